Background: an optimization exercise with open tools, aiming at small area. Do not read the settings as production practice. Where RTL was checked, it was by simulation tests only, not by an equivalence proof against the original. The runs stand in the order in which they began. Some may have run side by side, so a run need not build on the results above it, and the first need not be the original design. Not every run is shown, and edits may drop behaviour that the tests do not exercise. Only the layout flow was run in run 11; the RTL was not checked for function there. The clock cells of runs 10 to 14 come from the design's own scripts or RTL, not from TritonCTS. No driver is modelled on the clock port, so clock power and skew are understated where the tree is cut down; a real chip needs a root buffer or a tree. Power is estimated from default activity; no workload was simulated.

File: run.sh
#!/bin/bash
# synth_recipe.tcl (not shown) runs the flow's synth.tcl, then flattens the netlist and writes it again
# the make line also repeats each setting of config.mk as NAME=value (left out here)
make -C /OpenROAD-flow-scripts/flow DESIGN_CONFIG=/design/flow/config.mk WORK_HOME=/design/flow/orfs CLKGATE_MAP_FILE= SYNTH_SCRIPT=/design/flow/synth_recipe.tcl finish
File: config.mk
export PLATFORM = sky130hd
export DESIGN_NAME = arkanoid_audio
export DESIGN_NICKNAME = arkanoid_audio
export VERILOG_FILES = /design/flow/design.v
export SDC_FILE = /design/flow/constraint.sdc
export NUM_CORES = 4
export LEC_CHECK = 0
export CAP_MARGIN = 20
export CORE_MARGIN = 2
export CORE_UTILIZATION = 40
export SLEW_MARGIN = 20
File: constraint.sdc
create_clock -name core_clock -period 20.0 [get_ports {clk_48m}]
set_input_delay 4.0000 -clock core_clock [delete_from_list [all_inputs] [get_ports {clk_48m}]]
set_output_delay 4.0000 -clock core_clock [all_outputs]
set_load 0.01 [all_outputs]
File: design.v
module jt49_dcrm2 #(parameter sw=8) (
    input                clk,
    input                cen,
    input                rst,
    input         [sw-1:0]  din,
    output signed [sw-1:0]  dout
);
localparam dw=10;  
reg  signed [sw+dw:0] integ, exact, error;
reg  signed [sw:0] pre_dout;
reg signed [sw:0] q;
always @(*) begin
    exact = integ+error;
    q = exact[sw+dw:dw];
    pre_dout  = { 1'b0, din } - q;
end
assign dout = pre_dout[sw-1:0];
always @(posedge clk)
    if( rst ) begin
        integ <= {sw+dw+1{1'b0}};
        error <= {sw+dw+1{1'b0}};
    end else if( cen ) begin
        integ <= integ + pre_dout;  
        error <= exact-{q, {dw{1'b0}}};
    end
endmodule
module iir_1st_order
#(
	parameter COEFF_WIDTH = 18,
	parameter COEFF_SCALE = 15,
	parameter DATA_WIDTH  = 16,
	parameter COUNT_BITS  = 10
)
(
	input clk,
	input reset,
	input [COUNT_BITS - 1 : 0] div,
	input signed [COEFF_WIDTH - 1 : 0] A2, B1, B2,
   input signed [DATA_WIDTH - 1 :0] in,
   output [DATA_WIDTH - 1:0] out
);
	reg signed [DATA_WIDTH-1:0] x0,x1,y0;
	reg signed [DATA_WIDTH + COEFF_WIDTH - 1 : 0] out32;
	reg [COUNT_BITS - 1:0] count;
	assign out = y0;
	always @ (*) begin
		out32 <= (B1*x0 + B2*x1) - A2*y0;  
	end
	always @ (posedge clk) begin
		if(reset) begin
			count <= 0;
			x0 <= 0;
			x1 <= 0;
			y0 <= 0;
		end
		else begin
			count <= count + 1'd1;
			if (count == div - 1) begin
					count <= 0;
					y0 <= {out32[DATA_WIDTH + COEFF_WIDTH - 1] , out32[COEFF_SCALE + DATA_WIDTH - 2 : COEFF_SCALE]};
					x1 <= x0;
					x0 <= in;
			end
		end
	end
endmodule  
module iir_2nd_order
#(
	parameter COEFF_WIDTH = 18,
	parameter COEFF_SCALE = 14,
	parameter DATA_WIDTH  = 16,
	parameter COUNT_BITS  = 10
)
(
	input clk,
	input reset,
	input [COUNT_BITS - 1 : 0] div,
	input signed [COEFF_WIDTH - 1 : 0] A2, A3, B1, B2, B3,
   input signed [DATA_WIDTH - 1 : 0] in,
   output [DATA_WIDTH - 1 : 0] out
);
	reg signed [DATA_WIDTH-1 : 0] x0,x1,x2;
	reg signed [DATA_WIDTH-1 : 0] y0,y1;
	reg signed [(DATA_WIDTH + COEFF_WIDTH - 1) : 0] out32;
	reg [COUNT_BITS : 0] count;
	assign out = y0;
	always @ (*) begin
		out32 <= (B1*x0 + B2*x1 + B3*x2) - (A2*y0 + A3*y1);  
	end
	always @ (posedge clk) begin
		if(reset) begin
			count <=  0;
			x0 <= 0;
			x1 <= 0;
			x2 <= 0;
			y0 <= 0;
			y1 <= 0; 
		end
		else begin
			count <= count + 1'd1;
			if (count == div - 1) begin
					count <= 0;
					y1 <= y0;
					y0 <= {out32[DATA_WIDTH + COEFF_WIDTH - 1] , out32[(DATA_WIDTH + COEFF_SCALE - 2) : COEFF_SCALE]};
					x2 <= x1;
					x1 <= x0;
					x0 <= in;
			end
		end
	end
endmodule  
module arkanoid_lpf(
	input clk,
	input reset,
	input signed [15:0] in,
	output signed [15:0] out);
	wire [9:0] div = 10'd256;  
	wire signed [17:0] A2;
	wire signed [17:0] B2;
	wire signed [17:0] B1;
	wire signed [15:0] audio_post_lpf1;
	assign A2 = -18'd18211;
	assign B1 = 18'd7278;
	assign B2 = 18'd7278;
	iir_1st_order lpf6db(.clk(clk),
								.reset(reset),
								.div(div),
								.A2(A2),
								.B1(B1),
								.B2(B2),
								.in(in),
								.out(audio_post_lpf1)); 
	assign out = audio_post_lpf1;
endmodule
module arkanoid_audio
(
	input                clk_48m,
	input                reset,       
	input          [9:0] sound_raw,   
	input                pause,
	input                vol_boost,
	output signed [15:0] sound
);
reg [8:0] div;
always @(posedge clk_48m) begin
	if(!reset)
		div <= 9'd0;
	else
		div <= div + 9'd1;
end
wire dcrm_cen = !div;
wire signed [15:0] sound_dcrm;
jt49_dcrm2 #(16) dcrm
(
	.clk(clk_48m),
	.cen(dcrm_cen),
	.rst(~reset),
	.din({5'd0, sound_raw}),
	.dout(sound_dcrm)
);
wire signed [15:0] sound_filtered;
arkanoid_lpf lpf
(
	.clk(clk_48m),
	.reset(~reset),
	.in(sound_dcrm),
	.out(sound_filtered)
);
assign sound = pause ? 16'd0 : vol_boost ? (sound_filtered <<< 16'd5) : (sound_filtered <<< 16'd4);
endmodule
==> run summary, run 1 <==
outcome timing/DRC/antenna clean; CTS tree yes; maxcap violations 0; Die Span X 239 microns; die height 239 microns; Post-DP HPWL 46800 microns; FILL cells 5480; Final min period 10.13 ns; crit-path max cell delay 0.55 ns; fraction of the yosys area taken by sequential cells 0.0939; vias per inst 4.99; Die ar. 57400 sq um; share of cells above drive strength 1 0.0255; final hold violation count 0; crit path max-delay cell type fa_1; gr usage total 0.198; DR vias 16100; Post-Syn Area 22200 sq um; crit share post-route 0.507; IO buf count 25; clock root buffer clkbuf_16; async set-reset flop share out of synthesis 0; Clock transition at path regs 0.09 ns; Seq cells post-synth 104; number of synthesized flops with an enable pin 0; HP Class register to register; First DRT Iteration DRCs 760; worst-skew pair later-pin latency 0.40 ns; ranking of synthesized cells by area fa_1 32%, ha_1 19%, inv_1 9.7%; Initial Util 0.403; gpl congestion 0.916; Num Clock Sinks 104; worst reg2reg path depth 37; Worst setup EP type register; Setup CP Type register to register; worst-case clock buffer depth 2; average routed wire per standard cell 16.8 microns; post-CTS setup buffers 0; Area Overhead vs Synth 5.96%; Synth area leader fa_1; WP data arrival 10.44 ns; crit-path most repeated cell fa_1; Synth Warn # 4; post-synthesis instance total 2463; H-tree depth 3; Pwr Density 44.5 nW/um^2; drt pass-1 iters 5; initial antenna violation count 0; Worst slew margin 0.337; most common cell after layout, fill and taps aside inv_1; total congestion overflow 0; Layout Skew 0.0190 ns; Nets 3171; Setup TNS 0 ns; vias in the first global route 16900; hold_ws 0.467 ns; core area 55000 sq um; CTS buffer count 9; CP Launch Type register; Antenna Nets Post-Route 0; Syn Area/Cell 9.01 sq um; # IOs 30; DRC Markers 0; drt total wl 54100 microns; largest net degree at the start of global routing 79; Worst Path Max Fanout 7; most frequent cells in the layout 574 x inv_1, 355 x fa_1, 336 x ha_1; leakage power 12.0 nW; CTS-repair resized insts 0; required time worst endpoint 20.31 ns; worst hold stages 2; Slew @ Worst Pin 0.991 ns; ant diodes 0; post-synth cell types 86; final setup vio count 0; row count 86; RSZ-0062 raised after global routing false; Synth Flop Type dfxtp_1; maximum clock frequency 98.7 MHz; Final Max Tran Viols 0; Max VDD drop 0.0000897 V; share of the synthesized area in the top cell type 0.320; first-pass GRT wire length 88100 microns; Hold-fix buffers, CTS 0
## flip-flops by register name, summed over array words and instances, names as in the netlist
signal / cells
lpf.lpf6db.x0: 16
lpf.lpf6db.y0: 16
lpf.lpf6db.count: 10
div: 9
dcrm.integ: 27
dcrm.error: 10
lpf.lpf6db.x1: 16
## routing by layer
layer,track usage,part of all wire
met5,0,0
met2,0.343,0.49
met3,0.0300,0.035
met1,0.251,0.44
met4,0.0678,0.033
## power breakdown
| part | total, W | internal (W) | switching, W |
|---|---|---|---|
| combinational | 0.000589 | 0.000256 | 0.000334 |
| sequential | 0.000269 | 0.000233 | 0.0000358 |
| clock | 0.000188 | 0.0000875 | 0.000100 |
## synthesized netlist by cell type (all sizes together) (3+ instances only)
| cell type | number |
|---|---|
| a2111oi | 3 |
| a211o | 4 |
| a211oi | 19 |
| a21boi | 7 |
| a21o | 57 |
| a21oi | 160 |
| a311oi | 3 |
| a31o | 3 |
| a31oi | 11 |
| and2 | 12 |
| and3 | 17 |
| and4 | 5 |
| buf | 8 |
| clkbuf | 37 |
| dfxtp | 104 |
| fa | 355 |
| ha | 336 |
| inv | 576 |
| mux2i | 20 |
| nand2 | 171 |
| nand2b | 12 |
| nand3 | 33 |
| nand4 | 20 |
| nand4b | 4 |
| nor2 | 118 |
| nor2b | 16 |
| nor3 | 23 |
| nor4 | 6 |
| nor4b | 3 |
| o211ai | 9 |
| o21a | 9 |
| o21ai | 59 |
| o21bai | 15 |
| o311ai | 3 |
| o31ai | 9 |
| or2 | 4 |
| or3 | 20 |
| or4 | 3 |
| xnor2 | 109 |
| xor2 | 52 |
## cell families after synthesis
group                    count (synthesis)  share of synthesized area
other                                    1                   0.000169
adder cells (fa/ha/maj)                691                      0.510
XOR/XNOR                               161                     0.0636
AO/OA/AOI/OAI                          394                      0.113
multiplexers                            20                    0.00903
buffers and inverters                  623                      0.109
AND/OR/NAND/NOR                        469                      0.101
flip-flops                             104                     0.0939
## critical path: cells and delay by family, from the launching register on
| kind | cells | cell delay (ns) |
|---|---|---|
| fa+ha+maj | 13 | 5.92 |
| compound gates | 15 | 2.84 |
| flops | 1 | 0.36 |
| simple gates | 2 | 0.35 |
| xor+xnor | 2 | 0.34 |
| buf+inv | 5 | 0.25 |
## layout make-up
class	instances	area, sq um	share of cell area
clock buffers	9	225	0.00958
clock inverters	7	66.3	0.00282
inverters	576	2160	0.0920
multi-input cells	1739	17700	0.753
flip-flops and latches	104	2080	0.0886
well taps	748	936	0.0398
repair buffers	36	333	0.0142
## final timing paths
kind         slack, ns                 to              from
max               9.87  lpf.lpf6db.y0[15]  lpf.lpf6db.x0[8]
min               0.47      dcrm.error[7]     dcrm.error[7]
max reg2reg       9.87  lpf.lpf6db.y0[15]  lpf.lpf6db.x0[8]
min reg2reg       0.47      dcrm.error[7]     dcrm.error[7]
## per-stage QoR
step                      setup WS [ns]  total power, W   util  instance area [sq um]  cells
final                              9.87         0.00105  0.427                  23500   3219
after global routing               9.31         0.00114  0.427                  23500   3219
after CTS                          9.90         0.00105  0.427                  23500   3219
after detailed placement           9.91        0.000855  0.422                  23200   3203
after global placement            10.09        0.000844  0.422                  23200   3203
after floorplan                   10.54        0.000737      -                  22200   2466
==> run 2: changes to the inputs <==
==> design.v (replaced) <==
module arkanoid_audio
(
	input                clk_48m,
	input                reset,       
	input          [9:0] sound_raw,   
	input                pause,
	input                vol_boost,
	output signed [15:0] sound
);
reg [8:0] div;
always @(posedge clk_48m) begin
	if(!reset)
		div <= 9'd0;
	else
		div <= div + 9'd1;
end
wire [7:0] t8 = div[7:0];
wire [3:0] mi = t8[3:0];           
wire [3:0] mk = t8[7:4];           
wire dw    = ~div[8] & (t8 >= 8'd1) & (t8 <= 8'd21);    
wire cw    = (t8 >= 8'd1) & (t8 <= 8'd12);              
wire mw    = t8[7] | t8[6];                             
wire j0    = (t8 == 8'd1);
wire jlt10 = (t8 >= 8'd1) & (t8 <= 8'd10);
wire jle10 = (t8 >= 8'd1) & (t8 <= 8'd11);
wire lpf_edge = (t8 == 8'd255);
reg vB;
always @(posedge clk_48m) begin
	if(!reset)
		vB <= 1'b0;
	else if(div == 9'd511)
		vB <= 1'b1;
end
wire vA = vB | div[8];
reg [31:0] er;      
reg [14:0] ar;      
reg [11:0] X;       
reg [11:0] S;       
reg [10:0] y;       
reg  [2:0] dc;      
reg        mc;      
reg        cc;      
reg        sc;      
wire eE = er[10] & vB;                
wire eR = eE & jlt10;
wire ee = er[0] & vB & jlt10;         
wire eq = er[20] & vB & jle10;        
wire es = S[0] & jlt10;               
wire [2:0] dcin = j0 ? 3'd2 : dc;
wire [3:0] dsum = eE + eR + !ee + es + !eq + dcin;
always @(posedge clk_48m) begin
	dc <= dsum[3:1];
	er[30:10] <= er[31:11];
	er[8:0] <= er[9:1];
	er[9] <= dw ? dsum[0] : er[10];
	er[31] <= (dw & jlt10) ? eE : er[0];
end
wire cs = ar[0] & jlt10;
wire cq = er[20] & jle10;
wire ccin = j0 | cc;
wire xbit = cs ^ !cq ^ ccin;
wire Xo = X[0] & vB;
wire scin = !j0 & sc;
wire sbit = xbit ^ Xo ^ scin;
always @(posedge clk_48m) begin
	cc <= (cs & !cq) | (cs & ccin) | (!cq & ccin);
	sc <= (xbit & Xo) | (xbit & scin) | (Xo & scin);
	if(cw)
		X <= {xbit, X[11:1]};
	if(div == 9'd0)
		S <= {2'b00, sound_raw};
	else if(cw | (mw & (mi == 4'd15)))
		S <= {sbit, S[11:1]};
end
reg yb;
always @(*) begin
	case(mk)
		4'd4:  yb = y[0];
		4'd5:  yb = y[1];
		4'd6:  yb = y[2];
		4'd7:  yb = y[3];
		4'd8:  yb = y[4];
		4'd9:  yb = y[5];
		4'd10: yb = y[6];
		4'd11: yb = y[7];
		4'd12: yb = y[8];
		4'd13: yb = y[9];
		default: yb = y[10];
	endcase
end
wire bs = S[0] & vA & mw;
wire by = yb & vA & mw;
wire [15:0] cpos = (bs ? 16'd7278 : 16'd0) + (by ? 16'd18211 : 16'd0);
wire [15:0] op16 = (mk == 4'd15) ? -cpos : cpos;
wire opb = op16[mi];
wire ma = ar[0];
wire mcin = (mi != 4'd0) & mc;
wire msum = ma ^ opb ^ mcin;
wire ain = mw & ((mi == 4'd0) ? mc : msum);
always @(posedge clk_48m) begin
	mc <= (ma & opb) | (ma & mcin) | (opb & mcin);
	ar[14] <= ain;
	ar[13:12] <= ar[14:13];
	ar[11] <= !lpf_edge & ar[12];
	ar[10:1] <= lpf_edge ? sound_raw : ar[11:2];
	ar[0] <= ar[1];
	if(lpf_edge)
		y <= ar[14:4];
end
wire en = vA & !pause;
assign sound = !en ? 16'd0 : vol_boost ? {y, 5'd0} : {y[10], y, 4'd0};
endmodule
==> run 2 against run 1 <==
Still clean. Sequential cell count shrank 6. First-iteration DRC count shrank 87%. Hold slack lost 0.15 ns. Die area shrank 81%. Sequential power shrank 9.3%. Clock skew shrank 0.0071 ns. Critical path depth shrank 33. Wire length shrank 88%. Sequential share of layout area grew 42 points. Global-route usage shrank 6.7 points. Via count shrank 86%. Cell area shrank 81%.
==> run summary, run 2 <==
Worst slew margin 0.581 (was 0.337); Clock Power Share 0.335 (was 0.180); worst hold stages 0 (was 2); Area Overhead vs Synth 13.4% (was 5.96%); Syn Area/Cell 12.9 sq um (was 9.01 sq um); most frequent cell after synthesis dfxtp_1 (was inv_1); vias per inst 4.81 (was 4.99); drt total wl 6620 microns (was 54100 microns); Die Span X 104 microns (was 239 microns); most common cell after layout, fill and taps aside dfxtp_1 (was inv_1); die height 104 microns (was 239 microns); ant diodes 0 (unchanged); gr usage total 0.130 (was 0.198); CTS-repair resized insts 0 (unchanged); Pwr Density 91.6 nW/um^2 (was 44.5 nW/um^2); worst-skew pair later-pin latency 0.35 ns (was 0.40 ns); Die ar. 10800 sq um (was 57400 sq um); Gate power share 0.078 (was 0.563); min-delay src er[22] (was dcrm.error[7]); HP Class register to register (unchanged); Nets 365 (was 3171); Synth Flop Type dfxtp_1 (unchanged); Hold-fix buffers, CTS 0 (unchanged); DR vias 2270 (was 16100); max reg flops 32 (was 27); First DRT Iteration DRCs 97 (was 760); final setup vio count 0 (unchanged); core area 9730 sq um (was 55000 sq um); Seq pwr share 0.587 (was 0.257); Slew @ Worst Pin 0.628 ns (was 0.991 ns); Setup TNS 0 ns (unchanged); async set-reset flop share out of synthesis 0 (unchanged); Final min period 9.67 ns (was 10.13 ns); gpl congestion 0.804 (was 0.916); Max VDD drop 0.0000511 V (was 0.0000897 V); CTS tree yes (unchanged); Tot Pwr 0.000416 W (was 0.00105 W); row count 36 (was 86); IO buf count 25 (unchanged); worst reg2reg path depth 13 (was 37); required time worst endpoint 16.00 ns (was 20.31 ns); CTS buffer count 9 (unchanged); r2r startpoint div[0] (was lpf.lpf6db.x0[8]); Synth area leader dfxtp_1 (was fa_1); Num Clock Sinks 98 (was 104); worst-case clock buffer depth 2 (unchanged); Initial Util 0.411 (was 0.403); share of the synthesized area in the top cell type 0.325 (was 0.320); Post-DP HPWL 4690 microns (was 46800 microns); RSZ-0062 raised after global routing false (unchanged); maxcap violations 0 (unchanged); # IOs 30 (unchanged); Synth Warn # 1 (was 4); outcome timing/DRC/antenna clean (unchanged); P_int 0.000326 W (was 0.000577 W); Worst Path Max Fanout 11 (was 7); average routed wire per standard cell 14.0 microns (was 16.8 microns); vias in the first global route 2233 (was 16900); most frequent cells in the layout 65 x dfxtp_1, 33 x edfxtp_1, 25 x clkdlybuf4s50_1 (was 574 x inv_1, 355 x fa_1, 336 x ha_1); post-synth cell types 59 (was 86); number of synthesized flops with an enable pin 33 (was 0); top cells by instance count after synthesis 65 x dfxtp_1, 33 x edfxtp_1, 23 x nor2_1 (was 575 x inv_1, 355 x fa_1, 336 x ha_1); Antenna Nets Post-Route 0 (unchanged); crit share post-route 0.484 (was 0.507); WP data arrival 5.67 ns (was 10.44 ns); Reg2Reg Setup Slack 16.06 ns (was 9.87 ns); DRC Markers 0 (unchanged); Seq cells post-synth 98 (was 104); fraction of the yosys area taken by sequential cells 0.573 (was 0.0939); drt pass-1 iters 4 (was 5); Clock transition at path regs 0.09 ns (about the same); sw frac 0.216 (was 0.449); maximum clock frequency 103 MHz (was 98.7 MHz); H-tree depth 3 (unchanged); post-CTS setup buffers 0 (unchanged); clock root buffer clkbuf_8 (was clkbuf_16); Setup CP Type input port to primary output (was register to register); Post-Syn Area 4000 sq um (was 22200 sq um); RR Endpoint dc[1] (was lpf.lpf6db.y0[15]); largest register by flop count er (was dcrm.integ); share of cells above drive strength 1 0.159 (was 0.0255); first-pass GRT wire length 11200 microns (was 88100 microns); Final Max Tran Viols 0 (unchanged); leakage power 1.79 nW (was 12.0 nW); Worst setup EP type primary output (was register); post-synthesis instance total 311 (was 2463); Switch Pwr 0.0000899 W (was 0.000470 W); largest net degree at the start of global routing 24 (was 79); ranking of synthesized cells by area dfxtp_1 33%, edfxtp_1 25%, mux2_2 6.2% (was fa_1 32%, ha_1 19%, inv_1 9.7%); Hold Path End er[21] (was dcrm.error[7]); Largest regs er: 32 flops, ar: 15 flops; final hold violation count 0 (unchanged); total congestion overflow 0 (unchanged); initial antenna violation count 0 (unchanged); CP Launch Type input port (was register); Layout Skew 0.0119 ns (was 0.0190 ns)
run 2: kinds of logic (layout without fill, tap and decap cells):
family / after synthesis / after routing / synth area share
DFF: 98 / 98 / 0.573
buffers and inverters: 32 / 57 / 0.0447
AOI/OAI and AO/OA: 30 / 30 / 0.0560
adders and majority gates: 17 / 17 / 0.0644
xor gates and xnor gates: 7 / 7 / 0.0153
other: 1 / 4 / 0.000937
muxes: 43 / 43 / 0.122
and+or+nand+nor: 83 / 83 / 0.123
run 2: worst max-delay path, cell delays in order:
cell	delay, ns
clkdlybuf4s50_1	0.84
mux2i_1	0.17
nor2_1	0.11
clkdlybuf4s50_1	0.55
run 2: how the worst max path moves through the flow:
stage	startpoint	end	slack, ns	cells after the start
global route	vol_boost	sound[10]	10.19	4
floorplan	vol_boost	sound[10]	11.27	3
finish	vol_boost	sound[10]	10.33	4
CTS	vol_boost	sound[7]	10.33	4
detailed placement	vol_boost	sound[7]	10.33	4
global placement	vol_boost	sound[8]	10.36	4
run 2: power by group through the flow:
stage / logic [W] / clock network [W] / registers, W
6_report: 0.0000325 / 0.000139 / 0.000244
2_1_floorplan: 0.0000251 / 0 / 0.000245
3_5_place_dp: 0.0000328 / 0 / 0.000249
4_1_cts: 0.0000332 / 0.000144 / 0.000245
5_1_grt: 0.0000363 / 0.000151 / 0.000247
3_3_place_gp: 0.0000322 / 0 / 0.000248
run 2: layer usage:
layer  wire length [microns]  up-vias  share of wire  track usage
li1                        -     1125              -            -
met1                    3390     1100           0.51        0.183
met2                    2910       37           0.44        0.193
met3                     214        8          0.032       0.0338
met4                     102        0          0.015       0.0512
met5                       0        -              0            0
run 2: area by class of cell:
type / instances / area [sq um]
Fill cell: 910 / 5190
Sequential cell: 98 / 2290
Multi-Input combinational cell: 184 / 1550
Timing Repair Buffer: 25 / 250
Tap cell: 133 / 166
Clock buffer: 12 / 145
Clock inverter: 4 / 75.1
Inverter: 16 / 60.1
run 2: through the flow:
stage	hold WS (ns)	utilization	area, sq um	setup slack (ns)	cells
3_3_place_gp	0.310	0.443	4310	10.36	456
5_1_grt	0.330	0.466	4540	10.19	472
3_5_place_dp	0.312	0.443	4310	10.33	456
6_report	0.318	0.466	4540	10.33	472
2_1_floorplan	0.310	-	4010	11.27	314
4_1_cts	0.321	0.466	4530	10.33	472
==> run 3: changes to the inputs <==
--- a/config.mk
+++ b/config.mk
@@ -7,2 +7,3 @@
 export LEC_CHECK = 0
+export ABC_AREA = 1
 export CAP_MARGIN = 20
==> run 3 against run 2 <==
Critical path depth is 2 higher. Critical endpoint is now sound[6]. Total power is 3.9% lower. Maximum frequency is 1.2% lower. Still clean. Largest cell class unchanged. Non-clock buffer count stayed put. Largest power group unchanged. Via count is 15% higher. Combinational power is 8.3% lower.
==> run summary, run 3 <==
post-synthesis instance total 419 (was 311); sw frac 0.246 (was 0.216); Nets 475 (was 365); CTS tree yes (unchanged); Synth Flop Type dfxtp_1 (unchanged); Synth area leader dfxtp_1 (unchanged); total congestion overflow 0 (unchanged); Die Span X 103 microns (was 104 microns); Syn Area/Cell 9.41 sq um (was 12.9 sq um); DP Cell Count 566 (was 456); Worst setup EP type primary output (unchanged); RSZ-0062 raised after global routing false (unchanged); register area 2290 sq um (unchanged); HP Class register to register (unchanged); gpl congestion 0.830 (was 0.804); core area 9680 sq um (was 9730 sq um); top cells by instance count after synthesis 85 x nand2_1, 65 x dfxtp_1, 65 x inv_1 (was 65 x dfxtp_1, 33 x edfxtp_1, 23 x nor2_1); CP Launch Type input port (unchanged); final worst slack 10.21 ns (was 10.33 ns); WP data arrival 5.79 ns (was 5.67 ns); number of synthesized flops with an enable pin 33 (unchanged); vias in the first global route 2610 (was 2233); Initial Util 0.407 (was 0.411); post-CTS setup buffers 0 (unchanged); Max VDD drop 0.0000457 V (was 0.0000511 V); max reg flops 32 (unchanged); Clock transition at path regs 0.09 ns (about the same); CTS buffer count 9 (unchanged); average routed wire per standard cell 11.6 microns (was 14.0 microns); largest register by flop count er (unchanged); H-tree depth 3 (unchanged); crit share post-route 0.490 (was 0.484); most common cell after layout, fill and taps aside nand2_1 (was dfxtp_1); Post-DP HPWL 4860 microns (was 4690 microns); DR vias 2618 (was 2270); Clock Power Share 0.316 (was 0.335); FILL cells 930 (was 910); Layout Cells excl Fill 582 (was 472); CP cell instances clkdlybuf4s50_1 > nand2_1 > o21ai_0 > nand2_1 > inv_1 > clkdlybuf4s50_1 (was clkdlybuf4s50_1 > mux2i_1 > nor2_1 > clkdlybuf4s50_1); gr usage total 0.144 (was 0.130); total buffers and inverters traversed by the critical path 3 (was 2); Slew @ Worst Pin 0.668 ns (was 0.628 ns); most frequent cell after synthesis nand2_1 (was dfxtp_1); DP Worst Slack 10.21 ns (was 10.33 ns); ranking of synthesized cells by area dfxtp_1 33%, edfxtp_1 25%, nand2_1 8.1% (was dfxtp_1 33%, edfxtp_1 25%, mux2_2 6.2%); DRC Markers 0 (unchanged); worst-skew pair later-pin latency 0.36 ns (was 0.35 ns); vias per inst 4.50 (was 4.81); drt total wl 6730 microns (was 6620 microns); Final min period 9.79 ns (was 9.67 ns); clock root buffer clkbuf_8 (unchanged); Switch Pwr 0.0000983 W (was 0.0000899 W); ant diodes 0 (unchanged); Num Clock Sinks 98 (unchanged); Synth Warn # 1 (unchanged); maximum clock frequency 102 MHz (was 103 MHz); Post-Syn Area 3940 sq um (was 4000 sq um); initial antenna violation count 0 (unchanged); Final Max Tran Viols 0 (unchanged); Layout Skew 0.0171 ns (was 0.0119 ns); row count 36 (unchanged); P_int 0.000301 W (was 0.000326 W); post-synth cell types 35 (was 59); CP Launch Point vol_boost (unchanged); Area Overhead vs Synth 13.8% (was 13.4%); Largest regs er: 32 flops, ar: 15 flops (unchanged); Hold-fix buffers, CTS 0 (unchanged); outcome timing/DRC/antenna clean (unchanged); delay-heaviest family, CP buffers and inverters (unchanged); Worst slew margin 0.554 (was 0.581); Util after Layout 0.464 (was 0.466); area of the multi-input gates 1310 sq um (was 1550 sq um); r2r startpoint div[0] (unchanged); worst-case clock buffer depth 2 (unchanged); crit path max-delay cell type clkdlybuf4s50_1 (unchanged); final setup vio count 0 (unchanged); leakage power 1.93 nW (was 1.79 nW); Pwr Density 89.0 nW/um^2 (was 91.6 nW/um^2); First DRT Iteration DRCs 84 (was 97); required time worst endpoint 16.00 ns (about the same); Seq pwr share 0.609 (was 0.587); most frequent cells in the layout 85 x nand2_1, 65 x dfxtp_1, 65 x inv_1 (was 65 x dfxtp_1, 33 x edfxtp_1, 25 x clkdlybuf4s50_1); share of the synthesized area in the top cell type 0.330 (was 0.325); largest net degree at the start of global routing 24 (unchanged); Seq cells post-synth 98 (unchanged); final hold violation count 0 (unchanged); Gate power share 0.075 (was 0.078); # IOs 30 (unchanged); crit-path max cell delay 0.86 ns (was 0.84 ns); Die ar. 10700 sq um (was 10800 sq um); Tot Pwr 0.000399 W (was 0.000416 W); first-pass GRT wire length 11700 microns (was 11200 microns); Antenna Nets Post-Route 0 (unchanged); share of cells above drive strength 1 0.0757 (was 0.159); async set-reset flop share out of synthesis 0 (unchanged); CTS-repair resized insts 0 (unchanged); drt pass-1 iters 4 (unchanged); Setup CP Type input port to primary output (unchanged); maxcap violations 0 (unchanged); IO buf count 25 (unchanged); Setup TNS 0 ns (unchanged); fraction of the yosys area taken by sequential cells 0.581 (was 0.573); die height 103 microns (was 104 microns); Worst Path Max Fanout 18 (was 11); min-delay src er[13] (was er[22])
[run 3: cell types whose count changed after synthesis, sizes merged, moves of 4 or more]
cell and change:
nor2 +23, xnor2 -4, mux2i -14, nor3b -4, nand2 +73, nand3 +16
and2 -12, inv +52, mux2 -24, a21oi +5, o21ai +28
[run 3: per-stage QoR]
stage / hold slack, ns / instance area (sq um)
floorplan: 0.310 / 3960
global placement: 0.310 / 4280
detailed placement: 0.312 / 4280
CTS: 0.326 / 4490
global route: 0.339 / 4490
finish: 0.326 / 4490
[run 3: final cells by class]
| cell class | count | share of cell area |
|---|---|---|
| flip-flops and latches | 98 | 0.511 |
| multi-input cells | 240 | 0.292 |
| inverters | 70 | 0.0585 |
| repair buffers | 25 | 0.0557 |
| well taps | 133 | 0.0371 |
| clock buffers | 10 | 0.0332 |
| clock inverters | 6 | 0.0128 |
[run 3: logic make-up after synthesis]
| kind of cell | share of synthesized area |
|---|---|
| and+or+nand+nor | 0.178 |
| DFF | 0.581 |
| buffers and inverters | 0.0891 |
| AOI/OAI and AO/OA | 0.0714 |
| adders and majority gates | 0.0654 |
| xor gates and xnor gates | 0.00666 |
| muxes | 0.00761 |
| other | 0.000951 |
[run 3: final timing paths]
path,end,slack (ns),cells after the start
worst max register to register,dc[0],16.45,15
worst max-delay path,sound[6],10.21,6
worst min register to register,er[12],0.33,0
worst min-delay path,er[12],0.33,0
[run 3: power by group through the flow]
| stage | sequential [W] | clock, W | combinational (W) |
|---|---|---|---|
| finish | 0.000243 | 0.000126 | 0.0000298 |
| detailed placement | 0.000248 | 0 | 0.0000295 |
| global placement | 0.000248 | 0 | 0.0000290 |
| global route | 0.000247 | 0.000137 | 0.0000346 |
| floorplan | 0.000245 | 0 | 0.0000219 |
| CTS | 0.000244 | 0.000131 | 0.0000302 |
[run 3: layer usage]
metal,vias up,global-route usage,share of wire
li1,1365,-,-
met1,1209,0.192,0.51
met2,33,0.226,0.45
met3,11,0.0323,0.029
met4,0,0.0628,0.018
met5,-,0,0
==> run 4: changes to the inputs <==
--- a/config.mk
+++ b/config.mk
@@ -10,3 +10,4 @@
 export CORE_MARGIN = 2
-export CORE_UTILIZATION = 40
+export CORE_UTILIZATION = 75
+export PLACE_DENSITY = 0.8
 export SLEW_MARGIN = 20
==> run 4 against run 3 <==
Sequential cell count did not move. Maximum frequency shrank 0.10%. Total power decreased by 1.6%. Non-clock buffer count unchanged. Highest routed layer unchanged. Cell count fell by 11%. Clock skew is 0.0056 ns lower. Die area shrank 45%. Synthesized cell count stayed put. Largest power group unchanged. Sequential share of layout area increased by 1.2 points. Via count up 7.3%. Worst setup slack got worse by 0.010 ns.
==> run summary, run 4 <==
Clock transition at path regs 0.10 ns (was 0.09 ns); HP Class register to register (unchanged); H-tree depth 3 (unchanged); hold_ws 0.327 ns (was 0.326 ns); IO buf count 25 (unchanged); fraction of the yosys area taken by sequential cells 0.581 (unchanged); Synth Warn # 1 (unchanged); max reg flops 32 (unchanged); final non-filler cell area 4390 sq um (was 4490 sq um); Nets 475 (unchanged); Post-Syn Area 3940 sq um (unchanged); worst-case clock buffer depth 2 (unchanged); share of cells above drive strength 1 0.0757 (unchanged); Post-DP HPWL 5320 microns (was 4860 microns); Synth Flop Type dfxtp_1 (unchanged); CTS tree yes (unchanged); area share of xor/xnor cells in the synthesized design 0.00666 (unchanged); Final min period 9.80 ns (was 9.79 ns); core area 5070 sq um (was 9680 sq um); async set-reset flop share out of synthesis 0 (unchanged); vias per inst 5.41 (was 4.50); Worst slew margin 0.553 (was 0.554); Pwr Density 89.6 nW/um^2 (was 89.0 nW/um^2); Initial Util 0.777 (was 0.407); die height 76.5 microns (was 103 microns); post-synthesis instance total 419 (unchanged); Max VDD drop 0.0000794 V (was 0.0000457 V); largest net degree at the start of global routing 24 (unchanged); Syn Area/Cell 9.41 sq um (unchanged); post-CTS setup buffers 0 (unchanged); crit-path most repeated cell clkdlybuf4s50_1; CP cell instances clkdlybuf4s50_1 > nor2_1 > a211oi_1 > clkdlybuf4s50_1 (was clkdlybuf4s50_1 > nand2_1 > o21ai_0 > nand2_1 > inv_1 > clkdlybuf4s50_1); Die ar. 5850 sq um (was 10700 sq um); Antenna Nets Post-Route 0 (unchanged); drt total wl 7400 microns (was 6730 microns); Synth area leader dfxtp_1 (unchanged); Setup TNS 0 ns (unchanged); Area Overhead vs Synth 11.3% (was 13.8%); Slew @ Worst Pin 0.665 ns (was 0.668 ns); first-pass GRT wire length 12600 microns (was 11700 microns); DR vias 2809 (was 2618); RSZ-0062 raised after global routing false (unchanged); DRC Markers 0 (unchanged); Compound-Gate Fraction of Synth Area 0.0714 (unchanged); CTS-repair resized insts 0 (unchanged); clock root buffer clkbuf_8 (unchanged); maximum clock frequency 102 MHz (about the same); DP Cell Count 503 (was 566); gpl congestion 0.905 (was 0.830); largest family of logic cells by synthesized area simple AND/OR/NAND/NOR gates (unchanged); mux contribution to synthesized area 0.00761 (unchanged); number of synthesized flops with an enable pin 33 (unchanged); gr usage total 0.280 (was 0.144); Post-Synth Adder-Cell Area 0.0654 (unchanged); Die Span X 76.5 microns (was 103 microns); drt pass-1 iters 5 (was 4); Final Max Tran Viols 0 (unchanged); outcome timing/DRC/antenna clean (unchanged); FILL cells 260 (was 930); Util after Layout 0.865 (was 0.464); average routed wire per standard cell 14.3 microns (was 11.6 microns); most frequent cells in the layout 85 x nand2_1, 65 x dfxtp_1, 65 x inv_1 (unchanged); most frequent cell after synthesis nand2_1 (unchanged); First DRT Iteration DRCs 208 (was 84); placed cell area 4200 sq um (was 4280 sq um); final hold violation count 0 (unchanged); Num Clock Sinks 98 (unchanged); crit-path max cell delay 0.87 ns (was 0.86 ns); maxcap violations 0 (unchanged); vias in the first global route 2832 (was 2610); ranking of synthesized cells by area dfxtp_1 33%, edfxtp_1 25%, nand2_1 8.1% (unchanged); Largest regs er: 32 flops, ar: 15 flops (unchanged); CTS buffer count 9 (unchanged); WP data arrival 5.80 ns (was 5.79 ns); Worst setup EP type primary output (unchanged); row count 26 (was 36); top cells by instance count after synthesis 85 x nand2_1, 65 x dfxtp_1, 65 x inv_1 (unchanged); crit share post-route 0.490 (about the same); final setup vio count 0 (unchanged); worst-skew pair later-pin latency 0.36 ns (about the same); post-synth cell types 35 (unchanged); Post-Synth Simple-Gate Area 0.178 (unchanged); largest register by flop count er (unchanged); crit path max-delay cell type clkdlybuf4s50_1 (unchanged); CP Launch Type input port (unchanged); Setup CP Type input port to primary output (unchanged); total congestion overflow 0 (unchanged); share of the synthesized area in the top cell type 0.330 (unchanged); Layout Skew 0.0114 ns (was 0.0171 ns); initial antenna violation count 0 (unchanged); Layout Cells excl Fill 519 (was 582); required time worst endpoint 16.00 ns (about the same); ant diodes 0 (unchanged); leakage power 1.93 nW (about the same); # IOs 30 (unchanged); Worst Path Max Fanout 18 (unchanged); Hold-fix buffers, CTS 0 (unchanged); most common cell after layout, fill and taps aside nand2_1 (unchanged); Seq cells post-synth 98 (unchanged)
## run 4: cell types whose count changed in the layout (fill, tap and decap cells not counted), sizes merged
cell / delta
clkinvlp: -1
clkinv: -1
inv: +2
## run 4: final timing paths
kind,slack [ns],depth (start not counted),to,start
worst max register to register,16.45,15,dc[0],div[0]
worst min register to register,0.33,0,er[18],er[19]
worst max-delay path,10.20,4,sound[7],vol_boost
worst min-delay path,0.33,0,er[18],er[19]
## run 4: area by class of cell
type                            instances  area, sq um  area share
Clock buffer                           10          138      0.0314
Sequential cell                        98         2290       0.522
Tap cell                               70         87.6      0.0200
Inverter                               70          263      0.0599
Timing Repair Buffer                   25          250      0.0570
Multi-Input combinational cell        240         1310       0.299
Clock inverter                          6         46.3      0.0106
## run 4: logic make-up after synthesis
group	Yosys count
xor+xnor	3
mux	3
compound gates	51
buf+inv	84
fa+ha+maj	17
simple gates	162
flops	98
other cells	1
## run 4: power breakdown
part           internal (W)  total (W)  switching [W]
sequential         0.000236   0.000245     0.00000954
clock             0.0000501   0.000118      0.0000677
combinational     0.0000103  0.0000302      0.0000198
total              0.000296   0.000393      0.0000971
## run 4: worst max-delay path: cells and delay by family
family,cells,cell delay (ns)
buffers and inverters,2,1.44
AOI/OAI and AO/OA,1,0.24
and+or+nand+nor,1,0.11
## run 4: per-layer routing
metal  share of wire  global-route usage  wire length (microns)  up-vias
met3           0.057              0.0889                    419       22
met2            0.51               0.479                   3800      107
met5               0                   0                      0        -
li1                -                   -                      -     1362
met4           0.022               0.105                    160        0
met1            0.41               0.333                   3020     1318
## run 4: stage by stage
stage                     setup slack (ns)  power [W]
after global routing                 10.04   0.000409
final                                10.20   0.000393
after detailed placement             10.20   0.000278
after floorplan                      11.25   0.000266
after global placement               10.27   0.000275
after CTS                            10.21   0.000395
==> run 5: changes to the inputs <==
==> flow/run.sh (new file) <==
#!/bin/bash
# Standard ORFS layout with smaller port buffers and no CTS dummy loads.
set -euo pipefail
cd "$(dirname "${BASH_SOURCE[0]}")/.."
export BUFFER_PORTS_ARGS="-buffer_cell sky130_fd_sc_hd__buf_1"
export CTS_ARGS="-sink_clustering_enable -repair_clock_nets -dont_use_dummy_load"
bash standard.sh finish > flow_standard.log 2>&1
==> standard.sh (new file) <==
#!/bin/bash
# synth_recipe.tcl (not shown) runs the flow's synth.tcl, then flattens the netlist and writes it again
# the make line also repeats each setting of config.mk as NAME=value (left out here)
make -C /OpenROAD-flow-scripts/flow DESIGN_CONFIG=/design/flow/config.mk WORK_HOME=/design/flow/orfs CLKGATE_MAP_FILE= SYNTH_SCRIPT=/design/flow/synth_recipe.tcl "${@:-finish}"
--- a/config.mk
+++ b/config.mk
@@ -10,4 +10,4 @@
 export CORE_MARGIN = 2
-export CORE_UTILIZATION = 75
-export PLACE_DENSITY = 0.8
+export CORE_UTILIZATION = 70
+export PLACE_DENSITY = 0.75
 export SLEW_MARGIN = 20
removed: run.sh
==> run 5 against run 4 <==
Sequential share of layout area grew 2.7 points. Area after synthesis unchanged. Maximum frequency increased by 7.9%. First-iteration DRC count down 8.2%. Global-route usage fell by 5.4 points. Critical path depth did not move. Clock-buffer cell count decreased by 1. Critical endpoint is now sound[14]. Largest cell class unchanged. Largest power group unchanged.
==> run summary, run 5 <==
CP Launch Type input port (unchanged); fraction of the yosys area taken by sequential cells 0.581 (unchanged); RSZ-0062 raised after global routing false (unchanged); Worst slew margin 0.513 (was 0.553); worst reg2reg path depth 15 (unchanged); WP data arrival 5.08 ns (was 5.80 ns); HP Class register to register (unchanged); average routed wire per standard cell 12.5 microns (was 14.3 microns); leakage power 1.83 nW (was 1.93 nW); most frequent cell after synthesis nand2_1 (unchanged); H-tree depth 3 (unchanged); DRC Markers 0 (unchanged); maximum clock frequency 110 MHz (was 102 MHz); DR vias 2598 (was 2809); largest family of logic cells by synthesized area simple AND/OR/NAND/NOR gates (unchanged); Die Span X 79.1 microns (was 76.5 microns); first-pass GRT wire length 10800 microns (was 12600 microns); clock root buffer clkbuf_8 (unchanged); die height 79.1 microns (was 76.5 microns); share of the synthesized area in the top cell type 0.330 (unchanged); CP cell instances buf_1 > nor2_1 > a211oi_1 > buf_1 (was clkdlybuf4s50_1 > nor2_1 > a211oi_1 > clkdlybuf4s50_1); Area Overhead vs Synth 5.84% (was 11.3%); critical path depth 4 (unchanged); number of synthesized flops with an enable pin 33 (unchanged); gr usage total 0.226 (was 0.280); final non-filler cell area 4170 sq um (was 4390 sq um); vias per inst 5.05 (was 5.41); ranking of synthesized cells by area dfxtp_1 33%, edfxtp_1 25%, nand2_1 8.1% (unchanged); Compound-Gate Fraction of Synth Area 0.0714 (unchanged); worst-case clock buffer depth 2 (unchanged); ant diodes 0 (unchanged); area share of xor/xnor cells in the synthesized design 0.00666 (unchanged); Antenna Nets Post-Route 0 (unchanged); most common cell after layout, fill and taps aside nand2_1 (unchanged); Worst setup EP type primary output (unchanged); share of cells above drive strength 1 0.0611 (was 0.0757); worst hold stages 0 (unchanged); Largest regs er: 32 flops, ar: 15 flops (unchanged); required time worst endpoint 16.00 ns (about the same); Util after Layout 0.763 (was 0.865); post-synthesis instance total 419 (unchanged); Synth Flop Type dfxtp_1 (unchanged); core area 5470 sq um (was 5070 sq um); Post-Synth Adder-Cell Area 0.0654 (unchanged); crit-path max cell delay 0.54 ns (was 0.87 ns); crit-path most repeated cell buf_1 (was clkdlybuf4s50_1); # IOs 30 (unchanged); initial antenna violation count 0 (unchanged); Hold-fix buffers, CTS 0 (unchanged); First DRT Iteration DRCs 191 (was 208); largest register by flop count er (unchanged); Setup TNS 0 ns (unchanged); Die ar. 6250 sq um (was 5850 sq um); final setup vio count 0 (unchanged); max reg flops 32 (unchanged); Post-Syn Area 3940 sq um (unchanged); Clock transition at path regs 0.11 ns (was 0.10 ns); Initial Util 0.721 (was 0.777); DP Worst Slack 10.94 ns (was 10.20 ns); maxcap violations 0 (unchanged); delay-heaviest family, CP buffers and inverters (unchanged); Synth area leader dfxtp_1 (unchanged); Slew @ Worst Pin 0.730 ns (was 0.665 ns); crit share post-route 0.454 (was 0.490); mux contribution to synthesized area 0.00761 (unchanged); Final min period 9.08 ns (was 9.80 ns); post-synth cell types 35 (unchanged); Seq cells post-synth 98 (unchanged); Layout Skew 0.0401 ns (was 0.0114 ns); Worst Path Max Fanout 18 (unchanged); total buffers and inverters traversed by the critical path 2 (unchanged); Setup CP Type input port to primary output (unchanged); outcome timing/DRC/antenna clean (unchanged); Post-Synth Simple-Gate Area 0.178 (unchanged); hold_ws 0.316 ns (was 0.327 ns); Post-DP HPWL 4750 microns (was 5320 microns); IO buf count 25 (unchanged); worst-skew pair later-pin latency 0.36 ns (about the same); post-CTS setup buffers 0 (unchanged); Num Clock Sinks 98 (unchanged); async set-reset flop share out of synthesis 0 (unchanged); CTS-repair resized insts 0 (unchanged); Final Max Tran Viols 0 (unchanged); CTS tree yes (unchanged); drt total wl 6450 microns (was 7400 microns); Pwr Density 88.3 nW/um^2 (was 89.6 nW/um^2); Max VDD drop 0.0000769 V (was 0.0000794 V); top cells by instance count after synthesis 85 x nand2_1, 65 x dfxtp_1, 65 x inv_1 (unchanged); gpl congestion 0.857 (was 0.905); largest net degree at the start of global routing 24 (unchanged); placed cell area 4050 sq um (was 4200 sq um); crit path max-delay cell type buf_1 (was clkdlybuf4s50_1); row count 27 (was 26); Syn Area/Cell 9.41 sq um (unchanged); CTS buffer count 9 (unchanged); drt pass-1 iters 4 (was 5); final worst slack 10.92 ns (was 10.20 ns); total congestion overflow 0 (unchanged); vias in the first global route 2446 (was 2832); Nets 475 (unchanged); final hold violation count 0 (unchanged); Synth Warn # 1 (unchanged); most frequent cells in the layout 85 x nand2_1, 65 x dfxtp_1, 65 x inv_1 (unchanged)
run 5: cell counts after synthesis:
No cell type changed its count.
run 5: worst reg2reg max path, delay by kind of cell, from the launching register on:
kind          cells  cell delay [ns]
flops             1             0.53
buf+inv           5             0.50
fa+ha+maj         5             1.87
simple gates      5             0.49
run 5: per-stage QoR:
stage	cells	power, W
floorplan	422	0.000266
detailed placement	505	0.000277
global route	514	0.000383
global placement	505	0.000274
CTS	514	0.000371
finish	514	0.000369
run 5: path summary, 6_finish.rpt:
path              from         to  slack [ns]
min reg2reg      er[3]      er[2]        0.32
max          vol_boost  sound[14]       10.92
max reg2reg     div[0]      dc[0]       16.52
min              er[3]      er[2]        0.32
run 5: logic make-up (layout without fill, tap and decap cells):
logic type / count (synthesis) / in the layout
adder cells (fa/ha/maj): 17 / 17
flip-flops: 98 / 98
buffers and inverters: 84 / 104
AO/OA/AOI/OAI: 51 / 51
XOR/XNOR: 3 / 3
multiplexers: 3 / 3
AND/OR/NAND/NOR: 162 / 162
other: 1 / 4
run 5: layer usage:
metal / wire [microns] / part of all wire / global-route usage
met1: 3080 / 0.48 / 0.301
met2: 3050 / 0.47 / 0.373
met3: 179 / 0.028 / 0.0341
met4: 135 / 0.021 / 0.0983
met5: 0 / 0 / 0
run 5: cell type report:
class,instances,area (sq um)
Tap cell,72,90.1
Sequential cell,98,2290
Clock buffer,9,124
Timing Repair Buffer,25,93.8
Multi-Input combinational cell,240,1310
Inverter,70,263
Fill cell,395,1300
run 5: report_power, final:
part / switching (W) / leakage, nW / total (W) / internal (W)
clock network: 0.0000558 / 0.0647 / 0.0000962 / 0.0000404
registers: 0.00000861 / 0.858 / 0.000244 / 0.000236
logic: 0.0000193 / 0.907 / 0.0000281 / 0.00000886
total: 0.0000837 / 1.83 / 0.000369 / 0.000285
==> run 6: changes to the inputs <==
--- a/design.v
+++ b/design.v
@@ -36,4 +36,5 @@
 reg [14:0] ar;      
-reg [11:0] X;       
-reg [11:0] S;       
+reg [15:0] X;       
+reg [14:0] S;       
+reg        bsl;     
 reg [10:0] y;       
@@ -67,8 +68,8 @@
 	sc <= (xbit & Xo) | (xbit & scin) | (Xo & scin);
-	if(cw)
-		X <= {xbit, X[11:1]};
-	if(div == 9'd0)
-		S <= {2'b00, sound_raw};
-	else if(cw | (mw & (mi == 4'd15)))
-		S <= {sbit, S[11:1]};
+	X <= {cw ? xbit : X[0], X[15:1]};
+	S[14] <= cw ? sbit : S[0];
+	S[13:10] <= S[14:11];
+	S[9:0] <= (div == 9'd0) ? sound_raw : S[10:1];
+	if(mi == 4'd15)
+		bsl <= S[13];
 end
@@ -90,9 +91,10 @@
 end
-wire bs = S[0] & vA & mw;
-wire by = yb & vA & mw;
+wire mg = vA & mw;
+wire bs = bsl & mg;
+wire by = yb & mg;
+wire last = (mk == 4'd15);        
 wire [15:0] cpos = (bs ? 16'd7278 : 16'd0) + (by ? 16'd18211 : 16'd0);
-wire [15:0] op16 = (mk == 4'd15) ? -cpos : cpos;
-wire opb = op16[mi];
+wire opb = cpos[mi] ^ last;
 wire ma = ar[0];
-wire mcin = (mi != 4'd0) & mc;
+wire mcin = (mi == 4'd0) ? last : mc;
 wire msum = ma ^ opb ^ mcin;
==> run 6 against run 5 <==
Wire length shrank 3.6%. Sequential power grew 7%. Worst setup slack lost 0.054 ns. Highest routed layer unchanged.
==> run summary, run 6 <==
outcome timing/DRC/antenna clean (unchanged); vias per inst 5.14 (was 5.05); initial antenna violation count 0 (unchanged); Max VDD drop 0.0000880 V (was 0.0000769 V); worst reg2reg path depth 20 (was 15); worst-case clock buffer depth 2 (unchanged); most frequent cells in the layout 94 x dfxtp_1, 79 x nand2_1, 45 x inv_1 (was 85 x nand2_1, 65 x dfxtp_1, 65 x inv_1); Post-DP HPWL 4520 microns (was 4750 microns); CP Launch Type input port (unchanged); crit-path max cell delay 0.53 ns (was 0.54 ns); Hold-fix buffers, CTS 0 (unchanged); crit path max-delay cell type buf_1 (unchanged); First DRT Iteration DRCs 157 (was 191); largest net degree at the start of global routing 20 (was 24); Nets 439 (was 475); Final Max Tran Viols 0 (unchanged); Seq cells post-synth 106 (was 98); crit-path most repeated cell buf_1 (unchanged); Final min period 9.14 ns (was 9.08 ns); most common cell after layout, fill and taps aside dfxtp_1 (was nand2_1); Die Span X 77.1 microns (was 79.1 microns); Synth Flop Type dfxtp_1 (unchanged); drt total wl 6210 microns (was 6450 microns); post-synth cell types 31 (was 35); Worst Path Max Fanout 15 (was 18); maximum clock frequency 109 MHz (was 110 MHz); largest register by flop count er (unchanged); DRC Markers 0 (unchanged); r2r startpoint div[5] (was div[0]); IO buf count 25 (unchanged); row count 26 (was 27); Pwr Density 96.3 nW/um^2 (was 88.3 nW/um^2); Util after Layout 0.783 (was 0.763); Syn Area/Cell 9.96 sq um (was 9.41 sq um); required time worst endpoint 16.00 ns (about the same); drt pass-1 iters 4 (unchanged); Largest regs er: 32 flops, X: 16 flops (was er: 32 flops, ar: 15 flops); CTS buffer count 9 (unchanged); number of synthesized flops with an enable pin 12 (was 33); average routed wire per standard cell 13.1 microns (was 12.5 microns); Reg2Reg Setup Slack 16.41 ns (was 16.52 ns); die height 77.1 microns (was 79.1 microns); worst-skew pair later-pin latency 0.37 ns (was 0.36 ns); WP data arrival 5.14 ns (was 5.08 ns); Antenna Nets Post-Route 0 (unchanged); Hold Path End er[15] (was er[2]); # IOs 30 (unchanged); ranking of synthesized cells by area dfxtp_1 50%, edfxtp_1 9.6%, nand2_1 7.9% (was dfxtp_1 33%, edfxtp_1 25%, nand2_1 8.1%); CTS-repair resized insts 0 (unchanged); Area Overhead vs Synth 7.45% (was 5.84%); Initial Util 0.729 (was 0.721); fraction of the yosys area taken by sequential cells 0.599 (was 0.581); total congestion overflow 0 (unchanged); leakage power 1.80 nW (was 1.83 nW); HP Class register to register (unchanged); Layout Skew 0.0347 ns (was 0.0401 ns); Worst slew margin 0.499 (was 0.513); Slew @ Worst Pin 0.746 ns (was 0.730 ns); clock root buffer clkbuf_8 (unchanged); ant diodes 0 (unchanged); Setup CP Type input port to primary output (unchanged); CP cell instances buf_1 > mux2_2 > nand2_1 > inv_1 > buf_1 (was buf_1 > nor2_1 > a211oi_1 > buf_1); gpl congestion 0.885 (was 0.857); first-pass GRT wire length 11000 microns (was 10800 microns); Die ar. 5950 sq um (was 6250 sq um); final non-filler cell area 4020 sq um (was 4170 sq um); Clock transition at path regs 0.08 ns (was 0.11 ns); share of cells above drive strength 1 0.0714 (was 0.0611); Synth area leader dfxtp_1 (unchanged); most frequent cell after synthesis dfxtp_1 (was nand2_1); placed cell area 3900 sq um (was 4050 sq um); Tot Pwr 0.000388 W (was 0.000369 W); final hold violation count 0 (unchanged); Worst setup EP type primary output (unchanged); gr usage total 0.239 (was 0.226); crit share post-route 0.457 (was 0.454); Post-Syn Area 3740 sq um (was 3940 sq um); Synth Warn # 1 (unchanged); min-delay src er[16] (was er[3]); final setup vio count 0 (unchanged); post-synthesis instance total 376 (was 419); async set-reset flop share out of synthesis 0 (unchanged); RR Endpoint ar[14] (was dc[0]); post-CTS setup buffers 0 (unchanged); worst hold stages 0 (unchanged); maxcap violations 0 (unchanged); Num Clock Sinks 106 (was 98); CTS tree yes (unchanged); Setup TNS 0 ns (unchanged); top cells by instance count after synthesis 94 x dfxtp_1, 79 x nand2_1, 45 x inv_1 (was 85 x nand2_1, 65 x dfxtp_1, 65 x inv_1); H-tree depth 3 (unchanged); max reg flops 32 (unchanged); share of the synthesized area in the top cell type 0.503 (was 0.330); DR vias 2449 (was 2598); vias in the first global route 2540 (was 2446); core area 5140 sq um (was 5470 sq um); RSZ-0062 raised after global routing false (unchanged)
run 6: stage by stage:
stage,hold slack (ns),setup slack [ns],cells
after detailed placement,0.312,10.87,467
final,0.317,10.86,476
after global placement,0.310,10.90,467
after CTS,0.315,10.88,476
after floorplan,0.310,11.02,379
after global routing,0.318,10.76,476
run 6: kinds of logic after synthesis:
group                    count (synthesis)  share of synthesized area
AND/OR/NAND/NOR                        147                      0.171
AO/OA/AOI/OAI                           27                     0.0404
XOR/XNOR                                 2                    0.00468
flip-flops                             106                      0.599
other                                    1                    0.00100
multiplexers                            18                     0.0525
adder cells (fa/ha/maj)                 17                     0.0688
buffers and inverters                   58                     0.0631
run 6: critical path, delay by kind of cell:
kind	cells	cell delay, ns
AND/OR/NAND/NOR	1	0.05
buffers and inverters	3	0.68
multiplexers	1	0.40
run 6: cell type report:
class / count / area, sq um
fillers: 350 / 1120
clock buffers: 9 / 124
flip-flops and latches: 106 / 2240
well taps: 70 / 87.6
repair buffers: 27 / 109
multi-input cells: 215 / 1280
inverters: 49 / 184
run 6: how the worst max path moves through the flow:
stage                          from   endpoint  cells after the start
after global routing      vol_boost   sound[5]                      5
after CTS                 vol_boost   sound[5]                      5
after global placement    vol_boost   sound[5]                      5
final                     vol_boost   sound[5]                      5
after detailed placement  vol_boost   sound[5]                      5
after floorplan           vol_boost  sound[13]                      4
run 6: per-layer routing:
metal  vias to the layer above  GRT usage  share of wire
li1                       1249          -              -
met1                      1128      0.297           0.46
met2                        58      0.388           0.47
met3                        14     0.0671          0.051
met4                         0      0.105          0.023
met5                         -          0              0
run 6: power by group:
group	internal, W	leakage (nW)	total [W]	switching [W]
Clock	0.0000405	0.0647	0.0000994	0.0000590
Combinational	0.0000123	0.853	0.0000264	0.0000141
Sequential	0.000251	0.882	0.000262	0.0000105
Total	0.000304	1.80	0.000388	0.0000836
==> run 7: changes to the inputs <==
==> flow/run.sh (replaced) <==
#!/bin/bash
set -euo pipefail
cd "$(dirname "${BASH_SOURCE[0]}")/.."
export BUFFER_PORTS_ARGS="-buffer_cell sky130_fd_sc_hd__buf_1"
export CTS_ARGS="-sink_clustering_enable -repair_clock_nets -dont_use_dummy_load -sink_clustering_size 30 -sink_clustering_max_diameter 100 -buf_list sky130_fd_sc_hd__clkbuf_8"
bash standard.sh finish > flow_standard.log 2>&1
==> run 7 against run 6 <==
Via count unchanged. Cell area unchanged. Hold slack unchanged.
==> run summary, run 7 <==
crit path max-delay cell type buf_1 (unchanged); DR vias 2449 (unchanged); average routed wire per standard cell 13.1 microns (unchanged); met2 wire length 2900 microns (unchanged); Compound-Gate Fraction of Synth Area 0.0404 (unchanged); vias per inst 5.14 (unchanged); HP Class register to register (unchanged); Layout Skew 0.0347 ns (unchanged); Slew @ Worst Pin 0.746 ns (unchanged); Syn Area/Cell 9.96 sq um (unchanged); max reg flops 32 (unchanged); Seq cells post-synth 106 (unchanged); required time worst endpoint 16.00 ns (about the same); DP Worst Slack 10.87 ns (unchanged); final worst slack 10.86 ns (unchanged); Worst setup EP type primary output (unchanged); maxcap violations 0 (unchanged); worst reg2reg path depth 20 (unchanged); gpl congestion 0.885 (unchanged); async set-reset flop share out of synthesis 0 (unchanged); Die Span X 77.1 microns (unchanged); CTS tree yes (unchanged); share of cells above drive strength 1 0.0714 (unchanged); Nets 439 (unchanged); post-synthesis instance total 376 (unchanged); final non-filler cell area 4020 sq um (unchanged); most frequent cell after synthesis dfxtp_1 (unchanged); CTS buffer count 9 (unchanged); min-delay src er[16] (unchanged); Antenna Nets Post-Route 0 (unchanged); r2r startpoint div[5] (unchanged); Tot Pwr 0.000388 W (unchanged); Initial Util 0.729 (unchanged); share of the synthesized area in the top cell type 0.503 (unchanged); Setup TNS 0 ns (unchanged); crit-path max cell delay 0.53 ns (about the same); Num Clock Sinks 106 (unchanged); RSZ-0062 raised after global routing false (unchanged); Worst Path Max Fanout 15 (unchanged); Hold-fix buffers, CTS 0 (unchanged); Clock transition at path regs 0.08 ns (about the same); worst-skew pair later-pin latency 0.37 ns (about the same); most frequent cells in the layout 94 x dfxtp_1, 79 x nand2_1, 45 x inv_1 (unchanged); CP Launch Type input port (unchanged); # IOs 30 (unchanged); mux contribution to synthesized area 0.0525 (unchanged); Post-Synth Simple-Gate Area 0.171 (unchanged); number of synthesized flops with an enable pin 12 (unchanged); vias in the first global route 2540 (unchanged); placed cell area 3900 sq um (unchanged); crit-path most repeated cell buf_1 (unchanged); area share of xor/xnor cells in the synthesized design 0.00468 (unchanged); RR Endpoint ar[14] (unchanged); Max VDD drop 0.0000880 V (unchanged); final setup vio count 0 (unchanged); Synth Flop Type dfxtp_1 (unchanged); ranking of synthesized cells by area dfxtp_1 50%, edfxtp_1 9.6%, nand2_1 7.9% (unchanged); Final min period 9.14 ns (unchanged); post-CTS setup buffers 0 (unchanged); Worst slew margin 0.499 (unchanged); fraction of the yosys area taken by sequential cells 0.599 (unchanged); post-synth cell types 31 (unchanged); ant diodes 0 (unchanged); Reg2Reg Setup Slack 16.41 ns (about the same); gr usage total 0.239 (unchanged); H-tree depth 3 (unchanged); DP Cell Count 467 (unchanged); CTS-repair resized insts 0 (unchanged); outcome timing/DRC/antenna clean (unchanged); wl on met1 2860 microns (unchanged); Post-DP HPWL 4520 microns (unchanged); DR top layer met4 (unchanged); Hold Path End er[15] (unchanged); delay-heaviest family, CP buffers and inverters (unchanged); largest register by flop count er (unchanged); Area Overhead vs Synth 7.45% (unchanged); Synth area leader dfxtp_1 (unchanged); die height 77.1 microns (unchanged); worst-case clock buffer depth 2 (unchanged); Largest regs er: 32 flops, X: 16 flops (unchanged); Layout Cells excl Fill 476 (unchanged); Pwr Density 96.3 nW/um^2 (unchanged); Post-Synth Adder-Cell Area 0.0688 (unchanged); total congestion overflow 0 (unchanged); top cells by instance count after synthesis 94 x dfxtp_1, 79 x nand2_1, 45 x inv_1 (unchanged); leakage power 1.80 nW (unchanged); WP data arrival 5.14 ns (about the same); largest net degree at the start of global routing 20 (unchanged); Final Max Tran Viols 0 (unchanged); core area 5140 sq um (unchanged); largest family of logic cells by synthesized area simple AND/OR/NAND/NOR gates (unchanged); clock root buffer clkbuf_8 (unchanged); crit share post-route 0.457 (unchanged); Post-Syn Area 3740 sq um (unchanged); Die ar. 5950 sq um (unchanged); drt pass-1 iters 4 (unchanged); final hold violation count 0 (unchanged); first-pass GRT wire length 11000 microns (unchanged); Met3 Wirelength 314 microns (unchanged); maximum clock frequency 109 MHz (unchanged); drt total wl 6210 microns (unchanged); IO buf count 25 (unchanged); DRC Markers 0 (unchanged); CP cell instances buf_1 > mux2_2 > nand2_1 > inv_1 > buf_1 (unchanged); row count 26 (unchanged); initial antenna violation count 0 (unchanged); First DRT Iteration DRCs 157 (unchanged); total buffers and inverters traversed by the critical path 3 (unchanged); Synth Warn # 1 (unchanged); worst hold stages 0 (unchanged); most common cell after layout, fill and taps aside dfxtp_1 (unchanged); Setup CP Type input port to primary output (unchanged)
run 7: cell counts after synthesis:
No cell type changed its count.
run 7: layer usage:
| layer | global-route usage | up-vias |
|---|---|---|
| met5 | 0 | - |
| met4 | 0.105 | 0 |
| met2 | 0.388 | 58 |
| met1 | 0.297 | 1128 |
| met3 | 0.0671 | 14 |
| li1 | - | 1249 |
run 7: cells by family (layout without fill, tap and decap cells):
family | after synthesis | after routing
adder cells (fa/ha/maj) | 17 | 17
XOR/XNOR | 2 | 2
AND/OR/NAND/NOR | 147 | 147
buffers and inverters | 58 | 85
multiplexers | 18 | 18
other | 1 | 4
flip-flops | 106 | 106
AO/OA/AOI/OAI | 27 | 27
run 7: how the worst max path moves through the flow:
stage               startpoint   endpoint  slack, ns  depth (start not counted)
floorplan            vol_boost  sound[13]      11.02                          4
global placement     vol_boost   sound[5]      10.90                          5
detailed placement   vol_boost   sound[5]      10.87                          5
CTS                  vol_boost   sound[5]      10.88                          5
global route         vol_boost   sound[5]      10.76                          5
finish               vol_boost   sound[5]      10.86                          5
run 7: cell type report:
cell class	instances	area [sq um]
multi-input combinational	215	1280
clock buffer	9	124
sequential	106	2240
tap	70	87.6
fill	350	1120
inverter	49	184
timing repair buffer	27	109
run 7: where the power goes:
group	switching (W)	internal [W]
clock	0.0000590	0.0000405
combinational	0.0000141	0.0000123
sequential	0.0000105	0.000251
run 7: stage by stage:
stage                     hold WS (ns)  utilization
after floorplan                  0.310            -
after global placement           0.310        0.759
after detailed placement         0.312        0.759
after CTS                        0.315        0.783
after global routing             0.318        0.783
final                            0.317        0.783
==> run 8: changes to the inputs <==
==> flow/run.sh (replaced) <==
#!/bin/bash
set -euo pipefail
cd "$(dirname "${BASH_SOURCE[0]}")/.."
export BUFFER_PORTS_ARGS="-buffer_cell sky130_fd_sc_hd__buf_1"
export CTS_ARGS="-sink_clustering_enable -repair_clock_nets -dont_use_dummy_load -sink_clustering_size 10 -sink_clustering_max_diameter 40 -root_buf sky130_fd_sc_hd__clkbuf_8 -buf_list sky130_fd_sc_hd__clkbuf_4"
bash standard.sh finish > flow_standard.log 2>&1
==> run 8 against run 7 <==
Still clean on timing, DRC and antenna. Clock power about the same. Cell count did not move. Critical path depth unchanged. Via count is the same. Clock skew is the same.
==> run summary, run 8 <==
post-synth cell types 31 (unchanged); hold_ws 0.317 ns (unchanged); final setup vio count 0 (unchanged); DRC Markers 0 (unchanged); HP Class register to register (unchanged); FILL cells 350 (unchanged); Post-Syn Area 3740 sq um (unchanged); number of synthesized flops with an enable pin 12 (unchanged); area of the multi-input gates 1280 sq um (unchanged); drt total wl 6210 microns (unchanged); r2r startpoint div[5] (unchanged); Num Clock Sinks 106 (unchanged); First DRT Iteration DRCs 157 (unchanged); ranking of synthesized cells by area dfxtp_1 50%, edfxtp_1 9.6%, nand2_1 7.9% (unchanged); crit-path max cell delay 0.53 ns (about the same); Slew @ Worst Pin 0.746 ns (unchanged); DR vias 2449 (unchanged); gpl congestion 0.885 (unchanged); Setup CP Type input port to primary output (unchanged); Die Span X 77.1 microns (unchanged); Util after Layout 0.783 (unchanged); Synth area leader dfxtp_1 (unchanged); RSZ-0062 raised after global routing false (unchanged); row count 26 (unchanged); crit share post-route 0.457 (unchanged); delay-heaviest family, CP buffers and inverters (unchanged); min-delay src er[16] (unchanged); Seq cells post-synth 106 (unchanged); fraction of the yosys area taken by sequential cells 0.599 (unchanged); core area 5140 sq um (unchanged); outcome timing/DRC/antenna clean (unchanged); most frequent cells in the layout 94 x dfxtp_1, 79 x nand2_1, 45 x inv_1 (unchanged); largest register by flop count er (unchanged); worst-skew pair later-pin latency 0.37 ns (about the same); Worst slew margin 0.499 (unchanged); maxcap violations 0 (unchanged); maximum clock frequency 109 MHz (unchanged); Post-DP HPWL 4520 microns (unchanged); Pwr Density 96.3 nW/um^2 (unchanged); WP data arrival 5.14 ns (about the same); worst reg2reg path depth 20 (unchanged); post-synthesis instance total 376 (unchanged); IO buf count 25 (unchanged); CTS buffer count 9 (unchanged); Hold Path End er[15] (unchanged); average routed wire per standard cell 13.1 microns (unchanged); Hold-fix buffers, CTS 0 (unchanged); async set-reset flop share out of synthesis 0 (unchanged); post-CTS setup buffers 0 (unchanged); H-tree depth 3 (unchanged); CP cell instances buf_1 > mux2_2 > nand2_1 > inv_1 > buf_1 (unchanged); total congestion overflow 0 (unchanged); Antenna Nets Post-Route 0 (unchanged); Area Overhead vs Synth 7.45% (unchanged); Worst Path Max Fanout 15 (unchanged); worst-case clock buffer depth 2 (unchanged); Clock transition at path regs 0.08 ns (about the same); worst hold stages 0 (unchanged); initial antenna violation count 0 (unchanged); top cells by instance count after synthesis 94 x dfxtp_1, 79 x nand2_1, 45 x inv_1 (unchanged); Layout Skew 0.0347 ns (unchanged); vias in the first global route 2540 (unchanged); Worst setup EP type primary output (unchanged); share of the synthesized area in the top cell type 0.503 (unchanged); most frequent cell after synthesis dfxtp_1 (unchanged); largest net degree at the start of global routing 20 (unchanged); most common cell after layout, fill and taps aside dfxtp_1 (unchanged); CP Launch Type input port (unchanged); Nets 439 (unchanged); Final min period 9.14 ns (unchanged); Max VDD drop 0.0000880 V (unchanged); Tot Pwr 0.000388 W (unchanged); vias per inst 5.14 (unchanged); final hold violation count 0 (unchanged); Initial Util 0.729 (unchanged); leakage power 1.80 nW (unchanged); CTS-repair resized insts 0 (unchanged); # IOs 30 (unchanged); crit path max-delay cell type buf_1 (unchanged); crit-path most repeated cell buf_1 (unchanged); Final Max Tran Viols 0 (unchanged); max reg flops 32 (unchanged); RR Endpoint ar[14] (unchanged); Synth Warn # 1 (unchanged); Synth Flop Type dfxtp_1 (unchanged); CTS tree yes (unchanged); register area 2240 sq um (unchanged); gr usage total 0.239 (unchanged); die height 77.1 microns (unchanged); ant diodes 0 (unchanged); first-pass GRT wire length 11000 microns (unchanged); total buffers and inverters traversed by the critical path 3 (unchanged); share of cells above drive strength 1 0.0714 (unchanged); required time worst endpoint 16.00 ns (about the same); drt pass-1 iters 4 (unchanged); clock root buffer clkbuf_8 (unchanged); Setup TNS 0 ns (unchanged); Syn Area/Cell 9.96 sq um (unchanged); Reg2Reg Setup Slack 16.41 ns (about the same); Die ar. 5950 sq um (unchanged); Largest regs er: 32 flops, X: 16 flops (unchanged)
## run 8: where the power goes
group | switching [W] | internal, W | total [W]
Combinational | 0.0000141 | 0.0000123 | 0.0000264
Sequential | 0.0000105 | 0.000251 | 0.000262
Clock | 0.0000590 | 0.0000405 | 0.0000994
Total | 0.0000836 | 0.000304 | 0.000388
## run 8: how the worst max path moves through the flow
stage                    from         to  cells past startpoint
floorplan           vol_boost  sound[13]                      4
finish              vol_boost   sound[5]                      5
global placement    vol_boost   sound[5]                      5
CTS                 vol_boost   sound[5]                      5
detailed placement  vol_boost   sound[5]                      5
global route        vol_boost   sound[5]                      5
## run 8: final cells by class
type,instances,area share
multi-input cells,215,0.317
flip-flops and latches,106,0.557
inverters,49,0.0457
well taps,70,0.0218
clock buffers,9,0.0308
repair buffers,27,0.0271
## run 8: cells by family after synthesis
| family | synth area share |
|---|---|
| AO/OA/AOI/OAI | 0.0404 |
| XOR/XNOR | 0.00468 |
| adder cells (fa/ha/maj) | 0.0688 |
| buffers and inverters | 0.0631 |
| flip-flops | 0.599 |
| multiplexers | 0.0525 |
| other | 0.00100 |
| AND/OR/NAND/NOR | 0.171 |
## run 8: stage by stage
step,worst slack (ns),std cells,cell area (sq um)
after global routing,10.76,476,4020
after detailed placement,10.87,467,3900
after global placement,10.90,467,3900
after floorplan,11.02,379,3760
final,10.86,476,4020
after CTS,10.88,476,4020
## run 8: metal layers
metal,track usage,routed length (microns),up-vias
li1,-,-,1249
met1,0.297,2860,1128
met2,0.388,2900,58
met3,0.0671,314,14
met4,0.105,143,0
met5,0,0,-
==> run 9: changes to the inputs <==
==> flow/run.sh (replaced) <==
#!/bin/bash
# Own layout flow: the standard ORFS flow (standard.sh) with three changes:
#  - synthesis without the full-adder extraction step and with the ABC area
#    script in flow/abc_area.script (registers are untouched by both);
#  - port buffers are sky130_fd_sc_hd__buf_1;
#  - CTS without dummy loads.
# The make output goes to flow_standard.log, each ORFS step to orfs/logs/.
set -euo pipefail
cd "$(dirname "${BASH_SOURCE[0]}")/.."
rm -rf scripts_custom
cp -r "$FLOW_HOME/scripts" scripts_custom
cp flow/abc_area.script scripts_custom/abc_area.script
export BUFFER_PORTS_ARGS="-buffer_cell sky130_fd_sc_hd__buf_1"
export CTS_ARGS="-sink_clustering_enable -repair_clock_nets -dont_use_dummy_load"
bash standard.sh "SCRIPTS_DIR=$PWD/scripts_custom" "ADDER_MAP_FILE=" finish > flow_standard.log 2>&1
==> flow/abc_area.script (new file) <==
strash
&get -n
&deepsyn -T 30
&dch -f
&nf -R 1000 -p
&put
topo
dnsize -c
==> run 9 against run 8 <==
Highest routed layer unchanged. Clock skew fell by 0.0089 ns. Cell count fell by 24%. Via count fell by 15%. Clock power fell by 2%. Sequential power barely moved. Total power fell by 2.5%. Die area fell by 11%.
==> run summary, run 9 <==
DR vias 2073 (was 2449); ranking of synthesized cells by area dfxtp_1 57%, edfxtp_1 11%, mux2_1 6.8% (was dfxtp_1 50%, edfxtp_1 9.6%, nand2_1 7.9%); worst-skew pair later-pin latency 0.35 ns (was 0.37 ns); crit path max-delay cell type nor2b_1 (was buf_1); Max VDD drop 0.0000902 V (was 0.0000880 V); fraction of the yosys area taken by sequential cells 0.674 (was 0.599); Antenna Nets Post-Route 0 (unchanged); Final Max Tran Viols 0 (unchanged); Post-DP HPWL 3560 microns (was 4520 microns); # IOs 30 (unchanged); CTS-repair resized insts 0 (unchanged); Worst slew margin 0.534 (was 0.499); Hold-fix buffers, CTS 0 (unchanged); DRC Markers 0 (unchanged); crit share post-route 0.465 (was 0.457); number of synthesized flops with an enable pin 12 (unchanged); Clock transition at path regs 0.08 ns (about the same); average routed wire per standard cell 14.2 microns (was 13.1 microns); Setup CP Type input port to primary output (unchanged); largest register by flop count er (unchanged); vias per inst 5.73 (was 5.14); async set-reset flop share out of synthesis 0 (unchanged); Synth Flop Type dfxtp_1 (unchanged); share of the synthesized area in the top cell type 0.566 (was 0.503); Synth area leader dfxtp_1 (unchanged); CTS tree yes (unchanged); most common cell after layout, fill and taps aside dfxtp_1 (unchanged); final non-filler cell area 3600 sq um (was 4020 sq um); gr usage total 0.223 (was 0.239); Post-Syn Area 3330 sq um (was 3740 sq um); core area 4660 sq um (was 5140 sq um); initial antenna violation count 0 (unchanged); vias in the first global route 1889 (was 2540); total congestion overflow 0 (unchanged); Synth Warn # 1 (unchanged); Worst Path Max Fanout 10 (was 15); RSZ-0062 raised after global routing false (unchanged); total buffers and inverters traversed by the critical path 2 (was 3); first-pass GRT wire length 8760 microns (was 11000 microns); drt pass-1 iters 4 (unchanged); drt total wl 5150 microns (was 6210 microns); delay-heaviest family, CP simple AND/OR/NAND/NOR gates (was buffers and inverters); Area Overhead vs Synth 8.31% (was 7.45%); Worst setup EP type primary output (unchanged); FILL cells 307 (was 350); CTS buffer count 9 (unchanged); most frequent cells in the layout 94 x dfxtp_1, 25 x buf_1, 20 x nand2_1, 20 x mux2_1, 17 x nor2_1 (was 94 x dfxtp_1, 79 x nand2_1, 45 x inv_1); HP Class register to register (unchanged); CP Launch Type input port (unchanged); Seq cells post-synth 106 (unchanged); Largest regs er: 32 flops, X: 16 flops (unchanged); Num Clock Sinks 106 (unchanged); Final min period 9.31 ns (was 9.14 ns); CP cell instances buf_1 > or2_0 > nor2b_1 > a22o_1 > buf_1 (was buf_1 > mux2_2 > nand2_1 > inv_1 > buf_1); crit-path most repeated cell buf_1 (unchanged); Die ar. 5320 sq um (was 5950 sq um); Setup TNS 0 ns (unchanged); max reg flops 32 (unchanged); row count 25 (was 26); Layout Skew 0.0258 ns (was 0.0347 ns); maxcap violations 0 (unchanged); most frequent cell after synthesis dfxtp_1 (unchanged); die height 72.9 microns (was 77.1 microns); clock root buffer clkbuf_8 (unchanged); final hold violation count 0 (unchanged); WP data arrival 5.31 ns (was 5.14 ns); hold_ws 0.310 ns (was 0.317 ns); final setup vio count 0 (unchanged); Tot Pwr 0.000378 W (was 0.000388 W); leakage power 1.39 nW (was 1.80 nW); Syn Area/Cell 12.1 sq um (was 9.96 sq um); required time worst endpoint 16.00 ns (about the same); worst-case clock buffer depth 2 (unchanged); crit-path max cell delay 0.55 ns (was 0.53 ns); IO buf count 25 (unchanged); share of cells above drive strength 1 0.0357 (was 0.0714); Die Span X 72.9 microns (was 77.1 microns); outcome timing/DRC/antenna clean (unchanged); ant diodes 0 (unchanged); First DRT Iteration DRCs 184 (was 157); Slew @ Worst Pin 0.693 ns (was 0.746 ns); Initial Util 0.714 (was 0.729); maximum clock frequency 107 MHz (was 109 MHz); largest net degree at the start of global routing 19 (was 20); gpl congestion 0.868 (was 0.885); Nets 324 (was 439); placed cell area 3480 sq um (was 3900 sq um); post-synthesis instance total 274 (was 376); H-tree depth 3 (unchanged); top cells by instance count after synthesis 94 x dfxtp_1, 20 x mux2_1, 20 x nand2_1 (was 94 x dfxtp_1, 79 x nand2_1, 45 x inv_1); Reg2Reg Setup Slack 17.05 ns (was 16.41 ns); Pwr Density 105 nW/um^2 (was 96.3 nW/um^2); post-synth cell types 34 (was 31); post-CTS setup buffers 0 (unchanged)
[run 9: changes by cell type in the layout (fill, tap and decap cells not counted), sizes merged, moves of 10 or more]
cell / before / now
ha: 11 / 0
inv: 46 / 0
a22o: 0 / 10
nand2: 80 / 20
nand3: 17 / 5
nor2: 31 / 18
[run 9: stage by stage]
| stage | cells | setup WS (ns) | utilization |
|---|---|---|---|
| detailed placement | 353 | 10.71 | 0.746 |
| floorplan | 277 | 11.09 | - |
| finish | 362 | 10.69 | 0.773 |
| global route | 362 | 10.57 | 0.773 |
| CTS | 362 | 10.67 | 0.773 |
| global placement | 353 | 10.81 | 0.746 |
[run 9: path summary, 6_finish.rpt]
check,startpoint,endpoint,cells after the start
worst max register to register,div[1],dc[1],12
worst min register to register,er[27],er[26],0
worst min-delay path,er[27],er[26],0
worst max-delay path,pause,sound[5],5
[run 9: logic make-up (layout without fill, tap and decap cells)]
group                    after synthesis  in the layout  synth area share
other                                  1              4           0.00113
AND/OR/NAND/NOR                       72             72             0.105
multiplexers                          20             20            0.0677
AO/OA/AOI/OAI                         56             56             0.110
adder cells (fa/ha/maj)                1              1           0.00301
flip-flops                           106            106             0.674
XOR/XNOR                               9              9            0.0237
buffers and inverters                  9             40            0.0147
[run 9: layout make-up]
cell class / count / area (sq um) / share of cell area
flip-flops and latches: 106 / 2240 / 0.622
multi-input cells: 162 / 1050 / 0.291
clock buffers: 9 / 124 / 0.0344
repair buffers: 26 / 101 / 0.0281
well taps: 54 / 67.6 / 0.0188
inverters: 5 / 18.8 / 0.00521
[run 9: report_power, final]
part | switching, W | internal, W | total, W
Clock | 0.0000573 | 0.0000405 | 0.0000978
Combinational | 0.0000118 | 0.00000952 | 0.0000213
Sequential | 0.0000109 | 0.000248 | 0.000259
[run 9: routing by layer]
metal / GRT usage / routed length [microns] / vias up
met3: 0.0829 / 225 / 9
li1: - / - / 1033
met2: 0.327 / 2320 / 57
met5: 0 / 0 / -
met1: 0.298 / 2510 / 974
met4: 0.0926 / 89 / 0
==> run 10: changes to the inputs <==
==> flow/run.sh (replaced) <==
#!/bin/bash
# Own layout flow: the standard ORFS flow (standard.sh) with these changes:
#  - synthesis without the full-adder extraction step and with the ABC area
#    script in flow/abc_area.script (registers are untouched by both);
#  - port buffers are sky130_fd_sc_hd__buf_1;
#  - clock tree: instead of TritonCTS, flow/manual_cts.tcl makes
#    MANUAL_CTS_K leaf buffers driven by the clock port, one per cluster of
#    flip-flops; the rest of the CTS step (legalisation, timing repair) is kept.
# The make output goes to flow_standard.log, each ORFS step to orfs/logs/.
set -euo pipefail
cd "$(dirname "${BASH_SOURCE[0]}")/.."
K=${MANUAL_CTS_K:-3}
B=${MANUAL_CTS_BUF:-sky130_fd_sc_hd__clkbuf_16}
rm -rf scripts_custom
cp -r "$FLOW_HOME/scripts" scripts_custom
cp flow/abc_area.script scripts_custom/abc_area.script
cp flow/manual_cts.tcl scripts_custom/manual_cts.tcl
sed -i "s|^log_cmd clock_tree_synthesis {\*}\$cts_args|source \$::env(SCRIPTS_DIR)/manual_cts.tcl; manual_cts $K $B|" scripts_custom/cts.tcl
grep -q "manual_cts $K" scripts_custom/cts.tcl
export BUFFER_PORTS_ARGS="-buffer_cell sky130_fd_sc_hd__buf_1"
bash standard.sh "SCRIPTS_DIR=$PWD/scripts_custom" "ADDER_MAP_FILE=" finish > flow_standard.log 2>&1
==> flow/manual_cts.tcl (new file) <==
# Manual clock tree: the clock port drives MANUAL_CTS_K leaf buffers
# (MANUAL_CTS_BUF), each placed at the centroid of a cluster of flip-flops
# (k-means on the flip-flop locations) and driving that cluster's clock pins.
proc manual_cts { k bufname } {
  set block [ord::get_db_block]
  set db [ord::get_db]
  set port [$block findBTerm clk_48m]
  set clknet [$port getNet]
  set sinks {}
  foreach it [$clknet getITerms] {
    set inst [$it getInst]
    lassign [$inst getLocation] x y
    set m [$inst getMaster]
    set x [expr {$x + [$m getWidth] / 2}]
    set y [expr {$y + [$m getHeight] / 2}]
    lappend sinks [list $it $x $y]
  }
  set n [llength $sinks]
  # initial centers: spread along the sorted x+y order
  set sorted [lsort -real -index 1 $sinks]
  set centers {}
  for {set c 0} {$c < $k} {incr c} {
    set s [lindex $sorted [expr {int(($c + 0.5) * $n / $k)}]]
    lappend centers [list [lindex $s 1] [lindex $s 2]]
  }
  set cap [expr {int(ceil(double($n) / $k)) + 2}]
  for {set iter 0} {$iter < 30} {incr iter} {
    # capacity-limited assignment: nearest center with room, sinks in order of best distance
    set order {}
    foreach s $sinks {
      set best 1e18
      foreach c $centers { set d [expr {abs([lindex $s 1]-[lindex $c 0]) + abs([lindex $s 2]-[lindex $c 1])}]; if {$d < $best} {set best $d} }
      lappend order [list $s $best]
    }
    set order [lsort -real -index 1 $order]
    for {set c 0} {$c < $k} {incr c} { set cnt($c) 0; set grp($c) {} }
    foreach o $order {
      set s [lindex $o 0]
      set bc -1; set bd 1e18
      for {set c 0} {$c < $k} {incr c} {
        if {$cnt($c) >= $cap} continue
        set cc [lindex $centers $c]
        set d [expr {abs([lindex $s 1]-[lindex $cc 0]) + abs([lindex $s 2]-[lindex $cc 1])}]
        if {$d < $bd} {set bd $d; set bc $c}
      }
      incr cnt($bc); lappend grp($bc) $s
    }
    set centers {}
    for {set c 0} {$c < $k} {incr c} {
      set sx 0; set sy 0
      foreach s $grp($c) { set sx [expr {$sx + [lindex $s 1]}]; set sy [expr {$sy + [lindex $s 2]}] }
      set m [llength $grp($c)]
      if {$m == 0} {set m 1}
      lappend centers [list [expr {$sx / $m}] [expr {$sy / $m}]]
    }
  }
  set master [$db findMaster $bufname]
  for {set c 0} {$c < $k} {incr c} {
    set inst [odb::dbInst_create $block $master "clkbuf_manual_$c"]
    set net [odb::dbNet_create $block "clknet_manual_$c"]
    $net setSigType CLOCK
    set cc [lindex $centers $c]
    $inst setLocation [expr {int([lindex $cc 0] - [$master getWidth] / 2)}] [expr {int([lindex $cc 1] - [$master getHeight] / 2)}]
    $inst setPlacementStatus PLACED
    foreach s $grp($c) {
      set it [lindex $s 0]
      $it disconnect
      $it connect $net
    }
    [$inst findITerm A] connect $clknet
    [$inst findITerm X] connect $net
    puts "manual_cts: $bufname clkbuf_manual_$c drives [llength $grp($c)] sinks"
  }
  set_propagated_clock [all_clocks]
}
==> run 10 against run 9 <==
Total power down 5.8%. Area after synthesis stayed put. Hold slack gained 0.022 ns. Wire length down 1.7%. Sequential power is essentially flat. Still clean. Largest power group unchanged. Clock skew down 0.0086 ns. Cell area fell by 1.4%. Critical path depth unchanged. Global-route usage down 2.4 points. Cell count decreased by 1.7%.
==> run summary, run 10 <==
outcome timing/DRC/antenna clean (unchanged); ant diodes 0 (unchanged); first-pass GRT wire length 8620 microns (was 8760 microns); DRC Markers 0 (unchanged); First DRT Iteration DRCs 143 (was 184); HP Class register to register (unchanged); Area Overhead vs Synth 6.85% (was 8.31%); number of synthesized flops with an enable pin 12 (unchanged); Initial Util 0.714 (unchanged); max reg flops 32 (unchanged); RSZ-0062 raised after global routing false (unchanged); worst-skew pair later-pin latency 0.18 ns (was 0.35 ns); Tot Pwr 0.000356 W (was 0.000378 W); Hold-fix buffers, CTS 0 (unchanged); Clock transition at path regs 0.12 ns (was 0.08 ns); Slew @ Worst Pin 0.689 ns (was 0.693 ns); DP Worst Slack 10.71 ns (unchanged); CTS-repair resized insts 0 (unchanged); Final min period 9.30 ns (was 9.31 ns); Util after Layout 0.762 (was 0.773); crit share post-route 0.465 (about the same); final hold violation count 0 (unchanged); register area 2240 sq um (unchanged); final setup vio count 0 (unchanged); post-CTS setup buffers 0 (unchanged); Syn Area/Cell 12.1 sq um (unchanged); Post-Syn Area 3330 sq um (unchanged); post-synthesis instance total 274 (unchanged); fraction of the yosys area taken by sequential cells 0.674 (unchanged); Largest regs er: 32 flops, X: 16 flops (unchanged); r2r startpoint div[3] (was div[1]); die height 72.9 microns (unchanged); area of the multi-input gates 1050 sq um (unchanged); most common cell after layout, fill and taps aside dfxtp_1 (unchanged); WP data arrival 5.30 ns (was 5.31 ns); core area 4660 sq um (unchanged); drt total wl 5060 microns (was 5150 microns); Worst setup EP type primary output (unchanged); Max VDD drop 0.000111 V (was 0.0000902 V); average routed wire per standard cell 14.2 microns (about the same); most frequent cell after synthesis dfxtp_1 (unchanged); largest net degree at the start of global routing 38 (was 19); drt pass-1 iters 4 (unchanged); post-synth cell types 34 (unchanged); Setup TNS 0 ns (unchanged); Layout Skew 0.0171 ns (was 0.0258 ns); top cells by instance count after synthesis 94 x dfxtp_1, 20 x mux2_1, 20 x nand2_1 (unchanged); DR vias 2003 (was 2073); share of cells above drive strength 1 0.0166 (was 0.0357); gr usage total 0.199 (was 0.223); Seq cells post-synth 106 (unchanged); CP Launch Point pause (unchanged); row count 25 (unchanged); gpl congestion 0.868 (unchanged); Die ar. 5320 sq um (unchanged); min-delay src ar[1] (was er[27]); maxcap violations 0 (unchanged); initial antenna violation count 0 (unchanged); most frequent cells in the layout 94 x dfxtp_1, 25 x buf_1, 20 x nand2_1, 20 x mux2_1, 17 x nor2_1 (unchanged); Synth Flop Type dfxtp_1 (unchanged); Pwr Density 100 nW/um^2 (was 105 nW/um^2); Nets 318 (was 324); Worst Path Max Fanout 10 (unchanged); Synth area leader dfxtp_1 (unchanged); Final Max Tran Viols 0 (unchanged); FILL cells 306 (was 307); ranking of synthesized cells by area dfxtp_1 57%, edfxtp_1 11%, mux2_1 6.8% (unchanged); vias per inst 5.63 (was 5.73); Post-DP HPWL 3560 microns (unchanged); Die Span X 72.9 microns (unchanged); required time worst endpoint 16.00 ns (about the same); async set-reset flop share out of synthesis 0 (unchanged); final worst slack 10.70 ns (was 10.69 ns); Antenna Nets Post-Route 0 (unchanged); IO buf count 25 (unchanged); largest register by flop count er (unchanged); # IOs 30 (unchanged); vias in the first global route 1870 (was 1889); leakage power 1.36 nW (was 1.39 nW); CP Launch Type input port (unchanged); maximum clock frequency 108 MHz (was 107 MHz); Synth Warn # 1 (unchanged); total congestion overflow 0 (unchanged); Setup CP Type input port to primary output (unchanged); share of the synthesized area in the top cell type 0.566 (unchanged); Worst slew margin 0.537 (was 0.534)
run 10: changes by cell type in the layout (fill, tap and decap cells not counted), sizes merged:
cell    before  now
clkbuf       9    3
run 10: logic make-up (layout without fill, tap and decap cells):
group | count (synthesis) | in the layout | share of synthesized area
AOI/OAI and AO/OA | 56 | 56 | 0.110
other | 1 | 4 | 0.00113
adders and majority gates | 1 | 1 | 0.00301
buffers and inverters | 9 | 34 | 0.0147
DFF | 106 | 106 | 0.674
muxes | 20 | 20 | 0.0677
and+or+nand+nor | 72 | 72 | 0.105
xor gates and xnor gates | 9 | 9 | 0.0237
run 10: report_power, final:
group          internal (W)  switching (W)  leakage [nW]
clock network     0.0000280      0.0000474        0.0370
registers          0.000248      0.0000112         0.881
logic            0.00000953      0.0000121         0.441
run 10: layout make-up:
type / count / area share
inverter: 5 / 0.00528
timing repair buffer: 26 / 0.0285
tap: 54 / 0.0190
buffer: 3 / 0.0211
multi-input combinational: 162 / 0.295
sequential: 106 / 0.631
run 10: critical path, stage by stage:
cell and delay [ns]:
buf_1 0.07, or2_0 0.26, nor2b_1 0.55, a22o_1 0.24, buf_1 0.17
run 10: final timing paths:
path               to  cells past startpoint  slack [ns]
max reg2reg     dc[1]                     12       17.04
max          sound[5]                      5       10.70
min             ar[0]                      0        0.33
min reg2reg     ar[0]                      0        0.33
run 10: metal layers:
| metal | part of all wire | track usage | routed length [microns] | vias to the layer above |
|---|---|---|---|---|
| li1 | - | - | - | 1025 |
| met1 | 0.51 | 0.308 | 2580 | 924 |
| met2 | 0.45 | 0.322 | 2250 | 49 |
| met3 | 0.037 | 0.0138 | 185 | 5 |
| met4 | 0.0075 | 0.0185 | 38 | 0 |
| met5 | 0 | 0 | 0 | - |
run 10: stage by stage:
stage | std cells | cell area [sq um] | hold slack, ns
after floorplan | 277 | 3340 | 0.310
after global placement | 353 | 3480 | 0.311
after detailed placement | 353 | 3480 | 0.312
after CTS | 356 | 3550 | 0.337
after global routing | 356 | 3550 | 0.345
final | 356 | 3550 | 0.332
==> run 11: changes to the inputs <==
--- a/design.v
+++ b/design.v
@@ -40,3 +40,3 @@
 reg [10:0] y;       
-reg  [2:0] dc;      
+reg  [3:0] dc;      
 reg        mc;      
@@ -49,9 +49,19 @@
 wire es = S[0] & jlt10;               
-wire [2:0] dcin = j0 ? 3'd2 : dc;
-wire [3:0] dsum = eE + eR + !ee + es + !eq + dcin;
+wire d1c = !j0 & dc[0];
+wire d2c =  j0 | dc[1];
+wire d3c = !j0 & dc[2];
+wire d4c =  j0 | dc[3];
+wire d1s = eE ^ eR ^ d1c;
+wire d1k = (eE & eR) | (eE & d1c) | (eR & d1c);
+wire d2s = d1s ^ !ee ^ d2c;
+wire d2k = (d1s & !ee) | (d1s & d2c) | (!ee & d2c);
+wire d3s = d2s ^ es ^ d3c;
+wire d3k = (d2s & es) | (d2s & d3c) | (es & d3c);
+wire d4s = d3s ^ !eq ^ d4c;
+wire d4k = (d3s & !eq) | (d3s & d4c) | (!eq & d4c);
 always @(posedge clk_48m) begin
-	dc <= dsum[3:1];
+	dc <= {d4k, d3k, d2k, d1k};
 	er[30:10] <= er[31:11];
 	er[8:0] <= er[9:1];
-	er[9] <= dw ? dsum[0] : er[10];
+	er[9] <= dw ? d4s : er[10];
 	er[31] <= (dw & jlt10) ? eE : er[0];
--- a/flow/run.sh
+++ b/flow/run.sh
@@ -2,3 +2,3 @@
 # Own layout flow: the standard ORFS flow (standard.sh) with these changes:
-#  - synthesis without the full-adder extraction step and with the ABC area
+#  - synthesis extracting only full adders (no half adders), with the ABC area
 #    script in flow/abc_area.script (registers are untouched by both);
@@ -17,2 +17,4 @@
 cp flow/manual_cts.tcl scripts_custom/manual_cts.tcl
+sed -i "s/extract_fa {\*}\[dont_use_extract_fa_args\]/extract_fa -fa/" scripts_custom/synth.tcl
+grep -q "extract_fa -fa" scripts_custom/synth.tcl
 sed -i "s|^log_cmd clock_tree_synthesis {\*}\$cts_args|source \$::env(SCRIPTS_DIR)/manual_cts.tcl; manual_cts $K $B|" scripts_custom/cts.tcl
@@ -20,2 +22,2 @@
 export BUFFER_PORTS_ARGS="-buffer_cell sky130_fd_sc_hd__buf_1"
-bash standard.sh "SCRIPTS_DIR=$PWD/scripts_custom" "ADDER_MAP_FILE=" finish > flow_standard.log 2>&1
+bash standard.sh "SCRIPTS_DIR=$PWD/scripts_custom" finish > flow_standard.log 2>&1
--- a/config.mk
+++ b/config.mk
@@ -11,2 +11,3 @@
 export CORE_UTILIZATION = 70
+export GPL_TIMING_DRIVEN = 0
 export PLACE_DENSITY = 0.75
==> run 11 against run 10 <==
Combinational power decreased by 8%. Utilization increased by 1.5 points. Via count decreased by 2.2%. Register-to-register slack got worse by 1.1 ns. Highest routed layer unchanged. Worst setup slack improved by 0.22 ns. Total power increased by 0.28%. Still clean.
==> run summary, run 11 <==
DP Cell Count 340 (was 353); most frequent cells in the layout 95 x dfxtp_1, 25 x buf_1, 22 x mux2_1 (was 94 x dfxtp_1, 25 x buf_1, 20 x nand2_1, 20 x mux2_1, 17 x nor2_1); DRC Markers 0 (unchanged); drt total wl 5540 microns (was 5060 microns); final worst slack 10.92 ns (was 10.70 ns); gr usage total 0.211 (was 0.199); Nets 311 (was 318); Setup TNS 0 ns (unchanged); post-synth cell types 27 (was 34); CTS-repair resized insts 0 (unchanged); post-CTS setup buffers 0 (unchanged); leakage power 1.39 nW (was 1.36 nW); vias in the first global route 1813 (was 1870); Syn Area/Cell 12.9 sq um (was 12.1 sq um); crit share post-route 0.454 (was 0.465); IO buf count 25 (unchanged); Worst setup EP type primary output (unchanged); Gate power share 0.055 (was 0.061); CP Launch Type input port (unchanged); Final min period 9.08 ns (was 9.30 ns); maxcap violations 0 (unchanged); Post-Syn Area 3310 sq um (was 3330 sq um); r2r startpoint div[1] (was div[3]); Layout Skew 0.0106 ns (was 0.0171 ns); Hold-fix buffers, CTS 0 (unchanged); Post-DP HPWL 3860 microns (was 3560 microns); Util after Layout 0.777 (was 0.762); DP Worst Slack 10.57 ns (was 10.71 ns); max reg flops 32 (unchanged); P_int 0.000286 W (was 0.000285 W); DR vias 1959 (was 2003); core area 4630 sq um (was 4660 sq um); WP data arrival 5.08 ns (was 5.30 ns); Synth Flop Type dfxtp_1 (unchanged); outcome timing/DRC/antenna clean (unchanged); Layout Cells excl Fill 343 (was 356); average routed wire per standard cell 16.1 microns (was 14.2 microns); HP Class register to register (unchanged); CP Launch Point pause (unchanged); drt pass-1 iters 5 (was 4); Clock Power Share 0.217 (was 0.212); largest net degree at the start of global routing 38 (unchanged); number of synthesized flops with an enable pin 12 (unchanged); share of cells above drive strength 1 0.0450 (was 0.0166); Tot Pwr 0.000357 W (was 0.000356 W); Die Span X 72.8 microns (was 72.9 microns); Worst Path Max Fanout 10 (unchanged); first-pass GRT wire length 8870 microns (was 8620 microns); sw frac 0.199 (about the same); Switch Pwr 0.0000710 W (was 0.0000708 W); First DRT Iteration DRCs 106 (was 143); Synth Warn # 1 (unchanged); RSZ-0062 raised after global routing false (unchanged); required time worst endpoint 16.00 ns (about the same); Pwr Density 99.3 nW/um^2 (was 100 nW/um^2); Max VDD drop 0.0000990 V (was 0.000111 V); initial antenna violation count 0 (unchanged); fraction of the yosys area taken by sequential cells 0.683 (was 0.674); ant diodes 0 (unchanged); largest register by flop count er (unchanged); Setup CP Type input port to primary output (unchanged); min-delay src er[11] (was ar[1]); Final Max Tran Viols 0 (unchanged); gpl congestion 0.828 (was 0.868); Die ar. 5300 sq um (was 5320 sq um); final hold violation count 0 (unchanged); Seq pwr share 0.728 (was 0.727); worst-skew pair later-pin latency 0.18 ns (about the same); Clock transition at path regs 0.12 ns (about the same); post-synthesis instance total 256 (was 274); # IOs 30 (unchanged); maximum clock frequency 110 MHz (was 108 MHz); final setup vio count 0 (unchanged); Area Overhead vs Synth 8.65% (was 6.85%); Initial Util 0.715 (was 0.714); Seq cells post-synth 107 (was 106); most common cell after layout, fill and taps aside dfxtp_1 (unchanged); ranking of synthesized cells by area dfxtp_1 57%, edfxtp_1 11%, mux2_1 7.5% (was dfxtp_1 57%, edfxtp_1 11%, mux2_1 6.8%); Slew @ Worst Pin 0.889 ns (was 0.689 ns); async set-reset flop share out of synthesis 0 (unchanged); Synth area leader dfxtp_1 (unchanged); share of the synthesized area in the top cell type 0.574 (was 0.566); row count 25 (unchanged); Worst slew margin 0.404 (was 0.537); total congestion overflow 0 (unchanged); vias per inst 5.71 (was 5.63); Largest regs er: 32 flops, X: 16 flops (unchanged); top cells by instance count after synthesis 95 x dfxtp_1, 22 x mux2_1, 17 x nand2_1 (was 94 x dfxtp_1, 20 x mux2_1, 20 x nand2_1); Antenna Nets Post-Route 0 (unchanged); most frequent cell after synthesis dfxtp_1 (unchanged); die height 72.8 microns (was 72.9 microns)
==> run 11: cell count changes after synthesis, moves of 4 or more <==
cell / change
fa_1: +6
nor3_1: +4
nor2_1: -10
xnor2_1: -6
==> run 11: worst max-delay path: stages <==
cell	delay, ns
buf_1	0.11
nor3b_2	0.56
a22o_1	0.26
buf_1	0.15
==> run 11: path summary, 6_finish.rpt <==
check	end	slack, ns	depth (start not counted)
setup / recovery	sound[6]	10.92	4
hold / removal	er[10]	0.34	0
setup reg to reg	er[9]	15.97	11
hold reg to reg	er[10]	0.34	0
==> run 11: power by group through the flow <==
stage | combinational, W | sequential (W) | clock, W
final | 0.0000198 | 0.000260 | 0.0000773
after global routing | 0.0000223 | 0.000263 | 0.0000847
after CTS | 0.0000200 | 0.000261 | 0.0000781
after detailed placement | 0.0000192 | 0.000265 | 0
after global placement | 0.0000178 | 0.000263 | 0
after floorplan | 0.0000137 | 0.000259 | 0
==> run 11: cells by family (layout without fill, tap and decap cells) <==
| group | Yosys count | count (layout) | synth area share |
|---|---|---|---|
| DFF | 107 | 107 | 0.683 |
| other | 1 | 4 | 0.00113 |
| and+or+nand+nor | 66 | 66 | 0.103 |
| AOI/OAI and AO/OA | 44 | 44 | 0.0854 |
| adders and majority gates | 6 | 6 | 0.0363 |
| muxes | 22 | 22 | 0.0748 |
| buffers and inverters | 10 | 40 | 0.0159 |
==> run 11: area by class of cell <==
class	instances	area (sq um)
fill	296	1030
timing repair buffer	27	113
tap	54	67.6
sequential	107	2260
inverter	6	22.5
buffer	7	105
multi-input combinational	142	1030
==> run 11: metal layers <==
metal  share of wire  track usage
met1            0.48        0.316
met2            0.48        0.353
met3           0.026       0.0110
met4           0.013       0.0329
met5               0            0
==> run 11: metrics by stage <==
step                hold slack, ns  cell area [sq um]
finish                       0.340               3600
global route                 0.340               3600
CTS                          0.332               3590
detailed placement           0.312               3510
global placement             0.312               3480
floorplan                    0.310               3320
==> run 12: changes to the inputs <==
--- a/design.v
+++ b/design.v
@@ -38,8 +38,6 @@
 reg [14:0] S;       
-reg        bsl;     
+reg        sb;      
 reg [10:0] y;       
-reg  [3:0] dc;      
-reg        mc;      
+reg  [2:0] dc;      
 reg        cc;      
-reg        sc;      
 wire eE = er[10] & vB;                
@@ -49,19 +47,9 @@
 wire es = S[0] & jlt10;               
-wire d1c = !j0 & dc[0];
-wire d2c =  j0 | dc[1];
-wire d3c = !j0 & dc[2];
-wire d4c =  j0 | dc[3];
-wire d1s = eE ^ eR ^ d1c;
-wire d1k = (eE & eR) | (eE & d1c) | (eR & d1c);
-wire d2s = d1s ^ !ee ^ d2c;
-wire d2k = (d1s & !ee) | (d1s & d2c) | (!ee & d2c);
-wire d3s = d2s ^ es ^ d3c;
-wire d3k = (d2s & es) | (d2s & d3c) | (es & d3c);
-wire d4s = d3s ^ !eq ^ d4c;
-wire d4k = (d3s & !eq) | (d3s & d4c) | (!eq & d4c);
+wire [2:0] dcin = j0 ? 3'd2 : dc;
+wire [3:0] dsum = eE + eR + !ee + es + !eq + dcin;
 always @(posedge clk_48m) begin
-	dc <= {d4k, d3k, d2k, d1k};
+	dc <= dsum[3:1];
 	er[30:10] <= er[31:11];
 	er[8:0] <= er[9:1];
-	er[9] <= dw ? d4s : er[10];
+	er[9] <= dw ? dsum[0] : er[10];
 	er[31] <= (dw & jlt10) ? eE : er[0];
@@ -73,7 +61,11 @@
 wire Xo = X[0] & vB;
-wire scin = !j0 & sc;
+wire scin = !j0 & sb;
 wire sbit = xbit ^ Xo ^ scin;
 always @(posedge clk_48m) begin
-	cc <= (cs & !cq) | (cs & ccin) | (!cq & ccin);
-	sc <= (xbit & Xo) | (xbit & scin) | (Xo & scin);
+	cc <= cw ? ((cs & !cq) | (cs & ccin) | (!cq & ccin))
+	         : ((ma & opb) | (ma & mcin) | (opb & mcin));
+	if(cw)
+		sb <= (xbit & Xo) | (xbit & scin) | (Xo & scin);
+	else if(mi == 4'd15)
+		sb <= S[13];
 	X <= {cw ? xbit : X[0], X[15:1]};
@@ -82,4 +74,2 @@
 	S[9:0] <= (div == 9'd0) ? sound_raw : S[10:1];
-	if(mi == 4'd15)
-		bsl <= S[13];
 end
@@ -102,3 +92,3 @@
 wire mg = vA & mw;
-wire bs = bsl & mg;
+wire bs = sb & mg;
 wire by = yb & mg;
@@ -108,7 +98,6 @@
 wire ma = ar[0];
-wire mcin = (mi == 4'd0) ? last : mc;
+wire mcin = (mi == 4'd0) ? last : cc;
 wire msum = ma ^ opb ^ mcin;
-wire ain = mw & ((mi == 4'd0) ? mc : msum);
+wire ain = mw & ((mi == 4'd0) ? cc : msum);
 always @(posedge clk_48m) begin
-	mc <= (ma & opb) | (ma & mcin) | (opb & mcin);
 	ar[14] <= ain;
--- a/flow/run.sh
+++ b/flow/run.sh
@@ -2,3 +2,3 @@
 # Own layout flow: the standard ORFS flow (standard.sh) with these changes:
-#  - synthesis extracting only full adders (no half adders), with the ABC area
+#  - synthesis without the full-adder extraction step and with the ABC area
 #    script in flow/abc_area.script (registers are untouched by both);
@@ -17,4 +17,2 @@
 cp flow/manual_cts.tcl scripts_custom/manual_cts.tcl
-sed -i "s/extract_fa {\*}\[dont_use_extract_fa_args\]/extract_fa -fa/" scripts_custom/synth.tcl
-grep -q "extract_fa -fa" scripts_custom/synth.tcl
 sed -i "s|^log_cmd clock_tree_synthesis {\*}\$cts_args|source \$::env(SCRIPTS_DIR)/manual_cts.tcl; manual_cts $K $B|" scripts_custom/cts.tcl
@@ -22,2 +20,2 @@
 export BUFFER_PORTS_ARGS="-buffer_cell sky130_fd_sc_hd__buf_1"
-bash standard.sh "SCRIPTS_DIR=$PWD/scripts_custom" finish > flow_standard.log 2>&1
+bash standard.sh "SCRIPTS_DIR=$PWD/scripts_custom" "ADDER_MAP_FILE=" finish > flow_standard.log 2>&1
--- a/config.mk
+++ b/config.mk
@@ -11,3 +11,2 @@
 export CORE_UTILIZATION = 70
-export GPL_TIMING_DRIVEN = 0
 export PLACE_DENSITY = 0.75
==> run 12 against run 11 <==
Highest routed layer unchanged. Synthesized cell count grew 6.3%. Global-route usage shrank 1.3 points. Combinational power grew 52%. Largest cell class unchanged. Clock power shrank 1%.
==> run summary, run 12 <==
post-CTS setup buffers 0 (unchanged); ant diodes 0 (unchanged); most frequent cell after synthesis dfxtp_1 (unchanged); ranking of synthesized cells by area dfxtp_1 56%, edfxtp_1 11%, mux2_1 6.8% (was dfxtp_1 57%, edfxtp_1 11%, mux2_1 7.5%); # IOs 30 (unchanged); share of the synthesized area in the top cell type 0.556 (was 0.574); Setup CP Type input port to primary output (unchanged); CTS-repair resized insts 0 (unchanged); HP Class register to register (unchanged); Antenna Nets Post-Route 0 (unchanged); RSZ-0062 raised after global routing false (unchanged); core area 4630 sq um (unchanged); drt pass-1 iters 4 (was 5); Worst Path Max Fanout 10 (unchanged); worst-skew pair later-pin latency 0.18 ns (about the same); crit share post-route 0.468 (was 0.454); Post-DP HPWL 3560 microns (was 3860 microns); drt total wl 5180 microns (was 5540 microns); gpl congestion 0.877 (was 0.828); WP data arrival 5.36 ns (was 5.08 ns); Seq cells post-synth 104 (was 107); final setup vio count 0 (unchanged); vias in the first global route 1817 (was 1813); gr usage total 0.199 (was 0.211); die height 72.8 microns (unchanged); Syn Area/Cell 12.2 sq um (was 12.9 sq um); Synth Warn # 1 (unchanged); Die Span X 72.8 microns (unchanged); Tot Pwr 0.000378 W (was 0.000357 W); number of synthesized flops with an enable pin 12 (unchanged); First DRT Iteration DRCs 80 (was 106); Hold-fix buffers, CTS 0 (unchanged); sw frac 0.210 (was 0.199); Max VDD drop 0.000129 V (was 0.0000990 V); maximum clock frequency 107 MHz (was 110 MHz); first-pass GRT wire length 8420 microns (was 8870 microns); final non-filler cell area 3550 sq um (was 3600 sq um); worst reg2reg path depth 13 (was 11); required time worst endpoint 16.00 ns (about the same); leakage power 1.37 nW (was 1.39 nW); Gate power share 0.079 (was 0.055); initial antenna violation count 0 (unchanged); CP Launch Type input port (unchanged); vias per inst 5.54 (was 5.71); Setup TNS 0 ns (unchanged); Worst slew margin 0.284 (was 0.404); placed cell area 3470 sq um (was 3510 sq um); async set-reset flop share out of synthesis 0 (unchanged); largest net degree at the start of global routing 38 (unchanged); Worst setup EP type primary output (unchanged); Die ar. 5300 sq um (unchanged); max reg flops 32 (unchanged); most frequent cells in the layout 92 x dfxtp_1, 25 x buf_1, 20 x mux2_1 (was 95 x dfxtp_1, 25 x buf_1, 22 x mux2_1); share of cells above drive strength 1 0.0199 (was 0.0450); largest register by flop count er (unchanged); DP Worst Slack 10.65 ns (was 10.57 ns); Final Max Tran Viols 0 (unchanged); Seq pwr share 0.719 (was 0.728); post-synthesis instance total 272 (was 256); Initial Util 0.715 (unchanged); top cells by instance count after synthesis 92 x dfxtp_1, 20 x mux2_1, 19 x a21oi_1 (was 95 x dfxtp_1, 22 x mux2_1, 17 x nand2_1); DRC Markers 0 (unchanged); total congestion overflow 0 (unchanged); Pwr Density 107 nW/um^2 (was 99.3 nW/um^2); Clock transition at path regs 0.11 ns (was 0.12 ns); final worst slack 10.64 ns (was 10.92 ns); DR vias 1968 (was 1959); Largest regs er: 32 flops, X: 16 flops (unchanged); fraction of the yosys area taken by sequential cells 0.665 (was 0.683); worst hold stages 0 (unchanged); average routed wire per standard cell 14.6 microns (was 16.1 microns); IO buf count 25 (unchanged); Synth Flop Type dfxtp_1 (unchanged); final hold violation count 0 (unchanged); post-synth cell types 35 (was 27); Area Overhead vs Synth 7.11% (was 8.65%); Final min period 9.36 ns (was 9.08 ns); maxcap violations 0 (unchanged); Synth area leader dfxtp_1 (unchanged); Switch Pwr 0.0000794 W (was 0.0000710 W); Nets 317 (was 311); most common cell after layout, fill and taps aside dfxtp_1 (unchanged); outcome timing/DRC/antenna clean (unchanged); Clock Power Share 0.202 (was 0.217); row count 25 (unchanged); P_int 0.000298 W (was 0.000286 W); Layout Skew 0.0113 ns (was 0.0106 ns); Post-Syn Area 3310 sq um (unchanged); Slew @ Worst Pin 1.07 ns (was 0.889 ns)
-- run 12: cell count changes after synthesis, sizes merged, moves of 4 or more --
cell,change
fa,-6
nor2,+6
xor2,+6
nand2b,-5
a21oi,+4
xnor2,+4
-- run 12: layout make-up --
type / count / area, sq um
Sequential cell: 104 / 2200
Fill cell: 308 / 1080
Multi-Input combinational cell: 164 / 1080
Timing Repair Buffer: 27 / 109
Buffer: 3 / 75.1
Tap cell: 54 / 67.6
Inverter: 3 / 11.3
-- run 12: cell families after synthesis --
family                     after synthesis  share of synthesized area
DFF                                    104                      0.665
xor gates and xnor gates                10                     0.0265
adders and majority gates                2                    0.00605
and+or+nand+nor                         72                      0.112
other                                    1                    0.00113
buffers and inverters                    7                     0.0125
AOI/OAI and AO/OA                       55                      0.105
muxes                                   21                     0.0711
-- run 12: critical path: stages --
cell and delay (ns):
buf_1 0.10, nor3b_1 0.84, a22o_1 0.27, buf_1 0.16
-- run 12: path summary, 6_finish.rpt --
| kind | from | end | slack, ns |
|---|---|---|---|
| max reg2reg | div[1] | dc[2] | 16.74 |
| max | pause | sound[10] | 10.64 |
| min | er[19] | er[18] | 0.34 |
| min reg2reg | er[19] | er[18] | 0.34 |
-- run 12: power by group through the flow --
stage          Sequential, W  Clock (W)  Combinational, W
2_1_floorplan       0.000270          0         0.0000236
3_3_place_gp        0.000275          0         0.0000294
3_5_place_dp        0.000276          0         0.0000297
4_1_cts             0.000273  0.0000771         0.0000302
5_1_grt             0.000276  0.0000839         0.0000341
6_report            0.000272  0.0000762         0.0000300
-- run 12: routing by layer --
metal  wire length, microns  up-vias  GRT usage  share of wire
met3                    111        5     0.0138          0.021
met1                   2540      923      0.285           0.49
met2                   2450       24      0.339           0.47
met4                     80        0     0.0350          0.015
li1                       -     1016          -              -
met5                      0        -          0              0
-- run 12: through the flow --
stage	hold slack (ns)	std cells	utilization
detailed placement	0.312	352	0.750
finish	0.338	355	0.766
global placement	0.311	352	0.750
CTS	0.339	355	0.766
global route	0.346	355	0.766
floorplan	0.310	275	-
==> run 13: changes to the inputs <==
--- a/config.mk
+++ b/config.mk
@@ -8,3 +8,3 @@
 export ABC_AREA = 1
-export CAP_MARGIN = 20
+export CAP_MARGIN = 0
 export CORE_MARGIN = 2
@@ -12,2 +12,2 @@
 export PLACE_DENSITY = 0.75
-export SLEW_MARGIN = 20
+export SLEW_MARGIN = 0
==> run 13 against run 12 <==
Sequential share of layout area did not move. Global-route usage did not move. Sequential power barely moved. Wire length did not move. Synthesized cell count did not move. Register-to-register slack barely moved. Clock power barely moved. Hold slack did not move. Utilization did not move. Worst setup slack did not move. Maximum frequency did not move. Total power did not move. Critical path type unchanged.
==> run summary, run 13 <==
WP data arrival 5.36 ns (about the same); Pwr Density 107 nW/um^2 (unchanged); Final min period 9.36 ns (unchanged); CP Launch Type input port (unchanged); Layout Skew 0.0113 ns (unchanged); post-CTS setup buffers 0 (unchanged); Seq pwr share 0.719 (about the same); Setup CP Type input port to primary output (unchanged); Die ar. 5300 sq um (unchanged); First DRT Iteration DRCs 80 (unchanged); Slew @ Worst Pin 1.07 ns (unchanged); Area Overhead vs Synth 7.11% (unchanged); Clock transition at path regs 0.11 ns (about the same); core area 4630 sq um (unchanged); Initial Util 0.715 (unchanged); largest net degree at the start of global routing 38 (unchanged); fraction of the yosys area taken by sequential cells 0.665 (unchanged); most common cell after layout, fill and taps aside dfxtp_1 (unchanged); Max VDD drop 0.000129 V (unchanged); gr usage total 0.199 (unchanged); number of synthesized flops with an enable pin 12 (unchanged); critical path depth 4 (unchanged); maxcap violations 0 (unchanged); sw frac 0.210 (unchanged); crit-path max cell delay 0.84 ns (about the same); largest register by flop count er (unchanged); Post-Synth Simple-Gate Area 0.112 (unchanged); gpl congestion 0.877 (unchanged); leakage power 1.37 nW (unchanged); Die Span X 72.8 microns (unchanged); Syn Area/Cell 12.2 sq um (unchanged); row count 25 (unchanged); crit share post-route 0.468 (unchanged); share of the synthesized area in the top cell type 0.556 (unchanged); RSZ-0062 raised after global routing false (unchanged); CTS-repair resized insts 0 (unchanged); final non-filler cell area 3550 sq um (unchanged); Nets 317 (unchanged); Reg2Reg Setup Slack 16.74 ns (about the same); most frequent cell after synthesis dfxtp_1 (unchanged); average routed wire per standard cell 14.6 microns (unchanged); DRC Markers 0 (unchanged); Antenna Nets Post-Route 0 (unchanged); most frequent cells in the layout 92 x dfxtp_1, 25 x buf_1, 20 x mux2_1 (unchanged); maximum clock frequency 107 MHz (unchanged); area share of xor/xnor cells in the synthesized design 0.0265 (unchanged); vias in the first global route 1817 (unchanged); post-synth cell types 35 (unchanged); drt pass-1 iters 4 (unchanged); ant diodes 0 (unchanged); post-synthesis instance total 272 (unchanged); crit-path most repeated cell buf_1 (unchanged); ranking of synthesized cells by area dfxtp_1 56%, edfxtp_1 11%, mux2_1 6.8% (unchanged); mux contribution to synthesized area 0.0711 (unchanged); async set-reset flop share out of synthesis 0 (unchanged); Synth area leader dfxtp_1 (unchanged); Clock Power Share 0.202 (about the same); final setup vio count 0 (unchanged); placed cell area 3470 sq um (unchanged); max reg flops 32 (unchanged); # IOs 30 (unchanged); worst reg2reg path depth 13 (unchanged); final hold violation count 0 (unchanged); delay-heaviest family, CP simple AND/OR/NAND/NOR gates (unchanged); share of cells above drive strength 1 0.0199 (unchanged); Post-Syn Area 3310 sq um (unchanged); worst hold stages 0 (unchanged); Worst slew margin 0.284 (unchanged); Switch Pwr 0.0000794 W (unchanged); vias per inst 5.54 (unchanged); Gate power share 0.079 (about the same); Synth Flop Type dfxtp_1 (unchanged); Post-Synth Adder-Cell Area 0.00605 (unchanged); drt total wl 5180 microns (unchanged); DR vias 1968 (unchanged); worst-skew pair later-pin latency 0.18 ns (about the same); IO buf count 25 (unchanged); Worst Path Max Fanout 10 (unchanged); Synth Warn # 1 (unchanged); crit path capture sound[10] (unchanged); outcome timing/DRC/antenna clean (unchanged); Setup TNS 0 ns (unchanged); P_int 0.000298 W (unchanged); largest family of logic cells by synthesized area simple AND/OR/NAND/NOR gates (unchanged); Largest regs er: 32 flops, X: 16 flops (unchanged); die height 72.8 microns (unchanged); required time worst endpoint 16.00 ns (about the same); Compound-Gate Fraction of Synth Area 0.105 (unchanged); top cells by instance count after synthesis 92 x dfxtp_1, 20 x mux2_1, 19 x a21oi_1 (unchanged); Worst setup EP type primary output (unchanged); Hold-fix buffers, CTS 0 (unchanged); HP Class register to register (unchanged); Post-DP HPWL 3560 microns (unchanged); total congestion overflow 0 (unchanged); Seq cells post-synth 104 (unchanged); CP cell instances buf_1 > nor3b_1 > a22o_1 > buf_1 (unchanged); total buffers and inverters traversed by the critical path 2 (unchanged); first-pass GRT wire length 8420 microns (unchanged); crit path max-delay cell type nor3b_1 (unchanged); RR Endpoint dc[2] (unchanged); r2r startpoint div[1] (unchanged); initial antenna violation count 0 (unchanged); Final Max Tran Viols 0 (unchanged); CP Launch Point pause (unchanged)
## run 13: cell counts after synthesis
Identical to the previous run, type by type.
## run 13: final cells by class
class,instances,area [sq um]
flip-flops and latches,104,2200
fillers,308,1080
multi-input cells,164,1080
repair buffers,27,109
plain buffers,3,75.1
well taps,54,67.6
inverters,3,11.3
## run 13: cells by family (layout without fill, tap and decap cells)
logic type               count (synthesis)  in the layout
multiplexers                            21             21
flip-flops                             104            104
other                                    1              4
adder cells (fa/ha/maj)                  2              2
buffers and inverters                    7             33
XOR/XNOR                                10             10
AND/OR/NAND/NOR                         72             72
AO/OA/AOI/OAI                           55             55
## run 13: power by group through the flow
| stage | Combinational [W] | Sequential (W) | Clock [W] |
|---|---|---|---|
| 2_1_floorplan | 0.0000236 | 0.000270 | 0 |
| 3_3_place_gp | 0.0000294 | 0.000275 | 0 |
| 3_5_place_dp | 0.0000297 | 0.000276 | 0 |
| 4_1_cts | 0.0000302 | 0.000273 | 0.0000771 |
| 5_1_grt | 0.0000341 | 0.000276 | 0.0000839 |
| 6_report | 0.0000300 | 0.000272 | 0.0000762 |
## run 13: worst min-delay path by stage
stage                start      to  slack (ns)
finish              er[19]  er[18]        0.34
floorplan            S[11]   S[10]        0.31
detailed placement   er[1]   er[0]        0.31
global route        er[24]  er[23]        0.35
global placement    er[15]  er[14]        0.31
CTS                 er[19]  er[18]        0.34
## run 13: layer usage
metal,vias up,track usage,routed length (microns)
met3,5,0.0138,111
li1,1016,-,-
met2,24,0.339,2450
met4,0,0.0350,80
met5,-,0,0
met1,923,0.285,2540
## run 13: metrics by stage
step                      hold WS [ns]  power (W)  setup slack (ns)   util  cells
after global routing             0.346   0.000394             10.52  0.766    355
after CTS                        0.339   0.000380             10.66  0.766    355
after floorplan                  0.310   0.000294             11.06      -    275
final                            0.338   0.000378             10.64  0.766    355
after detailed placement         0.312   0.000306             10.65  0.750    352
after global placement           0.311   0.000304             10.77  0.750    352
==> run 14: changes to the inputs <==
--- a/design.v
+++ b/design.v
@@ -73,3 +73,3 @@
 	S[13:10] <= S[14:11];
-	S[9:0] <= (div == 9'd0) ? sound_raw : S[10:1];
+	S[9:0] <= (t8 == 8'd0) ? sound_raw : S[10:1];    
 end
@@ -104,3 +104,3 @@
 	ar[13:12] <= ar[14:13];
-	ar[11] <= !lpf_edge & ar[12];
+	ar[11] <= ar[12];
 	ar[10:1] <= lpf_edge ? sound_raw : ar[11:2];
--- a/config.mk
+++ b/config.mk
@@ -8,3 +8,3 @@
 export ABC_AREA = 1
-export CAP_MARGIN = 0
+export CAP_MARGIN = 20
 export CORE_MARGIN = 2
@@ -12,2 +12,2 @@
 export PLACE_DENSITY = 0.75
-export SLEW_MARGIN = 0
+export SLEW_MARGIN = 20
==> run 14 against run 13 <==
Maximum frequency up 0.55%. Highest routed layer unchanged. Global-route usage increased by 0.68 points. Via count grew 5.4%. Total power up 2.4%.
==> run summary, run 14 <==
RR Endpoint dc[2] (unchanged); CP cell instances buf_1 > or2_0 > nor2b_1 > a22o_1 > buf_1 (was buf_1 > nor3b_1 > a22o_1 > buf_1); Clock transition at path regs 0.10 ns (was 0.11 ns); crit-path max cell delay 0.57 ns (was 0.84 ns); Final Max Tran Viols 0 (unchanged); Layout Skew 0.0149 ns (was 0.0113 ns); average routed wire per standard cell 15.1 microns (was 14.6 microns); FILL cells 310 (was 308); post-synthesis instance total 279 (was 272); DP Worst Slack 10.71 ns (was 10.65 ns); crit-path most repeated cell buf_1 (unchanged); drt total wl 5460 microns (was 5180 microns); final non-filler cell area 3560 sq um (was 3550 sq um); Max VDD drop 0.000114 V (was 0.000129 V); final worst slack 10.69 ns (was 10.64 ns); initial antenna violation count 0 (unchanged); most frequent cells in the layout 92 x dfxtp_1, 25 x buf_1, 21 x nand2_1, 21 x mux2_1, 19 x a21oi_1 (was 92 x dfxtp_1, 25 x buf_1, 20 x mux2_1); ant diodes 0 (unchanged); drt pass-1 iters 4 (unchanged); maxcap violations 0 (unchanged); gr usage total 0.206 (was 0.199); Util after Layout 0.764 (was 0.766); Die Span X 73.0 microns (was 72.8 microns); Worst setup EP type primary output (unchanged); Tot Pwr 0.000387 W (was 0.000378 W); Worst Path Max Fanout 10 (unchanged); placed cell area 3490 sq um (was 3470 sq um); vias per inst 5.75 (was 5.54); delay-heaviest family, CP simple AND/OR/NAND/NOR gates (unchanged); async set-reset flop share out of synthesis 0 (unchanged); r2r startpoint div[4] (was div[1]); row count 25 (unchanged); top cells by instance count after synthesis 92 x dfxtp_1, 21 x mux2_1, 21 x nand2_1 (was 92 x dfxtp_1, 20 x mux2_1, 19 x a21oi_1); number of synthesized flops with an enable pin 12 (unchanged); final setup vio count 0 (unchanged); worst-skew pair later-pin latency 0.17 ns (was 0.18 ns); first-pass GRT wire length 8670 microns (was 8420 microns); required time worst endpoint 16.00 ns (about the same); ranking of synthesized cells by area dfxtp_1 55%, edfxtp_1 11%, mux2_1 7.1% (was dfxtp_1 56%, edfxtp_1 11%, mux2_1 6.8%); IO buf count 25 (unchanged); CP Launch Type input port (unchanged); most common cell after layout, fill and taps aside dfxtp_1 (unchanged); largest register by flop count er (unchanged); Syn Area/Cell 12.0 sq um (was 12.2 sq um); Synth Flop Type dfxtp_1 (unchanged); DRC Markers 0 (unchanged); WP data arrival 5.31 ns (was 5.36 ns); post-synth cell types 34 (was 35); Setup CP Type input port to primary output (unchanged); Hold Path End er[16] (was er[18]); Post-Syn Area 3330 sq um (was 3310 sq um); RSZ-0062 raised after global routing false (unchanged); HP Class register to register (unchanged); worst hold stages 0 (unchanged); Nets 323 (was 317); die height 73.0 microns (was 72.8 microns); Synth Warn # 1 (unchanged); Antenna Nets Post-Route 0 (unchanged); fraction of the yosys area taken by sequential cells 0.660 (was 0.665); outcome timing/DRC/antenna clean (unchanged); share of the synthesized area in the top cell type 0.552 (was 0.556); First DRT Iteration DRCs 117 (was 80); Seq cells post-synth 104 (unchanged); leakage power 1.37 nW (about the same); min-delay src er[17] (was er[19]); CTS-repair resized insts 0 (unchanged); Pwr Density 109 nW/um^2 (was 107 nW/um^2); largest net degree at the start of global routing 38 (unchanged); vias in the first global route 1874 (was 1817); Worst slew margin 0.532 (was 0.284); share of cells above drive strength 1 0.0163 (was 0.0199); maximum clock frequency 107 MHz (about the same); total buffers and inverters traversed by the critical path 2 (unchanged); final hold violation count 0 (unchanged); total congestion overflow 0 (unchanged); Slew @ Worst Pin 0.700 ns (was 1.07 ns); Synth area leader dfxtp_1 (unchanged); Reg2Reg Setup Slack 17.26 ns (was 16.74 ns); worst reg2reg path depth 12 (was 13); Hold-fix buffers, CTS 0 (unchanged); max reg flops 32 (unchanged); most frequent cell after synthesis dfxtp_1 (unchanged); Initial Util 0.715 (about the same); core area 4660 sq um (was 4630 sq um); crit path max-delay cell type nor2b_1 (was nor3b_1); # IOs 30 (unchanged); Largest regs er: 32 flops, X: 16 flops (unchanged); Setup TNS 0 ns (unchanged); Post-DP HPWL 3880 microns (was 3560 microns); DR vias 2075 (was 1968); Die ar. 5330 sq um (was 5300 sq um); crit share post-route 0.466 (was 0.468); gpl congestion 0.808 (was 0.877); Final min period 9.31 ns (was 9.36 ns); Area Overhead vs Synth 6.83% (was 7.11%); post-CTS setup buffers 0 (unchanged)
==> run 14: cell types whose count changed after synthesis, moves of 2 or more <==
cell / previous run / this run
nor4_1: 0 / 2
nor2b_1: 7 / 11
maj3_1: 2 / 0
a22oi_1: 3 / 0
nor2_1: 14 / 16
nand3_1: 9 / 6
nor3b_1: 6 / 3
nand2_1: 15 / 21
nand2b_1: 0 / 5
nand4_1: 3 / 1
and3_1: 3 / 5
==> run 14: logic make-up after synthesis <==
kind of cell / after synthesis / share of synthesized area
AND/OR/NAND/NOR: 82 / 0.123
XOR/XNOR: 10 / 0.0263
other: 1 / 0.00112
flip-flops: 104 / 0.660
multiplexers: 21 / 0.0709
AO/OA/AOI/OAI: 55 / 0.107
buffers and inverters: 6 / 0.0113
==> run 14: how the worst max path moves through the flow <==
stage | startpoint | end | slack [ns] | cells after the start
floorplan | pause | sound[10] | 11.09 | 3
global placement | pause | sound[10] | 10.80 | 5
detailed placement | pause | sound[8] | 10.71 | 5
CTS | pause | sound[8] | 10.70 | 5
global route | pause | sound[8] | 10.57 | 5
finish | pause | sound[8] | 10.69 | 5
==> run 14: per-stage QoR <==
stage	hold WS [ns]	instances
6_report	0.335	361
5_1_grt	0.344	361
4_1_cts	0.339	361
3_5_place_dp	0.312	358
3_3_place_gp	0.311	358
2_1_floorplan	0.310	282
==> run 14: area by class of cell <==
cell class | count | area [sq um] | area share
Inverter | 2 | 7.51 | 0.00211
Tap cell | 54 | 67.6 | 0.0190
Sequential cell | 104 | 2200 | 0.618
Buffer | 3 | 75.1 | 0.0211
Timing Repair Buffer | 26 | 101 | 0.0285
Multi-Input combinational cell | 172 | 1110 | 0.311
==> run 14: routing by layer <==
layer,share of wire,global-route usage
met1,0.47,0.306
met2,0.48,0.340
met3,0.046,0.0124
met4,0.012,0.0309
met5,0,0
==> run 14: power by group <==
| group | switching [W] | internal, W |
|---|---|---|
| combinational | 0.0000198 | 0.0000163 |
| clock | 0.0000468 | 0.0000280 |
| sequential | 0.0000167 | 0.000259 |

## afterwards: timing with drivers on the ports
The flow's constraints put no driver on any port. The routed layouts listed below were extracted and timed again, unchanged, in two steps.
Step 1, drivers: a clkbuf_16 drives clk_48m and a buf_2 each remaining input, both assumed.
Step 2 also shifts input and output timing later by t, the mid clock arrival at the registers, as if the neighbouring blocks saw the same clock.
a / b / c = no drivers / after step 1 / after step 2; a / b = the first two.
run	t (ns)	setup WS [ns]	worst hold slack (ns)	worst setup path after step 2	cell pins on the clock port's net
run 1	0.443	9.867 / 9.867 / 9.867	0.467 / 0.467 / 0.467	register to register	1
run 2	0.378	10.325 / 10.302 / 10.302	0.318 / 0.318 / 0.318	input to output	1
run 3	0.388	10.209 / 10.184 / 10.184	0.326 / 0.326 / 0.326	input to output	1
run 4	0.387	10.199 / 10.173 / 10.173	0.327 / 0.327 / 0.327	input to output	1
run 5	0.373	10.917 / 10.891 / 10.891	0.316 / 0.316 / 0.316	input to output	1
run 6	0.380	10.863 / 10.837 / 10.837	0.317 / 0.317 / 0.317	input to output	1
run 7	0.380	10.863 / 10.837 / 10.837	0.317 / 0.317 / 0.317	input to output	1
run 8	0.380	10.863 / 10.837 / 10.837	0.317 / 0.317 / 0.317	input to output	1
run 9	0.368	10.695 / 10.674 / 10.674	0.310 / 0.310 / 0.310	input to output	1
run 10	0.229	10.700 / 10.679 / 10.679	0.332 / 0.332 / 0.332	input to output	3
run 11	0.235	10.918 / 10.892 / 10.892	0.340 / 0.340 / 0.340	input to output	3
run 12	0.230	10.638 / 10.616 / 10.616	0.338 / 0.338 / 0.338	input to output	3
run 13	0.230	10.638 / 10.616 / 10.616	0.338 / 0.338 / 0.338	input to output	3
run 14	0.226	10.689 / 10.664 / 10.664	0.335 / 0.335 / 0.335	input to output	3
After both steps setup and hold are still met in every run listed.
